This is an optimization exercise on Yosys and OpenROAD, whose aim is small area, not a production implementation.
In this exercise RTL edits were held to simulation tests only and were not proved equivalent to the original.
Runs are listed by start time; runs that overlapped did not see each other's results, and the first one shown may already differ from the original design.
The series may have gaps, and a smaller design here may also do less where the tests do not look.
The clock cells of runs 9 to 11 come from the design's own scripts or RTL, not from TritonCTS.
The clock port is modelled as an ideal driver, which makes a skipped or thinned clock tree look cheaper than it is; a real chip needs a root buffer or a tree.

==> flow/design.v <==
module spi_master #(
  parameter SLAVES  = 4,    
  parameter D_WIDTH = 16    
) (
  input  wire               clock,     
  input  wire               reset_n,   
  input  wire               enable,    
  input  wire               cpol,      
  input  wire               cpha,      
  input  wire               cont,      
  input  wire [7:0]         clk_div,   
  input  wire [7:0]         addr,      
  input  wire [D_WIDTH-1:0] tx_data,   
  input  wire               miso,      
  output reg                sclk,      
  output reg  [SLAVES-1:0]  ss_n,      
  output reg                mosi,      
  output reg                mosi_oe,   
  output reg                busy,      
  output reg  [D_WIDTH-1:0] rx_data    
);
  localparam READY   = 1'b0;
  localparam EXECUTE = 1'b1;
  reg                state;         
  reg  signed [31:0] slave;         
  reg  signed [31:0] clk_ratio;     
  reg  signed [31:0] count;         
  reg         [5:0]  clk_toggles;   
  reg                assert_data;   
  reg                continue_f;    
  reg  [D_WIDTH-1:0] rx_buffer;     
  reg  [D_WIDTH-1:0] tx_buffer;     
  reg         [5:0]  last_bit_rx;   
  always @(posedge clock or negedge reset_n) begin
    if (!reset_n) begin
      busy    <= 1'b1;
      ss_n    <= {SLAVES{1'b1}};
      mosi_oe <= 1'b0;
      rx_data <= {D_WIDTH{1'b0}};
      state   <= READY;
    end else begin
      case (state)
        READY: begin
          busy       <= 1'b0;
          ss_n       <= {SLAVES{1'b1}};
          mosi_oe    <= 1'b0;
          continue_f <= 1'b0;
          if (enable) begin
            busy <= 1'b1;
            if ({24'd0, addr} < SLAVES)
              slave <= {24'd0, addr};
            else
              slave <= 0;
            if (clk_div == 8'd0) begin
              clk_ratio <= 1;
              count     <= 1;
            end else begin
              clk_ratio <= {24'd0, clk_div};
              count     <= {24'd0, clk_div};
            end
            sclk        <= cpol;
            assert_data <= ~cpha;
            tx_buffer   <= tx_data;
            clk_toggles <= 6'd0;
            last_bit_rx <= D_WIDTH*2 + cpha - 1;
            state       <= EXECUTE;
          end else begin
            state <= READY;
          end
        end
        EXECUTE: begin
          busy        <= 1'b1;
          ss_n[slave] <= 1'b0;
          if (count == clk_ratio) begin
            count       <= 1;
            assert_data <= ~assert_data;
            if (clk_toggles == D_WIDTH*2 + 1)
              clk_toggles <= 6'd0;
            else
              clk_toggles <= clk_toggles + 6'd1;
            if (clk_toggles <= D_WIDTH*2 && ss_n[slave] == 1'b0)
              sclk <= ~sclk;
            if (assert_data == 1'b0 && clk_toggles < last_bit_rx + 6'd1 && ss_n[slave] == 1'b0)
              rx_buffer <= {rx_buffer[D_WIDTH-2:0], miso};
            if (assert_data == 1'b1 && clk_toggles < last_bit_rx) begin
              mosi      <= tx_buffer[D_WIDTH-1];
              mosi_oe   <= 1'b1;
              tx_buffer <= {tx_buffer[D_WIDTH-2:0], 1'b0};
            end
            if (clk_toggles == last_bit_rx && cont == 1'b1) begin
              tx_buffer   <= tx_data;
              clk_toggles <= last_bit_rx - D_WIDTH*2 + 1;
              continue_f  <= 1'b1;
            end
            if (continue_f == 1'b1) begin
              continue_f <= 1'b0;
              busy       <= 1'b0;
              rx_data    <= rx_buffer;
            end
            if (clk_toggles == D_WIDTH*2 + 1 && cont == 1'b0) begin
              busy    <= 1'b0;
              ss_n    <= {SLAVES{1'b1}};
              mosi_oe <= 1'b0;
              rx_data <= rx_buffer;
              state   <= READY;
            end else begin
              state <= EXECUTE;
            end
          end else begin
            count <= count + 1;
            state <= EXECUTE;
          end
        end
      endcase
    end
  end
endmodule
==> flow/run.sh <==
#!/bin/bash
# synth_recipe.tcl (not shown) runs the flow's synth.tcl, then flattens the netlist and writes it again
# the make line also repeats each setting of config.mk as NAME=value (left out here)
make -C /OpenROAD-flow-scripts/flow DESIGN_CONFIG=/design/flow/config.mk WORK_HOME=/design/flow/orfs CLKGATE_MAP_FILE= SYNTH_SCRIPT=/design/flow/synth_recipe.tcl finish
==> flow/config.mk <==
export PLATFORM = sky130hd
export DESIGN_NAME = spi_master
export DESIGN_NICKNAME = spi_master
export VERILOG_FILES = /design/flow/design.v
export SDC_FILE = /design/flow/constraint.sdc
export NUM_CORES = 4
export LEC_CHECK = 0
export CAP_MARGIN = 20
export CORE_MARGIN = 2
export CORE_UTILIZATION = 40
export SLEW_MARGIN = 20
==> flow/constraint.sdc <==
create_clock -name core_clock -period 10.0 [get_ports {clock}]
set_input_delay 2.0000 -clock core_clock [delete_from_list [all_inputs] [get_ports {clock}]]
set_output_delay 2.0000 -clock core_clock [all_outputs]
set_load 0.01 [all_outputs]
==> results of run 1 <==
==> cell usage after synthesis (2+ instances only) <==
| cell type | number |
|---|---|
| a21o_1 | 2 |
| a21oi_1 | 6 |
| and2_1 | 4 |
| and3_1 | 7 |
| and4_1 | 6 |
| buf_2 | 6 |
| clkbuf_1 | 15 |
| dfrtp_1 | 18 |
| dfstp_2 | 5 |
| edfxtp_1 | 92 |
| ha_1 | 14 |
| inv_1 | 18 |
| mux2_1 | 9 |
| mux2_2 | 22 |
| nand2_1 | 32 |
| nand2b_1 | 4 |
| nand3_1 | 16 |
| nand4_1 | 12 |
| nor2_1 | 45 |
| nor2b_1 | 2 |
| nor3_1 | 12 |
| nor3b_1 | 3 |
| nor4_1 | 14 |
| nor4b_1 | 2 |
| o211a_1 | 2 |
| o21ai_0 | 5 |
| o22ai_1 | 2 |
| o2bb2ai_1 | 4 |
| o31ai_1 | 3 |
| o41ai_1 | 2 |
| xnor2_1 | 36 |
| xor2_1 | 8 |
==> per-stage QoR <==
stage	hold WS, ns	worst slack [ns]
2_1_floorplan	0.400	6.30
3_3_place_gp	0.404	5.55
3_5_place_dp	0.414	5.48
4_1_cts	0.431	5.93
5_1_grt	0.457	5.74
6_report	0.436	6.00
==> worst min-delay path by stage <==
stage | endpoint
final | mosi
after global routing | mosi
after CTS | mosi
after detailed placement | mosi
after global placement | mosi
after floorplan | mosi
==> registers in the layout (all words and copies together), names as in the netlist <==
name	count
last_bit_rx	2
mosi	1
count	32
state	1
ss_n	4
slave	8
clk_toggles	6
tx_buffer	16
rx_data	16
busy	1
assert_data	1
clk_ratio	8
rx_buffer	16
mosi_oe	1
continue_f	1
sclk	1
==> routing by layer <==
layer | global-route usage (%) | up-vias | routed length [um]
met2 | 23.5 | 81 | 4850
li1 | - | 1727 | -
met5 | 0 | - | 0
met4 | 8.26 | 0 | 269
met3 | 4.28 | 20 | 493
met1 | 20.9 | 1751 | 5100
==> logic make-up after synthesis <==
kind of cell,share of synthesized area (%)
AOI/OAI and AO/OA,3.93
xor gates and xnor gates,7.00
adders and majority gates,3.18
buffers and inverters,3.21
DFF,60.8
muxes,6.94
other,0.0681
and+or+nand+nor,14.9
==> cell type report <==
type	instances	share of cell area, %
well taps	176	3.19
repair buffers	66	9.42
clock buffers	23	7.70
inverters	18	0.978
flip-flops and latches	115	48.4
clock inverters	9	1.30
multi-input cells	289	29.0
==> summary.txt, run 1 <==
# TYPE chip_impl_metric gauge
chip_impl_metric{name="clock_buffer_depth",unit=""} 2
chip_impl_metric{name="crit_arrival",unit="ns"} 4.05
chip_impl_metric{name="placementRows",unit=""} 42
chip_impl_metric{name="postCtsHoldBufs",unit=""} 0
chip_impl_metric{name="tns",unit="ns"} 0
chip_impl_metric{name="num_vias",unit=""} 3579
chip_impl_metric{name="grt_max_degree",unit=""} 34
chip_impl_metric{name="finalWeightedCongestion",unit=""} 0.802
chip_impl_metric{name="insertedDiodeCount",unit=""} 0
chip_impl_metric{name="vias_in_the_first_global_route",unit=""} 3646
chip_impl_info{name="critical_path.cell_chain",value="clkdlybuf4s50_1 -> nand2_1 -> nor3_1 -> nand2b_1 -> o211a_1"} 1
chip_impl_metric{name="core_area",unit="sq um"} 13300
chip_impl_info{name="slowest_stage",value="o211a_1"} 1
chip_impl_metric{name="multiInputGateArea",unit="sq um"} 2000
chip_impl_metric{name="timing.clock.skew",unit="ns"} 0.00564
chip_impl_metric{name="cts_inserted_buffers",unit=""} 17
chip_impl_metric{name="initial_utilization",unit="%"} 41.2
chip_impl_metric{name="worst-path-stages",unit=""} 5
chip_impl_info{name="r2r-start",value="count[27]"} 1
chip_impl_info{name="timing.hold.worst.class",value="reg2reg"} 1
chip_impl_info{name="clockRootBuffer",value="clkbuf_16"} 1
chip_impl_metric{name="worst_skew_pair.late_latency",unit="ns"} 0.41
chip_impl_info{name="crit_end",value="tx_buffer[10]"} 1
chip_impl_metric{name="layout.cells.non_filler",unit=""} 696
chip_impl_metric{name="synth_warnings",unit=""} 1
chip_impl_metric{name="antenna_found_initial",unit=""} 0
chip_impl_metric{name="grt_first_pass_wirelength",unit="mm"} 17.7
chip_impl_metric{name="overflow",unit=""} 0
chip_impl_metric{name="io_buffer_count",unit=""} 62
chip_impl_metric{name="post_drt_wl_per_cell",unit="um"} 15.4
chip_impl_info{name="synth_ff_type",value="edfxtp_1"} 1
chip_impl_metric{name="seq_area_frac_synth",unit="%"} 60.8
chip_impl_metric{name="report.final.slew_viol_count",unit=""} 0
chip_impl_metric{name="regToRegSetupSlack",unit="ns"} 6.85
chip_impl_info{name="critical-path-top-delay-family",value="simple AND/OR/NAND/NOR gates"} 1
chip_impl_metric{name="post-route-cell-area",unit="sq um"} 6910
chip_impl_metric{name="maxCapViolations",unit=""} 0
chip_impl_metric{name="worst-slew-pin-transition",unit="ns"} 0.901
chip_impl_metric{name="post-synth-top-area-fraction",unit="%"} 50.2
chip_impl_metric{name="cts_num_sinks",unit=""} 115
chip_impl_metric{name="viasPerCell",unit=""} 5.14
chip_impl_metric{name="critPathMaxStageDelay",unit="ns"} 0.67
chip_impl_info{name="tritoncts",value="yes"} 1
chip_impl_info{name="timing.rr.end",value="rx_data[5]"} 1
chip_impl_metric{name="die-width",unit="um"} 121
chip_impl_info{name="worst_setup_path_startpoint",value="cont"} 1
chip_impl_info{name="synthDominantAreaCellType",value="edfxtp_1"} 1
chip_impl_metric{name="max_fanout_on_critical_path",unit=""} 19
chip_impl_metric{name="number_of_cells_on_the_worst_hold_path",unit=""} 0
chip_impl_metric{name="area.growth.synth_to_final",unit="%"} 25.5
chip_impl_info{name="start_kind",value="input pin"} 1
chip_impl_metric{name="worst_setup_hold_path_clk_slew",unit="ns"} 0.05
chip_impl_metric{name="die_h",unit="um"} 121
chip_impl_metric{name="nFillCells",unit=""} 1218
chip_impl_metric{name="critical_path_buf_inv_count",unit=""} 1
chip_impl_metric{name="placedCellCount",unit=""} 664
chip_impl_metric{name="hold_violations",unit=""} 0
chip_impl_metric{name="synth_area",unit="sq um"} 5500
chip_impl_metric{name="routed_wl",unit="mm"} 10.7
chip_impl_metric{name="post-route-drc-count",unit=""} 0
chip_impl_metric{name="design.final.nets",unit=""} 560
chip_impl_metric{name="setup_viol",unit=""} 0
chip_impl_metric{name="post-cts-setup-buffer-count",unit=""} 0
chip_impl_info{name="timing_worst_setup_path_type",value="in2reg"} 1
chip_impl_metric{name="seqCellArea",unit="sq um"} 3340
chip_impl_metric{name="antenna_violating_nets_post_route",unit=""} 0
chip_impl_info{name="unrepaired_setup_endpoints_after_global_routing",value="false"} 1
chip_impl_info{name="top_cells_by_area_in_the_synthesized_netlist",value="edfxtp_1 (50%), dfrtp_1 (8.2%), xnor2_1 (5.7%)"} 1
chip_impl_metric{name="dpl_hpwl",unit="mm"} 7.15
chip_impl_metric{name="critPathRequiredTime",unit="ns"} 10.05
chip_impl_info{name="mostFrequentLayoutCells",value="edfxtp_1 (92), clkdlybuf4s50_1 (62), nor2_1 (45)"} 1
chip_impl_info{name="leading_cell_type_in_the_layout_fill_and_taps_excluded",value="edfxtp_1"} 1
chip_impl_metric{name="number_of_flops_mapped_to_enable_cells_by_yosys",unit=""} 92
chip_impl_metric{name="share_of_async_settable_or_async_resettable_flops_after_synthesis",unit="%"} 20.0
chip_impl_metric{name="utilization",unit="%"} 51.7
chip_impl_metric{name="cts_max_level",unit=""} 4
chip_impl_info{name="timing.hold.worst.start",value="tx_buffer[15]"} 1
chip_impl_metric{name="post-route-period-util",unit="%"} 40.0
chip_impl_metric{name="drive_gt1_share",unit="%"} 12.3
chip_impl_metric{name="detailedRoute.firstIterationViolations",unit=""} 184
chip_impl_metric{name="relSlewSlack",unit="%"} 39.9
chip_impl_info{name="end_kind",value="flip-flop"} 1
chip_impl_metric{name="synth_seq_cells",unit=""} 115
chip_impl_metric{name="fin_crit",unit="ns"} 4.00
chip_impl_metric{name="post_synth_num_cell_types",unit=""} 44
chip_impl_metric{name="achievable-frequency",unit="GHz"} 0.250
chip_impl_metric{name="syn_area_per_cell",unit="sq um"} 12.5
chip_impl_metric{name="drtPass1Iterations",unit=""} 6
chip_impl_metric{name="area_of_the_die",unit="sq um"} 14700
chip_impl_metric{name="post_cts_gate_resize_count",unit=""} 0
chip_impl_metric{name="synthesis.instances",unit=""} 440
chip_impl_metric{name="worst-r2r-cell-count",unit=""} 5
chip_impl_metric{name="io_pins",unit=""} 63
chip_impl_info{name="status",value="finished clean"} 1
chip_impl_metric{name="placedInstanceArea",unit="sq um"} 6280
chip_impl_metric{name="grt_use_total",unit="%"} 15.7
Power of run 1 is not shown: the default activity estimate is doubtful for this run.
==> run 2, diff against run 1 <==
==> flow/design.v (replaced) <==
module spi_master #(
  parameter SLAVES  = 4,    
  parameter D_WIDTH = 16    
) (
  input  wire               clock,     
  input  wire               reset_n,   
  input  wire               enable,    
  input  wire               cpol,      
  input  wire               cpha,      
  input  wire               cont,      
  input  wire [7:0]         clk_div,   
  input  wire [7:0]         addr,      
  input  wire [D_WIDTH-1:0] tx_data,   
  input  wire               miso,      
  output reg                sclk,      
  output wire [SLAVES-1:0]  ss_n,      
  output reg                mosi,      
  output reg                mosi_oe,   
  output reg                busy,      
  output reg  [D_WIDTH-1:0] rx_data    
);
  reg                state;         
  reg                sel;           
  reg         [1:0]  slave;         
  reg         [7:0]  ratio;         
  reg         [7:0]  count;         
  reg         [5:0]  k;             
  reg                ph;            
  reg                continue_f;    
  reg  [D_WIDTH-1:0] rx_buffer;     
  reg  [D_WIDTH-1:0] tx_buffer;     
  assign ss_n = sel ? ~(4'b0001 << slave) : 4'b1111;
  wire toggle = ~sel | ~|count[7:1];
  wire ad     = ~(ph ^ k[0]);                  
  wire is33   = k[5] & k[0];
  wire tx     = ad & ~k[5];
  wire rx     = ~ad & sel & ~is33;
  wire reload = cont & ~ad & (ph ? k[5] : &k[4:1]);
  wire fin    = is33 & ~cont;
  always @(posedge clock or negedge reset_n) begin
    if (!reset_n) begin
      busy    <= 1'b1;
      mosi_oe <= 1'b0;
      rx_data <= {D_WIDTH{1'b0}};
      state   <= 1'b0;
      sel     <= 1'b0;
    end else if (!state) begin
      busy    <= enable;
      mosi_oe <= 1'b0;
      state   <= enable;
      sel     <= 1'b0;
    end else begin
      sel <= 1'b1;
      busy <= 1'b1;
      if (toggle) begin
        if (tx)
          mosi_oe <= 1'b1;
        if (continue_f)
          busy <= 1'b0;
        if (continue_f | fin)
          rx_data <= rx_buffer;
        if (fin) begin
          busy    <= 1'b0;
          mosi_oe <= 1'b0;
          state   <= 1'b0;
          sel     <= 1'b0;
        end
      end
    end
  end
  always @(posedge clock) begin
    count <= toggle ? ratio : count - 8'd1;
    if (!state) begin
      slave      <= (addr[7:2] == 6'd0) ? addr[1:0] : 2'd0;
      ratio      <= clk_div;
      ph         <= cpha;
      tx_buffer  <= tx_data;
      k          <= 6'd0;
      continue_f <= 1'b0;
      if (enable & reset_n)
        sclk <= cpol;
    end else if (toggle) begin
      continue_f <= reload;
      if (reload)
        k <= {5'd0, ph};
      else if (is33)
        k <= 6'd0;
      else
        k <= k + 6'd1;
      if (sel & ~is33)
        sclk <= ~sclk;
      if (rx)
        rx_buffer <= {rx_buffer[D_WIDTH-2:0], miso};
      if (tx) begin
        mosi      <= tx_buffer[D_WIDTH-1];
        tx_buffer <= {tx_buffer[D_WIDTH-2:0], 1'b0};
      end
      if (reload)
        tx_buffer <= tx_data;
    end
  end
endmodule
==> run 2 against run 1 <==
Final area is 41% lower. Die area is 41% lower. Critical path depth is 1 higher. Non-clock buffer count is 2 lower. First-iteration DRC count is 55% lower.
==> summary.txt, run 2 <==
# TYPE chip_impl_metric gauge
chip_impl_metric{name="synth_area",unit="sq um"} 3180
chip_impl_info{name="timing.hold.worst.start",value="tx_buffer[15]"} 1
chip_impl_metric{name="synthesis.instances",unit=""} 227
chip_impl_info{name="start_kind",value="input pin"} 1
chip_impl_metric{name="hold_violations",unit=""} 0
chip_impl_metric{name="crit_arrival",unit="ns"} 4.00
chip_impl_metric{name="io_buffer_count",unit=""} 62
chip_impl_metric{name="post-cts-setup-buffer-count",unit=""} 0
chip_impl_metric{name="number_of_flops_mapped_to_enable_cells_by_yosys",unit=""} 45
chip_impl_metric{name="drive_gt1_share",unit="%"} 15.4
chip_impl_metric{name="vias_in_the_first_global_route",unit=""} 1946
chip_impl_metric{name="core_area",unit="sq um"} 7730
chip_impl_metric{name="insertedDiodeCount",unit=""} 0
chip_impl_info{name="timing_worst_setup_path_type",value="in2reg"} 1
chip_impl_info{name="synth_ff_type",value="edfxtp_1"} 1
chip_impl_metric{name="placedCellCount",unit=""} 384
chip_impl_metric{name="dpl_hpwl",unit="mm"} 3.84
chip_impl_metric{name="cts_inserted_buffers",unit=""} 9
chip_impl_info{name="mostFrequentLayoutCells",value="clkdlybuf4s50_1 (62), edfxtp_1 (45), mux2_2 (22)"} 1
chip_impl_metric{name="syn_area_per_cell",unit="sq um"} 14.0
chip_impl_metric{name="postCtsHoldBufs",unit=""} 0
chip_impl_metric{name="post_drt_wl_per_cell",unit="um"} 14.0
chip_impl_metric{name="design.final.nets",unit=""} 334
chip_impl_metric{name="grt_max_degree",unit=""} 23
chip_impl_info{name="tritoncts",value="yes"} 1
chip_impl_metric{name="viasPerCell",unit=""} 4.95
chip_impl_metric{name="area.growth.synth_to_final",unit="%"} 28.2
chip_impl_metric{name="hold-worst-slack",unit="ns"} 0.424
chip_impl_metric{name="maxCapViolations",unit=""} 0
chip_impl_metric{name="max_fanout_on_critical_path",unit=""} 18
chip_impl_info{name="r2r-start",value="count[4]"} 1
chip_impl_info{name="end_kind",value="flip-flop"} 1
chip_impl_metric{name="routed_wl",unit="mm"} 5.61
chip_impl_metric{name="initial_utilization",unit="%"} 41.2
chip_impl_metric{name="fin_crit",unit="ns"} 3.96
chip_impl_metric{name="io_pins",unit=""} 63
chip_impl_metric{name="post-route-drc-count",unit=""} 0
chip_impl_metric{name="detailedRoute.firstIterationViolations",unit=""} 82
chip_impl_metric{name="post-route-period-util",unit="%"} 39.6
chip_impl_info{name="top_regs",value="rx_buffer: 16 flops, rx_data: 16 flops, tx_buffer: 16 flops"} 1
chip_impl_metric{name="synth_warnings",unit=""} 1
chip_impl_info{name="worst_setup_path_startpoint",value="cont"} 1
chip_impl_metric{name="share_of_async_settable_or_async_resettable_flops_after_synthesis",unit="%"} 25.0
chip_impl_metric{name="worst_setup_hold_path_clk_slew",unit="ns"} 0.08
chip_impl_metric{name="antenna_found_initial",unit=""} 0
chip_impl_metric{name="antenna_violating_nets_post_route",unit=""} 0
chip_impl_metric{name="clock_buffer_depth",unit=""} 2
chip_impl_info{name="unrepaired_setup_endpoints_after_global_routing",value="false"} 1
chip_impl_metric{name="overflow",unit=""} 0
chip_impl_metric{name="post-synth-top-area-fraction",unit="%"} 42.5
chip_impl_info{name="clockRootBuffer",value="clkbuf_8"} 1
chip_impl_metric{name="synth_seq_cells",unit=""} 80
chip_impl_metric{name="grt_use_total",unit="%"} 14.1
chip_impl_metric{name="die_h",unit="um"} 93.2
chip_impl_metric{name="critPathRequiredTime",unit="ns"} 10.04
chip_impl_metric{name="achievable-frequency",unit="GHz"} 0.253
chip_impl_metric{name="report.final.slew_viol_count",unit=""} 0
chip_impl_info{name="top_cells_by_area_in_the_synthesized_netlist",value="edfxtp_1 (42%), dfrtp_1 (15%), dfxtp_1 (9.4%)"} 1
chip_impl_metric{name="grt_first_pass_wirelength",unit="mm"} 9.37
chip_impl_metric{name="setup_viol",unit=""} 0
chip_impl_info{name="synth.most_common_cell",value="edfxtp_1"} 1
chip_impl_metric{name="post_synth_num_cell_types",unit=""} 44
chip_impl_metric{name="worst_skew_pair.late_latency",unit="ns"} 0.35
chip_impl_info{name="leading_cell_type_in_the_layout_fill_and_taps_excluded",value="clkdlybuf4s50_1"} 1
chip_impl_metric{name="area_of_the_die",unit="sq um"} 8680
chip_impl_metric{name="timing.clock.skew",unit="ns"} 0.00834
chip_impl_metric{name="post_cts_gate_resize_count",unit=""} 0
chip_impl_info{name="timing.hold.worst.class",value="reg2reg"} 1
chip_impl_metric{name="tns",unit="ns"} 0
chip_impl_metric{name="relSlewSlack",unit="%"} 41.1
chip_impl_metric{name="die-width",unit="um"} 93.2
chip_impl_metric{name="drtPass1Iterations",unit=""} 4
chip_impl_metric{name="worst-slew-pin-transition",unit="ns"} 0.881
chip_impl_metric{name="placementRows",unit=""} 32
chip_impl_metric{name="cts_max_level",unit=""} 3
chip_impl_metric{name="num_vias",unit=""} 1978
chip_impl_info{name="status",value="finished clean"} 1
chip_impl_metric{name="finalWeightedCongestion",unit=""} 0.800
chip_impl_info{name="synthDominantAreaCellType",value="edfxtp_1"} 1
chip_impl_metric{name="layout.cells.non_filler",unit=""} 400
chip_impl_metric{name="seq_area_frac_synth",unit="%"} 67.7
chip_impl_info{name="post_synth_most_frequent_cells",value="edfxtp_1 (45), mux2_2 (22), dfrtp_1 (19), nand2_1 (19), dfxtp_1 (15)"} 1
chip_impl_metric{name="cts_num_sinks",unit=""} 80
-- run 2: changes by cell type in the layout (fill, tap and decap cells not counted), sizes merged, moves of 14 or more --
cell    change
clkbuf     -14
xnor2      -32
dfxtp      +15
edfxtp     -47
nor2       -34
-- run 2: kinds of logic (layout without fill, tap and decap cells) --
logic type,after synthesis,after routing,share of synthesized area [%]
AOI/OAI and AO/OA,30,30,6.69
xor gates and xnor gates,5,5,1.38
adders and majority gates,2,2,0.786
buffers and inverters,13,84,1.93
DFF,80,80,67.7
muxes,31,31,11.0
and+or+nand+nor,66,66,10.6
-- run 2: critical path: stages --
cell	delay, ns
clkdlybuf4s50_1	0.57
nand4b_1	0.18
o211ai_2	0.74
nor2_1	0.11
a21oi_1	0.14
buf_4	0.25
-- run 2: path summary, 6_finish.rpt --
path                                 endpoint  slack, ns  cells past startpoint
worst max-delay path            tx_buffer[11]       6.04                      6
worst min-delay path                     mosi       0.42                      0
worst max register to register     rx_data[3]       7.06                      4
worst min register to register           mosi       0.42                      0
max in group asynchronous                busy       7.74                      2
min in group asynchronous          rx_data[7]       1.98                      2
-- run 2: per-stage QoR --
| stage | worst slack, ns | util, % | instance area (sq um) |
|---|---|---|---|
| 3_5_place_dp | 5.67 | 50.5 | 3900 |
| 2_1_floorplan | 5.85 | - | 3180 |
| 3_3_place_gp | 5.70 | 50.5 | 3900 |
| 6_report | 6.04 | 52.8 | 4080 |
| 4_1_cts | 6.02 | 52.8 | 4080 |
| 5_1_grt | 5.83 | 52.8 | 4080 |
-- run 2: metal layers --
layer	wire, um	vias up	share of wire (%)	GRT usage (%)
met5	0	-	0	0
met4	100	0	1.8	6.99
met3	253	9	4.5	3.30
met2	2550	45	45	20.7
met1	2710	947	48	19.7
li1	-	977	-	-
-- run 2: area by class of cell --
| type | count | area, sq um |
|---|---|---|
| Clock buffer | 9 | 124 |
| Clock inverter | 7 | 55.1 |
| Fill cell | 684 | 3650 |
| Inverter | 4 | 15.0 |
| Multi-Input combinational cell | 134 | 967 |
| Sequential cell | 80 | 2150 |
| Tap cell | 102 | 128 |
| Timing Repair Buffer | 64 | 636 |
Power of run 2 is not shown: the default activity estimate is doubtful for this run.
==> run 3, diff against run 2 <==
==> flow/flow/run.sh (new file) <==
#!/bin/bash
# Standard ORFS layout with two changes: port buffers are buf_1 cells, and
# the clock tree is built from clkbuf_4 cells without dummy loads.
set -euo pipefail
export BUFFER_PORTS_ARGS="-buffer_cell sky130_fd_sc_hd__buf_1"
export CTS_ARGS="-sink_clustering_enable -repair_clock_nets -dont_use_dummy_load -buf_list sky130_fd_sc_hd__clkbuf_4"
bash standard.sh > standard.log 2>&1
==> flow/standard.sh (new file) <==
#!/bin/bash
# synth_recipe.tcl (not shown) runs the flow's synth.tcl, then flattens the netlist and writes it again
# the make line also repeats each setting of config.mk as NAME=value (left out here)
make -C /OpenROAD-flow-scripts/flow DESIGN_CONFIG=/design/flow/config.mk WORK_HOME=/design/flow/orfs CLKGATE_MAP_FILE= SYNTH_SCRIPT=/design/flow/synth_recipe.tcl "${@:-finish}"
--- a/flow/config.mk
+++ b/flow/config.mk
@@ -7,5 +7,5 @@
 export LEC_CHECK = 0
 export CAP_MARGIN = 20
 export CORE_MARGIN = 2
-export CORE_UTILIZATION = 40
+export CORE_UTILIZATION = 60
 export SLEW_MARGIN = 20
removed: flow/run.sh
==> run 3 against run 2 <==
Count of clock-buffer cells in the layout unchanged. Routed wire length down 7.6%. Via count down 0.61%. First-iteration DRC count down 18%. Utilization up 17 points. Non-clock buffer count unchanged. Critical endpoint is now ss_n[0]. Synthesized cell count unchanged. Die area down 32%. Register-to-register slack about the same. Critical path depth down 4. Hold slack better by 0.0084 ns.
==> summary.txt, run 3 <==
# TYPE chip_impl_metric gauge
chip_impl_metric{name="utilization",unit="%"} 69.3
chip_impl_info{name="worst_setup_path_startpoint",value="sel"} 1
chip_impl_metric{name="dpl_hpwl",unit="mm"} 3.48
chip_impl_metric{name="routed_wl",unit="mm"} 5.18
chip_impl_metric{name="multiInputGateArea",unit="sq um"} 967
chip_impl_metric{name="placedCellCount",unit=""} 352
chip_impl_metric{name="viasPerCell",unit=""} 5.45
chip_impl_metric{name="placedInstanceArea",unit="sq um"} 3470
chip_impl_info{name="post_synth_most_frequent_cells",value="edfxtp_1 (45), mux2_2 (22), dfrtp_1 (19), nand2_1 (19), dfxtp_1 (15)"} 1
chip_impl_metric{name="design.final.nets",unit=""} 334
chip_impl_info{name="top_regs",value="rx_buffer: 16 flops, rx_data: 16 flops, tx_buffer: 16 flops"} 1
chip_impl_metric{name="critPathMaxStageDelay",unit="ns"} 0.56
chip_impl_metric{name="post_cts_gate_resize_count",unit=""} 0
chip_impl_metric{name="seq_area_frac_synth",unit="%"} 67.7
chip_impl_metric{name="max_fanout_on_critical_path",unit=""} 9
chip_impl_metric{name="postCtsHoldBufs",unit=""} 0
chip_impl_info{name="slowest_stage",value="dfrtp_1"} 1
chip_impl_metric{name="post_synth_xor_area_fraction",unit="%"} 1.38
chip_impl_info{name="synth_ff_type",value="edfxtp_1"} 1
chip_impl_metric{name="initial_utilization",unit="%"} 62.3
chip_impl_metric{name="synth_adder_area_share",unit="%"} 0.786
chip_impl_info{name="status",value="finished clean"} 1
chip_impl_metric{name="layout.cells.non_filler",unit=""} 361
chip_impl_metric{name="post_synth_and_or_nand_nor_area_fraction",unit="%"} 10.6
chip_impl_info{name="critical_path.cell_chain",value="or3b_2 -> buf_1"} 1
chip_impl_metric{name="tns",unit="ns"} 0
chip_impl_metric{name="detailedRoute.firstIterationViolations",unit=""} 67
chip_impl_metric{name="die_h",unit="um"} 76.8
chip_impl_metric{name="synth-compound-area-share",unit="%"} 6.69
chip_impl_metric{name="synthesis.instances",unit=""} 227
chip_impl_metric{name="area_of_the_die",unit="sq um"} 5900
chip_impl_metric{name="timing.clock.skew",unit="ns"} 0.0217
chip_impl_info{name="timing.hold.worst.start",value="rx_buffer[14]"} 1
chip_impl_info{name="synth.most_common_cell",value="edfxtp_1"} 1
chip_impl_metric{name="worst_skew_pair.late_latency",unit="ns"} 0.41
chip_impl_metric{name="relSlewSlack",unit="%"} 42.7
chip_impl_metric{name="worst-slew-pin-transition",unit="ns"} 0.857
chip_impl_metric{name="grt_use_total",unit="%"} 19.1
chip_impl_info{name="dominant_combinational_cell_family_by_area_after_synthesis",value="multiplexers"} 1
chip_impl_metric{name="post-synth-top-area-fraction",unit="%"} 42.5
chip_impl_metric{name="share_of_async_settable_or_async_resettable_flops_after_synthesis",unit="%"} 25.0
chip_impl_metric{name="clock_buffer_depth",unit=""} 2
chip_impl_info{name="clockRootBuffer",value="clkbuf_4"} 1
chip_impl_metric{name="num_vias",unit=""} 1966
chip_impl_metric{name="hold_violations",unit=""} 0
chip_impl_metric{name="critPathRequiredTime",unit="ns"} 8.00
chip_impl_info{name="critical-path-top-delay-family",value="flip-flops"} 1
chip_impl_metric{name="worst_setup_hold_path_clk_slew",unit="ns"} 0.11
chip_impl_metric{name="nFillCells",unit=""} 404
chip_impl_info{name="mostFrequentLayoutCells",value="buf_1 (62), edfxtp_1 (45), mux2_2 (22)"} 1
chip_impl_metric{name="critical_path_buf_inv_count",unit=""} 1
chip_impl_metric{name="io_pins",unit=""} 63
chip_impl_metric{name="post_drt_wl_per_cell",unit="um"} 14.4
chip_impl_metric{name="cts_max_level",unit=""} 3
chip_impl_metric{name="overflow",unit=""} 0
chip_impl_metric{name="finalWeightedCongestion",unit=""} 0.752
chip_impl_metric{name="post-route-cell-area",unit="sq um"} 3540
chip_impl_metric{name="synth_seq_cells",unit=""} 80
chip_impl_metric{name="achievable-frequency",unit="GHz"} 0.280
chip_impl_metric{name="number_of_flops_mapped_to_enable_cells_by_yosys",unit=""} 45
chip_impl_metric{name="post_synth_num_cell_types",unit=""} 44
chip_impl_metric{name="die-width",unit="um"} 76.8
chip_impl_metric{name="post-route-period-util",unit="%"} 35.7
chip_impl_metric{name="grt_first_pass_wirelength",unit="mm"} 8.69
chip_impl_info{name="top_cells_by_area_in_the_synthesized_netlist",value="edfxtp_1 (42%), dfrtp_1 (15%), dfxtp_1 (9.4%)"} 1
chip_impl_metric{name="placementRows",unit=""} 26
chip_impl_metric{name="core_area",unit="sq um"} 5110
chip_impl_metric{name="insertedDiodeCount",unit=""} 0
chip_impl_metric{name="report.final.slew_viol_count",unit=""} 0
chip_impl_metric{name="antenna_found_initial",unit=""} 0
chip_impl_metric{name="cts_num_sinks",unit=""} 80
chip_impl_info{name="end_kind",value="output port"} 1
chip_impl_metric{name="io_buffer_count",unit=""} 62
chip_impl_metric{name="area.growth.synth_to_final",unit="%"} 11.2
chip_impl_metric{name="drive_gt1_share",unit="%"} 13.4
chip_impl_metric{name="cts_inserted_buffers",unit=""} 9
chip_impl_info{name="start_kind",value="flip-flop"} 1
chip_impl_info{name="synthDominantAreaCellType",value="edfxtp_1"} 1
chip_impl_metric{name="grt_max_degree",unit=""} 23
chip_impl_info{name="timing.hold.worst.class",value="reg2reg"} 1
chip_impl_info{name="timing_worst_setup_path_type",value="reg2out"} 1
chip_impl_metric{name="synth_area",unit="sq um"} 3180
chip_impl_info{name="tritoncts",value="yes"} 1
chip_impl_metric{name="post-route-drc-count",unit=""} 0
chip_impl_metric{name="maxCapViolations",unit=""} 0
chip_impl_metric{name="syn_area_per_cell",unit="sq um"} 14.0
chip_impl_metric{name="setup_viol",unit=""} 0
chip_impl_metric{name="post-cts-setup-buffer-count",unit=""} 0
chip_impl_info{name="leading_cell_type_in_the_layout_fill_and_taps_excluded",value="buf_1"} 1
chip_impl_metric{name="crit_arrival",unit="ns"} 1.57
chip_impl_metric{name="synth_warnings",unit=""} 1
chip_impl_info{name="r2r-start",value="count[4]"} 1
chip_impl_metric{name="fin_crit",unit="ns"} 3.57
chip_impl_metric{name="drtPass1Iterations",unit=""} 4
chip_impl_metric{name="synth.area.mux_share",unit="%"} 11.0
chip_impl_info{name="unrepaired_setup_endpoints_after_global_routing",value="false"} 1
chip_impl_metric{name="antenna_violating_nets_post_route",unit=""} 0
chip_impl_metric{name="vias_in_the_first_global_route",unit=""} 1880
chip_impl_metric{name="seqCellArea",unit="sq um"} 2150
==> run 3: cell counts after synthesis <==
No cell type changed its count.
==> run 3: final cells by class <==
type / count / share of cell area, %
multi-input combinational: 134 / 27.3
sequential: 80 / 60.9
tap: 70 / 2.48
inverter: 4 / 0.424
clock buffer: 9 / 1.91
timing repair buffer: 64 / 7.00
==> run 3: stage by stage <==
stage | setup slack [ns] | hold slack (ns)
2_1_floorplan | 5.85 | 0.400
3_3_place_gp | 6.11 | 0.404
3_5_place_dp | 6.06 | 0.426
4_1_cts | 6.42 | 0.436
5_1_grt | 6.32 | 0.434
6_report | 6.43 | 0.432
==> run 3: layer usage <==
| metal | track usage [%] | vias up | wire, um |
|---|---|---|---|
| li1 | - | 969 | - |
| met1 | 26.2 | 938 | 2420 |
| met2 | 28.9 | 54 | 2400 |
| met3 | 7.18 | 5 | 317 |
| met4 | 5.45 | 0 | 46 |
| met5 | 0 | - | 0 |
==> run 3: path summary, 6_finish.rpt <==
kind	endpoint	slack, ns	cells after the start
worst max register to register	rx_data[5]	7.07	4
min in group asynchronous	rx_data[10]	1.53	2
max in group asynchronous	busy	8.17	2
worst min-delay path	rx_buffer[15]	0.43	0
worst max-delay path	ss_n[0]	6.43	2
worst min register to register	rx_buffer[15]	0.43	0
==> run 3: kinds of logic after synthesis <==
group | Yosys count
buf+inv | 13
compound gates | 30
flops | 80
fa+ha+maj | 2
mux | 31
xor+xnor | 5
simple gates | 66
Power of run 3 is not shown: the default activity estimate is doubtful for this run.
==> run 4, diff against run 3 <==
--- a/flow/design.v
+++ b/flow/design.v
@@ -29,6 +29,7 @@
   reg                continue_f;    
   reg  [D_WIDTH-1:0] rx_buffer;     
   reg  [D_WIDTH-1:0] tx_buffer;     
+  reg                tx_done;       
   assign ss_n = sel ? ~(4'b0001 << slave) : 4'b1111;
   wire toggle = ~sel | ~|count[7:1];
   wire ad     = ~(ph ^ k[0]);                  
@@ -75,6 +76,7 @@
       ratio      <= clk_div;
       ph         <= cpha;
       tx_buffer  <= tx_data;
+      tx_done    <= 1'b0;
       k          <= 6'd0;
       continue_f <= 1'b0;
       if (enable & reset_n)
@@ -91,12 +93,14 @@
         sclk <= ~sclk;
       if (rx)
         rx_buffer <= {rx_buffer[D_WIDTH-2:0], miso};
-      if (tx) begin
-        mosi      <= tx_buffer[D_WIDTH-1];
-        tx_buffer <= {tx_buffer[D_WIDTH-2:0], 1'b0};
+      if (tx)
+        mosi <= tx_buffer[~k[4:1]] & ~tx_done;
+      if (is33)
+        tx_done <= 1'b1;
+      if (reload) begin
+        tx_buffer <= tx_data;
+        tx_done   <= 1'b0;
       end
-      if (reload)
-        tx_buffer <= tx_data;
     end
   end
 endmodule
==> run 4 against run 3 <==
Setup slack better by 0.031 ns. Critical path depth is the same. Die area is 1.3% lower. Synthesized cell count down 1.8%. Area after synthesis is 1.3% lower. Cell count shrank 1.9%. Routed wire length decreased by 4.5%. Utilization down 0.49 points. Hold slack improved by 0.013 ns. Critical path type unchanged. Critical endpoint unchanged. Highest routed layer unchanged.
==> summary.txt, run 4 <==
# TYPE chip_impl_metric gauge
chip_impl_metric{name="report.final.slew_viol_count",unit=""} 0
chip_impl_info{name="synth_ff_type",value="edfxtp_1"} 1
chip_impl_info{name="mostFrequentLayoutCells",value="buf_1 (62), edfxtp_1 (45), dfrtp_1 (19)"} 1
chip_impl_metric{name="finalWeightedCongestion",unit=""} 0.744
chip_impl_metric{name="post_cts_gate_resize_count",unit=""} 0
chip_impl_metric{name="initial_utilization",unit="%"} 61.9
chip_impl_info{name="worst_hold_path.endpoint",value="count[7]"} 1
chip_impl_metric{name="io_pins",unit=""} 63
chip_impl_info{name="top_cells_by_area_in_the_synthesized_netlist",value="edfxtp_1 (43%), dfrtp_1 (15%), dfxtp_1 (10%)"} 1
chip_impl_metric{name="maxCapViolations",unit=""} 0
chip_impl_metric{name="synth_warnings",unit=""} 1
chip_impl_metric{name="num_vias",unit=""} 1936
chip_impl_metric{name="hold-worst-slack",unit="ns"} 0.445
chip_impl_metric{name="viasPerCell",unit=""} 5.47
chip_impl_metric{name="core_area",unit="sq um"} 5070
chip_impl_metric{name="worst-r2r-cell-count",unit=""} 4
chip_impl_info{name="tritoncts",value="yes"} 1
chip_impl_metric{name="crit_arrival",unit="ns"} 1.54
chip_impl_metric{name="synth_area",unit="sq um"} 3140
chip_impl_metric{name="worst_skew_pair.late_latency",unit="ns"} 0.40
chip_impl_metric{name="post-cts-setup-buffer-count",unit=""} 0
chip_impl_metric{name="post_drt_wl_per_cell",unit="um"} 14.0
chip_impl_metric{name="antenna_found_initial",unit=""} 0
chip_impl_metric{name="hold_violations",unit=""} 0
chip_impl_metric{name="regToRegSetupSlack",unit="ns"} 6.98
chip_impl_info{name="end_kind",value="output port"} 1
chip_impl_metric{name="achievable-frequency",unit="GHz"} 0.283
chip_impl_info{name="start_kind",value="flip-flop"} 1
chip_impl_metric{name="post-route-drc-count",unit=""} 0
chip_impl_info{name="status",value="finished clean"} 1
chip_impl_metric{name="synthesis.instances",unit=""} 223
chip_impl_metric{name="clock_buffer_depth",unit=""} 2
chip_impl_metric{name="design.final.nets",unit=""} 327
chip_impl_metric{name="placementRows",unit=""} 26
chip_impl_metric{name="seq_area_frac_synth",unit="%"} 69.2
chip_impl_metric{name="fin_crit",unit="ns"} 3.54
chip_impl_metric{name="cts_inserted_buffers",unit=""} 9
chip_impl_metric{name="post-synth-top-area-fraction",unit="%"} 43.0
chip_impl_metric{name="setup_viol",unit=""} 0
chip_impl_metric{name="vias_in_the_first_global_route",unit=""} 1826
chip_impl_info{name="clockRootBuffer",value="clkbuf_4"} 1
chip_impl_metric{name="drive_gt1_share",unit="%"} 10.9
chip_impl_metric{name="grt_max_degree",unit=""} 28
chip_impl_metric{name="synth_seq_cells",unit=""} 81
chip_impl_metric{name="dpl_hpwl",unit="mm"} 3.45
chip_impl_info{name="synthDominantAreaCellType",value="edfxtp_1"} 1
chip_impl_metric{name="critPathRequiredTime",unit="ns"} 8.00
chip_impl_metric{name="layout.cells.non_filler",unit=""} 354
chip_impl_metric{name="tns",unit="ns"} 0
chip_impl_metric{name="max_fanout_on_critical_path",unit=""} 9
chip_impl_info{name="post_synth_most_frequent_cells",value="edfxtp_1 (45), dfrtp_1 (19), nand2_1 (18)"} 1
chip_impl_info{name="leading_cell_type_in_the_layout_fill_and_taps_excluded",value="buf_1"} 1
chip_impl_metric{name="routed_wl",unit="mm"} 4.95
chip_impl_metric{name="area_of_the_die",unit="sq um"} 5830
chip_impl_metric{name="number_of_flops_mapped_to_enable_cells_by_yosys",unit=""} 45
chip_impl_info{name="synth.most_common_cell",value="edfxtp_1"} 1
chip_impl_metric{name="nFillCells",unit=""} 402
chip_impl_metric{name="overflow",unit=""} 0
chip_impl_metric{name="grt_use_total",unit="%"} 18.3
chip_impl_metric{name="die_h",unit="um"} 76.3
chip_impl_metric{name="antenna_violating_nets_post_route",unit=""} 0
chip_impl_metric{name="share_of_async_settable_or_async_resettable_flops_after_synthesis",unit="%"} 24.7
chip_impl_metric{name="die-width",unit="um"} 76.3
chip_impl_info{name="timing.hold.worst.class",value="reg2reg"} 1
chip_impl_info{name="timing.hold.worst.start",value="ratio[7]"} 1
chip_impl_info{name="timing_worst_setup_path_type",value="reg2out"} 1
chip_impl_metric{name="syn_area_per_cell",unit="sq um"} 14.1
chip_impl_metric{name="timing.clock.skew",unit="ns"} 0.0290
chip_impl_info{name="top_regs",value="rx_buffer: 16 flops, rx_data: 16 flops, tx_buffer: 16 flops"} 1
chip_impl_metric{name="relSlewSlack",unit="%"} 36.0
chip_impl_metric{name="grt_first_pass_wirelength",unit="mm"} 8.22
chip_impl_metric{name="postCtsHoldBufs",unit=""} 0
chip_impl_metric{name="drtPass1Iterations",unit=""} 4
chip_impl_info{name="timing.rr.end",value="rx_data[6]"} 1
chip_impl_metric{name="post_synth_num_cell_types",unit=""} 44
chip_impl_metric{name="area.growth.synth_to_final",unit="%"} 11.2
chip_impl_info{name="unrepaired_setup_endpoints_after_global_routing",value="false"} 1
chip_impl_metric{name="cts_num_sinks",unit=""} 81
chip_impl_metric{name="worst-slew-pin-transition",unit="ns"} 0.960
chip_impl_info{name="r2r-start",value="count[3]"} 1
chip_impl_metric{name="worst_setup_hold_path_clk_slew",unit="ns"} 0.11
chip_impl_metric{name="io_buffer_count",unit=""} 62
chip_impl_metric{name="detailedRoute.firstIterationViolations",unit=""} 85
chip_impl_metric{name="number_of_cells_on_the_worst_hold_path",unit=""} 2
chip_impl_metric{name="insertedDiodeCount",unit=""} 0
chip_impl_metric{name="cts_max_level",unit=""} 3
chip_impl_metric{name="post-route-period-util",unit="%"} 35.4
chip_impl_metric{name="placedCellCount",unit=""} 345
-- run 4: changes by cell type after synthesis, sizes merged, moves of 2 or more --
cell    change
clkbuf      +3
nand4b      -2
a31oi       +4
nor3        -5
mux2       -11
nor2b       +2
nor2        +3
a21oi       -2
mux4        +2
-- run 4: worst max-delay path by stage --
stage	from	end	depth (start not counted)
6_report	sel	ss_n[0]	2
4_1_cts	sel	ss_n[0]	2
5_1_grt	sel	ss_n[0]	2
2_1_floorplan	sel	ss_n[0]	2
3_5_place_dp	cont	rx_data[6]	4
3_3_place_gp	cont	rx_data[4]	4
-- run 4: layer usage --
metal | share of wire [%] | routed length, um | global-route usage, %
met1 | 45 | 2230 | 23.6
met2 | 50 | 2480 | 29.6
met3 | 3.6 | 179 | 4.27
met4 | 1.3 | 63 | 8.73
met5 | 0 | 0 | 0
-- run 4: area by class of cell --
type / count / area (sq um) / share of cell area [%]
inverter: 3 / 11.3 / 0.323
clock buffer: 9 / 67.6 / 1.94
sequential: 81 / 2170 / 62.3
tap: 70 / 87.6 / 2.51
multi-input combinational: 127 / 903 / 25.9
timing repair buffer: 64 / 248 / 7.10
-- run 4: cell families (layout without fill, tap and decap cells) --
family	after synthesis	after routing	share of synthesized area (%)
compound gates	32	32	7.13
simple gates	66	66	10.6
xor+xnor	5	5	1.39
buf+inv	15	76	2.19
fa+ha+maj	2	2	0.797
mux	22	22	8.61
flops	81	81	69.2
-- run 4: per-stage QoR --
stage	setup WS (ns)	instance area, sq um	utilization [%]
final	6.46	3490	68.8
after CTS	6.44	3490	68.8
after floorplan	6.92	3140	-
after global routing	6.37	3490	68.8
after global placement	6.55	3420	67.5
after detailed placement	6.49	3420	67.5
-- run 4: worst max-delay path: stages, from the launching register on --
cell and delay [ns]:
dfrtp_1 0.55, or3b_2 0.47, buf_1 0.14
Power of run 4 is not shown: the default activity estimate is doubtful for this run.
==> run 5, diff against run 4 <==
==> flow/flow/run.sh (replaced) <==
#!/bin/bash
# Standard ORFS layout with three changes: ABC maps the logic with an
# area-oriented script (flow/synth_area.tcl), port buffers are buf_1 cells,
# and the clock tree is built from clkbuf_4 cells without dummy loads.
set -euo pipefail
here=$(pwd)
export AREA_ABC_SCRIPT=$here/flow/area.abc
export FLOW_SYNTH_TCL=$here/synth_recipe.tcl
export BUFFER_PORTS_ARGS="-buffer_cell sky130_fd_sc_hd__buf_1"
export CTS_ARGS="-sink_clustering_enable -repair_clock_nets -dont_use_dummy_load -buf_list sky130_fd_sc_hd__clkbuf_4"
sed "s#SYNTH_SCRIPT=[^ ]*#SYNTH_SCRIPT=$here/flow/synth_area.tcl#" standard.sh > standard_area.sh
grep -q "SYNTH_SCRIPT=$here/flow/synth_area.tcl" standard_area.sh
bash standard_area.sh > standard.log 2>&1
==> flow/flow/area.abc (new file) <==
strash
&get -n
&st
&dch
&nf -R 1000
&put
strash
&get -n
&st
&dch
&nf -R 1000
&put
==> flow/flow/synth_area.tcl (new file) <==
# The standard synthesis (synth_recipe.tcl), with ABC run on an area-oriented
# script instead of ORFS's speed script. Only the combinational mapping changes.
proc abc {args} {
  set i [lsearch -exact $args -script]
  if { $i >= 0 } {
    set args [lreplace $args [expr { $i + 1 }] [expr { $i + 1 }] $::env(AREA_ABC_SCRIPT)]
  }
  puts "abc (area script): $args"
  yosys abc {*}$args
}
source $::env(FLOW_SYNTH_TCL)
==> run 5 against run 4 <==
Still clean. Area after synthesis is 4.2% lower. Routed wire length is 5.1% lower. Via count is 6.4% lower. Setup slack better by 0.41 ns. Non-clock buffer count is 3 higher. Maximum frequency is 13% higher. Final area is 1.8% lower. Utilization is 2.8 points higher. Critical path type unchanged. Critical endpoint is now ss_n[1]. Highest routed layer unchanged.
==> summary.txt, run 5 <==
# TYPE chip_impl_metric gauge
chip_impl_metric{name="placedCellCount",unit=""} 334
chip_impl_metric{name="post_synth_xor_area_fraction",unit="%"} 2.62
chip_impl_metric{name="critPathRequiredTime",unit="ns"} 8.00
chip_impl_metric{name="post_synth_and_or_nand_nor_area_fraction",unit="%"} 7.99
chip_impl_metric{name="achievable-frequency",unit="GHz"} 0.320
chip_impl_metric{name="synth.area.mux_share",unit="%"} 9.36
chip_impl_metric{name="drive_gt1_share",unit="%"} 6.88
chip_impl_metric{name="report.final.slew_viol_count",unit=""} 0
chip_impl_metric{name="worst-r2r-cell-count",unit=""} 7
chip_impl_metric{name="crit_arrival",unit="ns"} 1.13
chip_impl_metric{name="insertedDiodeCount",unit=""} 0
chip_impl_metric{name="relSlewSlack",unit="%"} 57.6
chip_impl_metric{name="synth_warnings",unit=""} 1
chip_impl_metric{name="postCtsHoldBufs",unit=""} 0
chip_impl_metric{name="overflow",unit=""} 0
chip_impl_metric{name="drtPass1Iterations",unit=""} 4
chip_impl_metric{name="synthesis.instances",unit=""} 200
chip_impl_metric{name="placementRows",unit=""} 25
chip_impl_metric{name="post_drt_wl_per_cell",unit="um"} 13.7
chip_impl_metric{name="synth_area",unit="sq um"} 3010
chip_impl_metric{name="post_synth_num_cell_types",unit=""} 29
chip_impl_metric{name="seq_area_frac_synth",unit="%"} 72.3
chip_impl_info{name="synth.most_common_cell",value="edfxtp_1"} 1
chip_impl_metric{name="viasPerCell",unit=""} 5.29
chip_impl_metric{name="worst_setup_hold_path_clk_slew",unit="ns"} 0.09
chip_impl_info{name="status",value="finished clean"} 1
chip_impl_metric{name="die_h",unit="um"} 74.8
chip_impl_info{name="critical_path.cell_chain",value="nand3b_1 -> buf_1"} 1
chip_impl_metric{name="antenna_found_initial",unit=""} 0
chip_impl_metric{name="synth-compound-area-share",unit="%"} 6.16
chip_impl_info{name="post_synth_most_frequent_cells",value="edfxtp_1 (45), dfrtp_1 (19), mux2_1 (17), nand2_1 (17)"} 1
chip_impl_metric{name="post-route-drc-count",unit=""} 0
chip_impl_info{name="timing_worst_setup_path_type",value="reg2out"} 1
chip_impl_info{name="end_kind",value="output port"} 1
chip_impl_info{name="tritoncts",value="yes"} 1
chip_impl_info{name="start_kind",value="flip-flop"} 1
chip_impl_metric{name="detailedRoute.firstIterationViolations",unit=""} 74
chip_impl_metric{name="number_of_cells_on_the_worst_hold_path",unit=""} 2
chip_impl_metric{name="vias_in_the_first_global_route",unit=""} 1765
chip_impl_metric{name="area.growth.synth_to_final",unit="%"} 14.0
chip_impl_info{name="leading_cell_type_in_the_layout_fill_and_taps_excluded",value="buf_1"} 1
chip_impl_metric{name="maxCapViolations",unit=""} 0
chip_impl_metric{name="routed_wl",unit="mm"} 4.70
chip_impl_metric{name="setup_viol",unit=""} 0
chip_impl_info{name="critical-path-top-delay-family",value="flip-flops"} 1
chip_impl_metric{name="design.final.nets",unit=""} 319
chip_impl_metric{name="dpl_hpwl",unit="mm"} 3.29
chip_impl_info{name="synth_ff_type",value="edfxtp_1"} 1
chip_impl_info{name="clockRootBuffer",value="clkbuf_4"} 1
chip_impl_info{name="worst_setup_path_startpoint",value="sel"} 1
chip_impl_info{name="timing.hold.worst.class",value="reg2reg"} 1
chip_impl_metric{name="hold_violations",unit=""} 0
chip_impl_metric{name="layout.cells.non_filler",unit=""} 343
chip_impl_metric{name="synth_adder_area_share",unit="%"} 0.832
chip_impl_metric{name="post-synth-top-area-fraction",unit="%"} 44.9
chip_impl_metric{name="worst-path-stages",unit=""} 2
chip_impl_info{name="slowest_stage",value="dfrtp_1"} 1
chip_impl_metric{name="grt_first_pass_wirelength",unit="mm"} 7.77
chip_impl_metric{name="finalWeightedCongestion",unit=""} 0.756
chip_impl_metric{name="antenna_violating_nets_post_route",unit=""} 0
chip_impl_info{name="top_regs",value="rx_buffer: 16 flops, rx_data: 16 flops, tx_buffer: 16 flops"} 1
chip_impl_metric{name="num_vias",unit=""} 1813
chip_impl_metric{name="die-width",unit="um"} 74.8
chip_impl_metric{name="timing.clock.skew",unit="ns"} 0.0325
chip_impl_metric{name="io_buffer_count",unit=""} 62
chip_impl_metric{name="worst_skew_pair.late_latency",unit="ns"} 0.40
chip_impl_metric{name="grt_max_degree",unit=""} 22
chip_impl_metric{name="area_of_the_die",unit="sq um"} 5590
chip_impl_metric{name="tns",unit="ns"} 0
chip_impl_info{name="top_cells_by_area_in_the_synthesized_netlist",value="edfxtp_1 (45%), dfrtp_1 (16%), dfxtp_1 (11%)"} 1
chip_impl_metric{name="max_fanout_on_critical_path",unit=""} 8
chip_impl_info{name="unrepaired_setup_endpoints_after_global_routing",value="false"} 1
chip_impl_metric{name="post-route-period-util",unit="%"} 31.3
chip_impl_metric{name="post_cts_gate_resize_count",unit=""} 0
chip_impl_info{name="dominant_combinational_cell_family_by_area_after_synthesis",value="multiplexers"} 1
chip_impl_metric{name="syn_area_per_cell",unit="sq um"} 15.0
chip_impl_metric{name="core_area",unit="sq um"} 4790
chip_impl_metric{name="share_of_async_settable_or_async_resettable_flops_after_synthesis",unit="%"} 24.7
chip_impl_info{name="r2r-start",value="count[4]"} 1
chip_impl_metric{name="cts_inserted_buffers",unit=""} 9
chip_impl_metric{name="dpl_worst_slack",unit="ns"} 6.89
chip_impl_metric{name="layout_setup_ws",unit="ns"} 6.87
chip_impl_metric{name="clock_buffer_depth",unit=""} 2
chip_impl_metric{name="io_pins",unit=""} 63
chip_impl_metric{name="fin_crit",unit="ns"} 3.13
chip_impl_info{name="timing.hold.worst.start",value="ratio[1]"} 1
chip_impl_metric{name="critPathMaxStageDelay",unit="ns"} 0.47
chip_impl_metric{name="post-cts-setup-buffer-count",unit=""} 0
chip_impl_metric{name="critical_path_buf_inv_count",unit=""} 1
chip_impl_metric{name="number_of_flops_mapped_to_enable_cells_by_yosys",unit=""} 45
chip_impl_metric{name="synth_seq_cells",unit=""} 81
chip_impl_info{name="synthDominantAreaCellType",value="edfxtp_1"} 1
chip_impl_metric{name="initial_utilization",unit="%"} 62.8
chip_impl_metric{name="worst-slew-pin-transition",unit="ns"} 0.633
chip_impl_info{name="mostFrequentLayoutCells",value="buf_1 (62), edfxtp_1 (45), dfrtp_1 (19)"} 1
chip_impl_metric{name="cts_num_sinks",unit=""} 81
chip_impl_metric{name="cts_max_level",unit=""} 3
chip_impl_metric{name="grt_use_total",unit="%"} 19.3
==> run 5: cell types whose count changed in the layout (fill, tap and decap cells not counted), sizes merged, moves of 4 or more <==
cell	previous run	this run
a32o	0	5
nor3	2	6
nor2b	5	0
nand3	10	5
a31oi	7	2
clkinv	0	6
==> run 5: metrics by stage <==
stage	instance area (sq um)	utilization (%)	hold WS (ns)
after floorplan	3010	-	0.418
after CTS	3430	71.6	0.448
after global placement	3360	70.2	0.425
after global routing	3430	71.6	0.456
final	3430	71.6	0.452
after detailed placement	3360	70.2	0.435
==> run 5: area by class of cell <==
cell class | instances | area (sq um)
inverters | 6 | 22.5
clock buffers | 9 | 67.6
multi-input cells | 113 | 811
fillers | 361 | 1360
well taps | 67 | 83.8
flip-flops and latches | 81 | 2170
repair buffers | 67 | 270
==> run 5: cells by family after synthesis <==
kind of cell               Yosys count
DFF                                 81
and+or+nand+nor                     53
AOI/OAI and AO/OA                   28
muxes                               21
xor gates and xnor gates             9
buffers and inverters                6
adders and majority gates            2
==> run 5: final timing paths <==
path                               endpoint  slack [ns]
worst max-delay path                ss_n[1]        6.87
worst min-delay path               count[1]        0.45
worst max register to register  rx_data[14]        7.82
worst min register to register     count[1]        0.45
max in group asynchronous              busy        8.17
min in group asynchronous        rx_data[2]        1.54
==> run 5: metal layers <==
metal  wire (um)  global-route usage (%)
met4          38                    8.33
met1        2110                    23.3
met5           0                       0
met2        2340                    31.6
met3         213                    6.83
==> run 5: worst reg2reg max path: stages (launching register included) <==
cell and delay, ns:
dfxtp_1 0.36, nor4_1 0.35, nand2_1 0.10, o21ai_1 0.30, nand2_1 0.21, nor2_1 0.14, buf_4 0.25, mux2_1 0.35
Power of run 5 is not shown: the default activity estimate is doubtful for this run.
==> run 6, diff against run 5 <==
--- a/flow/design.v
+++ b/flow/design.v
@@ -15,7 +15,7 @@
   output reg                sclk,      
   output wire [SLAVES-1:0]  ss_n,      
   output reg                mosi,      
-  output reg                mosi_oe,   
+  output wire               mosi_oe,   
   output reg                busy,      
   output reg  [D_WIDTH-1:0] rx_data    
 );
@@ -31,6 +31,7 @@
   reg  [D_WIDTH-1:0] tx_buffer;     
   reg                tx_done;       
   assign ss_n = sel ? ~(4'b0001 << slave) : 4'b1111;
+  assign mosi_oe = sel & ~(ph & (k == 6'd1) & ~continue_f & ~tx_done);
   wire toggle = ~sel | ~|count[7:1];
   wire ad     = ~(ph ^ k[0]);                  
   wire is33   = k[5] & k[0];
@@ -41,29 +42,24 @@
   always @(posedge clock or negedge reset_n) begin
     if (!reset_n) begin
       busy    <= 1'b1;
-      mosi_oe <= 1'b0;
       rx_data <= {D_WIDTH{1'b0}};
       state   <= 1'b0;
       sel     <= 1'b0;
     end else if (!state) begin
       busy    <= enable;
-      mosi_oe <= 1'b0;
       state   <= enable;
       sel     <= 1'b0;
     end else begin
       sel <= 1'b1;
       busy <= 1'b1;
       if (toggle) begin
-        if (tx)
-          mosi_oe <= 1'b1;
         if (continue_f)
           busy <= 1'b0;
         if (continue_f | fin)
           rx_data <= rx_buffer;
         if (fin) begin
           busy    <= 1'b0;
-          mosi_oe <= 1'b0;
-          state   <= 1'b0;
+              state   <= 1'b0;
           sel     <= 1'b0;
         end
       end
==> run 6 against run 5 <==
Maximum frequency is 15% lower. Critical path depth is 3 higher. Die area down 0.64%. Non-clock buffer count down 1. Utilization shrank 0.11 points. Synthesized cell count is 1.0% higher. Routed wire length decreased by 1.7%. Hold slack improved by 0.0015 ns. Count of clock-buffer cells in the layout unchanged. Critical path type unchanged.
==> summary.txt, run 6 <==
# TYPE chip_impl_metric gauge
chip_impl_metric{name="drtPass1Iterations",unit=""} 4
chip_impl_metric{name="post-cts-setup-buffer-count",unit=""} 0
chip_impl_metric{name="core_area",unit="sq um"} 4750
chip_impl_metric{name="worst_skew_pair.late_latency",unit="ns"} 0.40
chip_impl_metric{name="die-width",unit="um"} 74.6
chip_impl_metric{name="io_buffer_count",unit=""} 62
chip_impl_metric{name="placedInstanceArea",unit="sq um"} 3330
chip_impl_metric{name="post_drt_wl_per_cell",unit="um"} 13.4
chip_impl_info{name="end_kind",value="output port"} 1
chip_impl_metric{name="hold_violations",unit=""} 0
chip_impl_metric{name="synth_area",unit="sq um"} 2990
chip_impl_metric{name="placedCellCount",unit=""} 335
chip_impl_metric{name="detailedRoute.firstIterationViolations",unit=""} 75
chip_impl_metric{name="post-route-drc-count",unit=""} 0
chip_impl_metric{name="setup_viol",unit=""} 0
chip_impl_info{name="synth.most_common_cell",value="edfxtp_1"} 1
chip_impl_metric{name="viasPerCell",unit=""} 5.35
chip_impl_metric{name="initial_utilization",unit="%"} 62.8
chip_impl_metric{name="seq_area_frac_synth",unit="%"} 71.9
chip_impl_metric{name="worst-r2r-cell-count",unit=""} 7
chip_impl_metric{name="post-route-period-util",unit="%"} 36.7
chip_impl_metric{name="post_synth_num_cell_types",unit=""} 30
chip_impl_metric{name="share_of_async_settable_or_async_resettable_flops_after_synthesis",unit="%"} 23.8
chip_impl_metric{name="post-synth-top-area-fraction",unit="%"} 45.2
chip_impl_metric{name="clock_buffer_depth",unit=""} 2
chip_impl_info{name="post_synth_most_frequent_cells",value="edfxtp_1 (45), dfrtp_1 (18), nor2_1 (18)"} 1
chip_impl_metric{name="insertedDiodeCount",unit=""} 0
chip_impl_info{name="leading_cell_type_in_the_layout_fill_and_taps_excluded",value="buf_1"} 1
chip_impl_info{name="top_cells_by_area_in_the_synthesized_netlist",value="edfxtp_1 (45%), dfrtp_1 (15%), dfxtp_1 (11%)"} 1
chip_impl_metric{name="fin_crit",unit="ns"} 3.67
chip_impl_metric{name="syn_area_per_cell",unit="sq um"} 14.8
chip_impl_info{name="tritoncts",value="yes"} 1
chip_impl_metric{name="synth_warnings",unit=""} 1
chip_impl_metric{name="routed_wl",unit="mm"} 4.62
chip_impl_metric{name="achievable-frequency",unit="GHz"} 0.273
chip_impl_metric{name="area_of_the_die",unit="sq um"} 5560
chip_impl_metric{name="placementRows",unit=""} 25
chip_impl_metric{name="layout_setup_ws",unit="ns"} 6.33
chip_impl_metric{name="cts_max_level",unit=""} 3
chip_impl_metric{name="report.final.slew_viol_count",unit=""} 0
chip_impl_metric{name="relSlewSlack",unit="%"} 61.7
chip_impl_info{name="timing.hold.worst.class",value="reg2reg"} 1
chip_impl_metric{name="post_cts_gate_resize_count",unit=""} 0
chip_impl_metric{name="postCtsHoldBufs",unit=""} 0
chip_impl_info{name="unrepaired_setup_endpoints_after_global_routing",value="false"} 1
chip_impl_info{name="mostFrequentLayoutCells",value="buf_1 (62), edfxtp_1 (45), nor2_1 (18), dfrtp_1 (18)"} 1
chip_impl_metric{name="design.final.nets",unit=""} 321
chip_impl_metric{name="crit_arrival",unit="ns"} 1.67
chip_impl_metric{name="post-route-cell-area",unit="sq um"} 3400
chip_impl_info{name="clockRootBuffer",value="clkbuf_4"} 1
chip_impl_metric{name="vias_in_the_first_global_route",unit=""} 1710
chip_impl_metric{name="num_vias",unit=""} 1840
chip_impl_metric{name="grt_max_degree",unit=""} 21
chip_impl_metric{name="max_fanout_on_critical_path",unit=""} 8
chip_impl_metric{name="dpl_worst_slack",unit="ns"} 6.73
chip_impl_info{name="start_kind",value="flip-flop"} 1
chip_impl_metric{name="layout.cells.non_filler",unit=""} 344
chip_impl_metric{name="antenna_found_initial",unit=""} 0
chip_impl_metric{name="drive_gt1_share",unit="%"} 6.50
chip_impl_metric{name="worst_setup_hold_path_clk_slew",unit="ns"} 0.11
chip_impl_metric{name="overflow",unit=""} 0
chip_impl_info{name="top_regs",value="rx_buffer: 16 flops, rx_data: 16 flops, tx_buffer: 16 flops"} 1
chip_impl_metric{name="area.growth.synth_to_final",unit="%"} 13.9
chip_impl_metric{name="synthesis.instances",unit=""} 202
chip_impl_metric{name="finalWeightedCongestion",unit=""} 0.823
chip_impl_metric{name="antenna_violating_nets_post_route",unit=""} 0
chip_impl_metric{name="critPathRequiredTime",unit="ns"} 8.00
chip_impl_metric{name="grt_first_pass_wirelength",unit="mm"} 7.69
chip_impl_metric{name="cts_inserted_buffers",unit=""} 9
chip_impl_metric{name="timing.clock.skew",unit="ns"} 0.0340
chip_impl_info{name="status",value="finished clean"} 1
chip_impl_info{name="timing_worst_setup_path_type",value="reg2out"} 1
chip_impl_metric{name="maxCapViolations",unit=""} 0
chip_impl_metric{name="synth_seq_cells",unit=""} 80
chip_impl_metric{name="dpl_hpwl",unit="mm"} 3.25
chip_impl_metric{name="tns",unit="ns"} 0
chip_impl_info{name="synth_ff_type",value="edfxtp_1"} 1
chip_impl_info{name="synthDominantAreaCellType",value="edfxtp_1"} 1
chip_impl_metric{name="io_pins",unit=""} 63
chip_impl_metric{name="cts_num_sinks",unit=""} 80
chip_impl_metric{name="worst-slew-pin-transition",unit="ns"} 0.573
chip_impl_metric{name="number_of_cells_on_the_worst_hold_path",unit=""} 0
chip_impl_metric{name="grt_use_total",unit="%"} 19.0
chip_impl_metric{name="die_h",unit="um"} 74.6
chip_impl_metric{name="number_of_flops_mapped_to_enable_cells_by_yosys",unit=""} 45
[run 6: critical path, stage by stage (launching register included)]
cell and delay (ns):
dfxtp_1 0.56, clkinv_1 0.17, ha_1 0.20, nand3b_1 0.08, o41a_1 0.13, buf_1 0.16
[run 6: final timing paths]
| path | from | endpoint | slack, ns |
|---|---|---|---|
| max in group asynchronous | reset_n | busy | 8.18 |
| max reg2reg | count[3] | rx_data[0] | 7.78 |
| min | rx_buffer[2] | rx_buffer[3] | 0.45 |
| max | k[1] | mosi_oe | 6.33 |
| min in group asynchronous | reset_n | rx_data[5] | 1.54 |
| min reg2reg | rx_buffer[2] | rx_buffer[3] | 0.45 |
[run 6: cells by family (layout without fill, tap and decap cells)]
family	count (synthesis)	after routing	synth area share (%)
simple gates	58	58	9.09
fa+ha+maj	3	3	1.26
buf+inv	4	79	0.503
mux	20	20	9.05
flops	80	80	71.9
compound gates	28	28	5.53
xor+xnor	9	9	2.64
[run 6: cell type report]
class                      count  area, sq um
clock buffer                   9         67.6
inverter                       4         15.0
timing repair buffer          66          263
tap                           67         83.8
sequential                    80         2150
fill                         371         1350
multi-input combinational    118          823
[run 6: metrics by stage]
| stage | utilization (%) | hold WS (ns) |
|---|---|---|
| floorplan | - | 0.418 |
| global placement | 70.1 | 0.427 |
| finish | 71.5 | 0.454 |
| CTS | 71.5 | 0.458 |
| global route | 71.5 | 0.476 |
| detailed placement | 70.1 | 0.430 |
[run 6: per-layer routing]
| metal | vias up | routed length (um) | GRT usage (%) | part of all wire [%] |
|---|---|---|---|---|
| li1 | 904 | - | - | - |
| met1 | 860 | 2220 | 26.4 | 48 |
| met2 | 68 | 2050 | 28.3 | 44 |
| met3 | 8 | 263 | 4.34 | 5.7 |
| met4 | 0 | 83 | 10.1 | 1.8 |
| met5 | - | 0 | 0 | 0 |
Power of run 6 is not shown: the default activity estimate is doubtful for this run.
==> run 7, diff against run 6 <==
==> flow/flow/run.sh (replaced) <==
#!/bin/bash
# Standard ORFS layout with three changes: ABC maps the logic with several
# area-oriented scripts and keeps the smallest result (flow/synth_area.tcl),
# port buffers are buf_1 cells, and the clock tree is built from clkbuf_4
# cells without dummy loads. The resizer may only add small buffers
# (flow/dont_use.tcl, run before each step that can buffer), and after CTS
# a leaf clock buffer whose flip-flops would see a clock slew over 110 ps is
# upsized (flow/clock_fix.tcl). Each ORFS step logs to orfs/logs/.
set -euo pipefail
here=$(pwd)
export AREA_ABC_SCRIPTS="$(ls $here/flow/abc*.abc | tr '\n' ' ')"
export FLOW_SYNTH_TCL=$here/synth_recipe.tcl
export BUFFER_PORTS_ARGS="-buffer_cell sky130_fd_sc_hd__buf_1"
for step in GLOBAL_PLACE RESIZE CTS REPAIR_TIMING_POST_PLACE GLOBAL_ROUTE DETAIL_PLACE; do
  export PRE_${step}_TCL=$here/flow/dont_use.tcl
done
export POST_CTS_TCL=$here/flow/clock_fix.tcl
export CLOCK_SLEW_TARGET_PS=110
export CTS_ARGS="-sink_clustering_enable -repair_clock_nets -dont_use_dummy_load -buf_list sky130_fd_sc_hd__clkbuf_4"
sed "s#SYNTH_SCRIPT=[^ ]*#SYNTH_SCRIPT=$here/flow/synth_area.tcl#" standard.sh > standard_area.sh
grep -q "SYNTH_SCRIPT=$here/flow/synth_area.tcl" standard_area.sh
bash standard_area.sh > standard.log 2>&1
==> flow/flow/abc1.abc (new file) <==
strash
&get -n
&st
&dch
&nf -R 1000
&put
strash
&get -n
&st
&dch
&nf -R 1000
&put
==> flow/flow/abc2.abc (new file) <==
strash
&get -n
&st
&b
&dch
&nf -R 1000
&put
==> flow/flow/abc3.abc (new file) <==
strash
&get -n
&st
&syn3
&dch
&nf -R 1000
&put
strash
&get -n
&st
&syn3
&dch
&nf -R 1000
&put
==> flow/flow/abc4.abc (new file) <==
strash
&get -n
&st
&dch -f
&nf -R 1000
&put
==> flow/flow/abc5.abc (new file) <==
strash
&get -n
&st
&syn3
&dch
&nf -R 1000
&put
==> flow/flow/abc6.abc (new file) <==
strash
&get -n
&st
&dc2
&syn3
&dch
&nf -R 1000
&put
==> flow/flow/clock_fix.tcl (new file) <==
# Post-CTS hook: a clock buffer whose flip-flop clock pins would see a slew
# over the target gets the next larger clock buffer, then placement is
# legalized again.
proc my_clock_sink_slew { buf } {
  set worst 0
  set out [get_pins -of_objects $buf -filter "direction==output"]
  foreach pin [get_pins -of_objects [get_nets -of_objects $out] -filter "direction==input"] {
    if { [get_property $pin name] ne "CLK" } { continue }
    foreach a {min max} {
      foreach e {rise fall} {
        set s [get_property $pin slew_${a}_$e]
        if { $s > $worst } { set worst $s }
      }
    }
  }
  return $worst
}
set my_next_clkbuf {
  sky130_fd_sc_hd__clkbuf_2 sky130_fd_sc_hd__clkbuf_4
  sky130_fd_sc_hd__clkbuf_4 sky130_fd_sc_hd__clkbuf_8
  sky130_fd_sc_hd__clkbuf_8 sky130_fd_sc_hd__clkbuf_16
}
set my_slew_target [expr { $::env(CLOCK_SLEW_TARGET_PS) * 1e-12 }]
for { set pass 0 } { $pass < 3 } { incr pass } {
  estimate_parasitics -placement
  set changed 0
  foreach buf [get_cells clkbuf_*] {
    set slew [sta::time_ui_sta [my_clock_sink_slew $buf]]
    set cell [get_property $buf ref_name]
    if { $slew > $my_slew_target && [dict exists $my_next_clkbuf $cell] } {
      set bigger [dict get $my_next_clkbuf $cell]
      puts "clock_fix: [get_full_name $buf] $cell -> $bigger (sink slew [format %.1f [expr { $slew * 1e12 }]] ps)"
      replace_cell $buf $bigger
      incr changed
    }
  }
  if { $changed == 0 } { break }
  detailed_placement
}
estimate_parasitics -placement
set worst 0
foreach buf [get_cells clkbuf_*] {
  set worst [expr { max($worst, [sta::time_ui_sta [my_clock_sink_slew $buf]]) }]
}
puts "clock_fix: worst clock sink slew [format %.1f [expr { $worst * 1e12 }]] ps"
==> flow/flow/dont_use.tcl (new file) <==
# Keep the resizer's buffering to small buffers (step hook).
set_dont_use {sky130_fd_sc_hd__buf_4 sky130_fd_sc_hd__buf_6 sky130_fd_sc_hd__buf_8 sky130_fd_sc_hd__buf_12 sky130_fd_sc_hd__buf_16 sky130_fd_sc_hd__bufbuf_* sky130_fd_sc_hd__dlygate4sd* sky130_fd_sc_hd__dlymetal6s* sky130_fd_sc_hd__clkdlybuf4s* sky130_fd_sc_hd__clkbuf_8 sky130_fd_sc_hd__clkbuf_16}
==> flow/flow/synth_area.tcl (replaced) <==
# The standard synthesis (synth_recipe.tcl), except that ABC maps the logic
# with each of the area-oriented scripts in AREA_ABC_SCRIPTS instead of
# ORFS's speed script, and the smallest result is kept. Only the
# combinational mapping changes; the registers are mapped before ABC runs.
proc abc {args} {
  set i [lsearch -exact $args -script]
  set lib_args {}
  foreach lib $::env(LIB_FILES) { lappend lib_args -liberty $lib }
  yosys design -save my_pre_abc
  set best_area 1e30
  set best_script ""
  foreach script $::env(AREA_ABC_SCRIPTS) {
    yosys design -load my_pre_abc
    yosys abc {*}[lreplace $args [expr { $i + 1 }] [expr { $i + 1 }] $script]
    set out [yosys tee -q -s result.string stat {*}$lib_args]
    if { ![regexp {Chip area for module[^:]*:\s*([0-9.]+)} $out -> area] } {
      error "no area for ABC script $script"
    }
    puts "ABC script $script: area $area"
    if { $area < $best_area } {
      set best_area $area
      set best_script $script
    }
  }
  puts "ABC script kept: $best_script (area $best_area)"
  yosys design -load my_pre_abc
  yosys abc {*}[lreplace $args [expr { $i + 1 }] [expr { $i + 1 }] $best_script]
}
source $::env(FLOW_SYNTH_TCL)
removed: flow/flow/area.abc
==> run 7 against run 6 <==
Still clean. Area after synthesis about the same. Cell count fell by 0.87%. Non-clock buffer count unchanged. First-iteration DRC count is 51% higher. Critical path type unchanged. Critical endpoint unchanged.
==> summary.txt, run 7 <==
# TYPE chip_impl_metric gauge
chip_impl_info{name="timing.hold.worst.class",value="reg2reg"} 1
chip_impl_metric{name="antenna_found_initial",unit=""} 0
chip_impl_info{name="synth.most_common_cell",value="edfxtp_1"} 1
chip_impl_metric{name="io_pins",unit=""} 63
chip_impl_metric{name="placementRows",unit=""} 25
chip_impl_info{name="top_regs",value="rx_buffer: 16 flops, rx_data: 16 flops, tx_buffer: 16 flops"} 1
chip_impl_metric{name="post-synth-top-area-fraction",unit="%"} 45.3
chip_impl_metric{name="tns",unit="ns"} 0
chip_impl_metric{name="drive_gt1_share",unit="%"} 4.74
chip_impl_metric{name="worst-slew-pin-transition",unit="ns"} 0.975
chip_impl_metric{name="io_buffer_count",unit=""} 62
chip_impl_info{name="timing_worst_setup_path_type",value="reg2out"} 1
chip_impl_metric{name="syn_area_per_cell",unit="sq um"} 15.0
chip_impl_metric{name="nFillCells",unit=""} 360
chip_impl_info{name="status",value="finished clean"} 1
chip_impl_metric{name="timing.clock.skew",unit="ns"} 0.0280
chip_impl_metric{name="worst-r2r-cell-count",unit=""} 5
chip_impl_metric{name="num_vias",unit=""} 1821
chip_impl_info{name="post_synth_most_frequent_cells",value="edfxtp_1 (45), dfrtp_1 (18), nor2_1 (18)"} 1
chip_impl_metric{name="vias_in_the_first_global_route",unit=""} 1681
chip_impl_info{name="mostFrequentLayoutCells",value="buf_1 (66), edfxtp_1 (45), nor2_1 (18), dfrtp_1 (18)"} 1
chip_impl_info{name="end_kind",value="output port"} 1
chip_impl_metric{name="achievable-frequency",unit="GHz"} 0.257
chip_impl_metric{name="insertedDiodeCount",unit=""} 0
chip_impl_metric{name="critPathRequiredTime",unit="ns"} 8.00
chip_impl_metric{name="dpl_hpwl",unit="mm"} 3.39
chip_impl_info{name="start_kind",value="flip-flop"} 1
chip_impl_metric{name="grt_use_total",unit="%"} 18.8
chip_impl_info{name="tritoncts",value="yes"} 1
chip_impl_metric{name="overflow",unit=""} 0
chip_impl_metric{name="area.growth.synth_to_final",unit="%"} 13.8
chip_impl_info{name="worst_setup_path_startpoint",value="k[1]"} 1
chip_impl_metric{name="synthesis.instances",unit=""} 199
chip_impl_metric{name="viasPerCell",unit=""} 5.34
chip_impl_metric{name="placedCellCount",unit=""} 332
chip_impl_metric{name="route.layer.met1.wl",unit="mm"} 2.21
chip_impl_metric{name="worst_setup_hold_path_clk_slew",unit="ns"} 0.10
chip_impl_metric{name="post-route-period-util",unit="%"} 38.9
chip_impl_metric{name="synth_seq_cells",unit=""} 80
chip_impl_metric{name="die-width",unit="um"} 74.5
chip_impl_metric{name="hold_violations",unit=""} 0
chip_impl_info{name="top_layer",value="met4"} 1
chip_impl_metric{name="initial_utilization",unit="%"} 62.8
chip_impl_metric{name="max_fanout_on_critical_path",unit=""} 10
chip_impl_metric{name="crit_arrival",unit="ns"} 1.89
chip_impl_info{name="synthDominantAreaCellType",value="edfxtp_1"} 1
chip_impl_metric{name="worst_skew_pair.late_latency",unit="ns"} 0.41
chip_impl_metric{name="post_synth_num_cell_types",unit=""} 34
chip_impl_metric{name="hold-worst-slack",unit="ns"} 0.432
chip_impl_metric{name="dpl_worst_slack",unit="ns"} 6.38
chip_impl_metric{name="share_of_async_settable_or_async_resettable_flops_after_synthesis",unit="%"} 23.8
chip_impl_metric{name="design.final.nets",unit=""} 318
chip_impl_metric{name="maxCapViolations",unit=""} 0
chip_impl_info{name="timing.rr.end",value="tx_buffer[15]"} 1
chip_impl_metric{name="finalWeightedCongestion",unit=""} 0.789
chip_impl_metric{name="routed_wl",unit="mm"} 4.78
chip_impl_info{name="leading_cell_type_in_the_layout_fill_and_taps_excluded",value="buf_1"} 1
chip_impl_metric{name="drtPass1Iterations",unit=""} 4
chip_impl_metric{name="grt_max_degree",unit=""} 18
chip_impl_metric{name="grt_first_pass_wirelength",unit="mm"} 7.53
chip_impl_metric{name="seq_area_frac_synth",unit="%"} 72.0
chip_impl_info{name="r2r-start",value="count[4]"} 1
chip_impl_metric{name="synth_area",unit="sq um"} 2990
chip_impl_metric{name="antenna_violating_nets_post_route",unit=""} 0
chip_impl_metric{name="regToRegSetupSlack",unit="ns"} 6.87
chip_impl_metric{name="post-route-drc-count",unit=""} 0
chip_impl_info{name="synth_ff_type",value="edfxtp_1"} 1
chip_impl_metric{name="route.met3.wl",unit="um"} 275
chip_impl_metric{name="area_of_the_die",unit="sq um"} 5560
chip_impl_info{name="top_cells_by_area_in_the_synthesized_netlist",value="edfxtp_1 (45%), dfrtp_1 (15%), dfxtp_1 (11%)"} 1
chip_impl_info{name="unrepaired_setup_endpoints_after_global_routing",value="false"} 1
chip_impl_metric{name="relSlewSlack",unit="%"} 35.0
chip_impl_metric{name="core_area",unit="sq um"} 4750
chip_impl_metric{name="number_of_flops_mapped_to_enable_cells_by_yosys",unit=""} 45
chip_impl_metric{name="die_h",unit="um"} 74.5
chip_impl_metric{name="detailedRoute.firstIterationViolations",unit=""} 113
chip_impl_metric{name="setup_viol",unit=""} 0
chip_impl_metric{name="layout.cells.non_filler",unit=""} 341
chip_impl_metric{name="dr_wl_met2",unit="mm"} 2.26
chip_impl_metric{name="layout_setup_ws",unit="ns"} 6.11
chip_impl_metric{name="fin_crit",unit="ns"} 3.89
chip_impl_metric{name="report.final.slew_viol_count",unit=""} 0
chip_impl_metric{name="post_drt_wl_per_cell",unit="um"} 14.0
chip_impl_metric{name="synth_warnings",unit=""} 1
chip_impl_info{name="crit_end",value="mosi_oe"} 1
chip_impl_metric{name="cts_num_sinks",unit=""} 80
run 7: changes by cell type in the layout (fill, tap and decap cells not counted), moves of 3 or more:
cell	before	now
o21ai_0	8	2
buf_1	62	66
buf_4	4	0
nand3_1	7	3
nand2_1	16	13
run 7: how the worst min path moves through the flow:
| stage | to | depth (start not counted) | slack [ns] | from |
|---|---|---|---|---|
| global placement | rx_buffer[4] | 0 | 0.42 | rx_buffer[3] |
| global route | rx_buffer[15] | 0 | 0.44 | rx_buffer[14] |
| floorplan | count[0] | 2 | 0.42 | ratio[0] |
| finish | rx_buffer[15] | 0 | 0.43 | rx_buffer[14] |
| detailed placement | count[0] | 2 | 0.43 | ratio[0] |
run 7: stage by stage:
stage	util, %	area, sq um
2_1_floorplan	-	2990
3_3_place_gp	69.8	3320
3_5_place_dp	69.8	3320
5_1_grt	71.4	3400
6_report	71.4	3400
run 7: kinds of logic after synthesis:
kind of cell / after synthesis / share of synthesized area (%)
flip-flops: 80 / 72.0
AND/OR/NAND/NOR: 56 / 9.35
AO/OA/AOI/OAI: 26 / 5.32
multiplexers: 21 / 8.97
XOR/XNOR: 9 / 2.64
buffers and inverters: 4 / 0.503
adder cells (fa/ha/maj): 3 / 1.26
run 7: area by class of cell:
type                            instances  area, sq um  share of cell area (%)
Inverter                                4         15.0                   0.442
Tap cell                               67         83.8                    2.47
Multi-Input combinational cell        115          822                    24.2
Clock buffer                            9         80.1                    2.36
Sequential cell                        80         2150                    63.2
Timing Repair Buffer                   66          248                    7.29
run 7: layer usage:
metal / up-vias / GRT usage (%)
met1: 858 / 24.2
met4: 0 / 5.36
li1: 896 / -
met2: 63 / 29.4
met5: - / 0
met3: 4 / 8.13
run 7: worst max-delay path, stage by stage (launching register included):
cell      delay, ns
dfxtp_1        0.60
clkinv_1       0.17
ha_1           0.21
nor4b_1        0.13
a21boi_0       0.19
buf_1          0.17
Power of run 7 is not shown: the default activity estimate is doubtful for this run.
==> run 8, diff against run 7 <==
--- a/flow/design.v
+++ b/flow/design.v
@@ -36,7 +36,7 @@
   wire ad     = ~(ph ^ k[0]);                  
   wire is33   = k[5] & k[0];
   wire tx     = ad & ~k[5];
-  wire rx     = ~ad & sel & ~is33;
+  wire rx     = ~ad;
   wire reload = cont & ~ad & (ph ? k[5] : &k[4:1]);
   wire fin    = is33 & ~cont;
   always @(posedge clock or negedge reset_n) begin
@@ -91,7 +91,7 @@
         rx_buffer <= {rx_buffer[D_WIDTH-2:0], miso};
       if (tx)
         mosi <= tx_buffer[~k[4:1]] & ~tx_done;
-      if (is33)
+      if (k[5])
         tx_done <= 1'b1;
       if (reload) begin
         tx_buffer <= tx_data;
==> run 8 against run 7 <==
Still clean on timing, DRC and antenna. First-iteration DRC count down 35%. Utilization down 0.079 points. Cell count up 0.88%. Hold slack about the same. Area after synthesis down 0.34%. Global-route usage down 0.42 points. Largest cell class unchanged.
==> summary.txt, run 8 <==
# TYPE chip_impl_metric gauge
chip_impl_metric{name="post_synth_xor_area_fraction",unit="%"} 2.65
chip_impl_metric{name="viasPerCell",unit=""} 5.26
chip_impl_metric{name="post-route-period-util",unit="%"} 36.8
chip_impl_metric{name="synthesis.instances",unit=""} 202
chip_impl_metric{name="timing.clock.skew",unit="ns"} 0.0287
chip_impl_metric{name="relSlewSlack",unit="%"} 31.0
chip_impl_metric{name="io_pins",unit=""} 63
chip_impl_metric{name="drtPass1Iterations",unit=""} 4
chip_impl_metric{name="critPathRequiredTime",unit="ns"} 8.00
chip_impl_metric{name="worst_skew_pair.late_latency",unit="ns"} 0.41
chip_impl_metric{name="post-route-drc-count",unit=""} 0
chip_impl_metric{name="worst-slew-pin-transition",unit="ns"} 1.03
chip_impl_metric{name="overflow",unit=""} 0
chip_impl_metric{name="core_area",unit="sq um"} 4750
chip_impl_metric{name="antenna_found_initial",unit=""} 0
chip_impl_metric{name="worst_setup_hold_path_clk_slew",unit="ns"} 0.10
chip_impl_metric{name="synth_warnings",unit=""} 1
chip_impl_info{name="mostFrequentLayoutCells",value="buf_1 (66), edfxtp_1 (45), nand2_1 (20)"} 1
chip_impl_metric{name="number_of_flops_mapped_to_enable_cells_by_yosys",unit=""} 45
chip_impl_metric{name="report.final.slew_viol_count",unit=""} 0
chip_impl_metric{name="post_synth_num_cell_types",unit=""} 31
chip_impl_metric{name="area_of_the_die",unit="sq um"} 5540
chip_impl_info{name="end_kind",value="output port"} 1
chip_impl_metric{name="cts_num_sinks",unit=""} 80
chip_impl_metric{name="maxCapViolations",unit=""} 0
chip_impl_info{name="dominant_combinational_cell_family_by_area_after_synthesis",value="multiplexers"} 1
chip_impl_metric{name="share_of_async_settable_or_async_resettable_flops_after_synthesis",unit="%"} 23.8
chip_impl_metric{name="insertedDiodeCount",unit=""} 0
chip_impl_metric{name="dpl_hpwl",unit="mm"} 3.27
chip_impl_metric{name="achievable-frequency",unit="GHz"} 0.272
chip_impl_metric{name="crit_arrival",unit="ns"} 1.68
chip_impl_metric{name="grt_first_pass_wirelength",unit="mm"} 7.35
chip_impl_info{name="synthDominantAreaCellType",value="edfxtp_1"} 1
chip_impl_metric{name="num_vias",unit=""} 1809
chip_impl_metric{name="seqCellArea",unit="sq um"} 2150
chip_impl_metric{name="synth_seq_cells",unit=""} 80
chip_impl_metric{name="nFillCells",unit=""} 345
chip_impl_info{name="synth_ff_type",value="edfxtp_1"} 1
chip_impl_metric{name="hold_violations",unit=""} 0
chip_impl_metric{name="routed_wl",unit="mm"} 4.62
chip_impl_metric{name="finalWeightedCongestion",unit=""} 0.777
chip_impl_metric{name="placementRows",unit=""} 25
chip_impl_metric{name="grt_use_total",unit="%"} 18.4
chip_impl_metric{name="multiInputGateArea",unit="sq um"} 808
chip_impl_metric{name="vias_in_the_first_global_route",unit=""} 1693
chip_impl_metric{name="hold-worst-slack",unit="ns"} 0.432
chip_impl_metric{name="synth_adder_area_share",unit="%"} 1.26
chip_impl_info{name="tritoncts",value="yes"} 1
chip_impl_metric{name="syn_area_per_cell",unit="sq um"} 14.7
chip_impl_info{name="leading_cell_type_in_the_layout_fill_and_taps_excluded",value="buf_1"} 1
chip_impl_metric{name="fin_crit",unit="ns"} 3.68
chip_impl_info{name="post_synth_most_frequent_cells",value="edfxtp_1 (45), nand2_1 (20), dfrtp_1 (18)"} 1
chip_impl_info{name="top_regs",value="rx_buffer: 16 flops, rx_data: 16 flops, tx_buffer: 16 flops"} 1
chip_impl_metric{name="die-width",unit="um"} 74.4
chip_impl_metric{name="utilization",unit="%"} 71.4
chip_impl_info{name="timing_worst_setup_path_type",value="reg2out"} 1
chip_impl_metric{name="post_synth_and_or_nand_nor_area_fraction",unit="%"} 8.45
chip_impl_metric{name="detailedRoute.firstIterationViolations",unit=""} 74
chip_impl_metric{name="seq_area_frac_synth",unit="%"} 72.2
chip_impl_metric{name="tns",unit="ns"} 0
chip_impl_info{name="synth.most_common_cell",value="edfxtp_1"} 1
chip_impl_metric{name="initial_utilization",unit="%"} 62.6
chip_impl_info{name="status",value="finished clean"} 1
chip_impl_metric{name="design.final.nets",unit=""} 321
chip_impl_metric{name="setup_viol",unit=""} 0
chip_impl_metric{name="synth_area",unit="sq um"} 2980
chip_impl_metric{name="grt_max_degree",unit=""} 18
chip_impl_info{name="timing.hold.worst.class",value="reg2reg"} 1
chip_impl_info{name="top_cells_by_area_in_the_synthesized_netlist",value="edfxtp_1 (45%), dfrtp_1 (15%), dfxtp_1 (11%)"} 1
chip_impl_metric{name="antenna_violating_nets_post_route",unit=""} 0
chip_impl_metric{name="io_buffer_count",unit=""} 62
chip_impl_metric{name="drive_gt1_share",unit="%"} 5.05
chip_impl_metric{name="post-synth-top-area-fraction",unit="%"} 45.4
chip_impl_info{name="unrepaired_setup_endpoints_after_global_routing",value="false"} 1
chip_impl_metric{name="max_fanout_on_critical_path",unit=""} 8
chip_impl_metric{name="die_h",unit="um"} 74.4
chip_impl_metric{name="area.growth.synth_to_final",unit="%"} 14.0
chip_impl_info{name="start_kind",value="flip-flop"} 1
chip_impl_metric{name="post_drt_wl_per_cell",unit="um"} 13.4
chip_impl_metric{name="synth.area.mux_share",unit="%"} 9.08
chip_impl_metric{name="synth-compound-area-share",unit="%"} 5.72
run 8: changes by cell type after synthesis, moves of 3 or more:
cell	delta
a21oi_1	-3
nand2_1	+7
nand3_1	+3
nor2_1	-5
o21ai_0	+11
run 8: path summary, 6_finish.rpt:
check / start / slack (ns) / end / cells past startpoint
min: ratio[3] / 0.43 / count[3] / 2
min reg2reg: ratio[3] / 0.43 / count[3] / 2
min in group asynchronous: reset_n / 1.50 / rx_data[12] / 1
max in group asynchronous: reset_n / 7.53 / rx_data[6] / 2
max: k[1] / 6.32 / mosi_oe / 5
max reg2reg: count[4] / 7.20 / rx_data[7] / 7
run 8: routing by layer:
layer | vias up | part of all wire (%) | GRT usage, %
met4 | 0 | 1.9 | 7.54
met2 | 49 | 48 | 29.0
met1 | 851 | 45 | 22.6
met5 | - | 0 | 0
li1 | 895 | - | -
met3 | 14 | 5.3 | 7.59
run 8: kinds of logic (layout without fill, tap and decap cells):
kind of cell,Yosys count,count (layout)
AND/OR/NAND/NOR,55,55
XOR/XNOR,9,9
multiplexers,20,20
flip-flops,80,80
adder cells (fa/ha/maj),3,3
AO/OA/AOI/OAI,30,30
buffers and inverters,5,80
run 8: area by class of cell:
class,instances,share of cell area [%]
sequential,80,63.3
clock buffer,9,2.54
inverter,5,0.553
tap,67,2.47
timing repair buffer,66,7.30
multi-input combinational,117,23.8
run 8: per-stage QoR:
step	setup WS, ns	area, sq um	cells
floorplan	6.20	2980	202
global route	6.12	3390	344
global placement	6.42	3310	335
finish	6.32	3390	344
detailed placement	6.36	3310	335
run 8: critical path, stage by stage (launching register included):
cell and delay (ns):
dfxtp_1 0.57, clkinv_1 0.16, ha_1 0.21, nand3_1 0.07, o21a_1 0.11, buf_1 0.18
Power of run 8 is not shown: the default activity estimate is doubtful for this run.
==> run 9, diff against run 8 <==
==> flow/flow/run.sh (replaced) <==
#!/bin/bash
# Standard ORFS layout (standard.sh) with these changes:
#  - ABC maps the logic with several area-oriented scripts and keeps the
#    smallest result (flow/synth_area.tcl); the registers are unchanged.
#  - port buffers are buf_1 cells.
#  - the resizer may only add small buffers (flow/dont_use.tcl, run before
#    each step that can buffer).
#  - the clock tree is built by hand (flow/clock_tree.tcl, in place of
#    TritonCTS): the clock port drives 4 clkbuf_8 cells, each feeding a
#    quarter of the flip-flops; after CTS a clock buffer whose flip-flops
#    would see a clock slew over 120 ps is upsized (flow/clock_fix.tcl).
# Each ORFS step logs to orfs/logs/; make's output goes to standard.log.
set -euo pipefail
here=$(pwd)
export AREA_ABC_SCRIPTS="$(ls $here/flow/abc*.abc | tr '\n' ' ')"
export FLOW_SYNTH_TCL=$here/synth_recipe.tcl
export BUFFER_PORTS_ARGS="-buffer_cell sky130_fd_sc_hd__buf_1"
for step in GLOBAL_PLACE RESIZE REPAIR_TIMING_POST_PLACE GLOBAL_ROUTE DETAIL_PLACE; do
  export PRE_${step}_TCL=$here/flow/dont_use.tcl
done
export PRE_CTS_TCL=$here/flow/clock_tree.tcl
export CLOCK_PORT_NET=clock
export CLOCK_TREE_LEAVES=4
export CLOCK_LEAF_CELL=sky130_fd_sc_hd__clkbuf_8
export CLOCK_ROOT_CELL=sky130_fd_sc_hd__clkbuf_4
export POST_CTS_TCL=$here/flow/clock_fix.tcl
export CLOCK_SLEW_TARGET_PS=120
sed "s#SYNTH_SCRIPT=[^ ]*#SYNTH_SCRIPT=$here/flow/synth_area.tcl#" standard.sh > standard_area.sh
grep -q "SYNTH_SCRIPT=$here/flow/synth_area.tcl" standard_area.sh
bash standard_area.sh > standard.log 2>&1
==> flow/flow/clock_tree.tcl (new file) <==
source [file join [file dirname [info script]] dont_use.tcl]

proc my_bisect { sinks n axis } {
  if { $n <= 1 || [llength $sinks] <= 1 } { return [list $sinks] }
  set idx [expr { $axis == 0 ? 1 : 2 }]
  set sorted [lsort -real -index $idx $sinks]
  set half [expr { [llength $sorted] / 2 }]
  set na [expr { $n / 2 }]
  set a [lrange $sorted 0 [expr { $half - 1 }]]
  set b [lrange $sorted $half end]
  return [concat [my_bisect $a $na [expr { 1 - $axis }]] \
            [my_bisect $b [expr { $n - $na }] [expr { 1 - $axis }]]]
}

proc my_manual_clock_tree { } {
  set block [ord::get_db_block]
  set db [ord::get_db]
  set clk [$block findNet $::env(CLOCK_PORT_NET)]
  set leaf_master [$db findMaster $::env(CLOCK_LEAF_CELL)]
  set root_master [$db findMaster $::env(CLOCK_ROOT_CELL)]
  set nleaves $::env(CLOCK_TREE_LEAVES)
  set sinks {}
  foreach it [$clk getITerms] {
    set inst [$it getInst]
    set box [$inst getBBox]
    set x [expr { ([$box xMin] + [$box xMax]) / 2 }]
    set y [expr { ([$box yMin] + [$box yMax]) / 2 }]
    lappend sinks [list $it $x $y]
  }
  set die [$block getDieArea]
  set axis [expr { ([$die dx] >= [$die dy]) ? 0 : 1 }]
  set groups [my_bisect $sinks $nleaves $axis]
  if { $nleaves > 4 } {
    set root [odb::dbInst_create $block $root_master clkbuf_root]
    set root_net [odb::dbNet_create $block clknet_root]
    $root_net setSigType CLOCK
    [$root findITerm A] connect $clk
    [$root findITerm X] connect $root_net
    set drive_net $root_net
  } else {
    set drive_net $clk
  }
  set lx 0; set ly 0; set c 0
  foreach g $groups {
    set sx 0; set sy 0
    foreach s $g { set sx [expr { $sx + [lindex $s 1] }]; set sy [expr { $sy + [lindex $s 2] }] }
    set cx [expr { $sx / [llength $g] }]
    set cy [expr { $sy / [llength $g] }]
    set leaf [odb::dbInst_create $block $leaf_master clkbuf_leaf_$c]
    set net [odb::dbNet_create $block clknet_leaf_$c]
    $net setSigType CLOCK
    foreach s $g {
      set it [lindex $s 0]
      $it disconnect
      $it connect $net
    }
    [$leaf findITerm A] connect $drive_net
    [$leaf findITerm X] connect $net
    $leaf setLocation [expr { int($cx) }] [expr { int($cy) }]
    $leaf setPlacementStatus PLACED
    set lx [expr { $lx + $cx }]; set ly [expr { $ly + $cy }]
    puts "clock_tree: leaf $c drives [llength $g] sinks"
    incr c
  }
  if { $nleaves > 4 } {
    $root setLocation [expr { int($lx / $c) }] [expr { int($ly / $c) }]
    $root setPlacementStatus PLACED
  }
}

# ORFS's cts.tcl calls clock_tree_synthesis next; build the tree here instead.
proc clock_tree_synthesis { args } {
  puts "clock_tree_synthesis replaced by the manual clock tree (flow/clock_tree.tcl)"
  my_manual_clock_tree
  # as clock_tree_synthesis does, time the clock through the new buffers
  set_propagated_clock [all_clocks]
}
==> run 9 against run 8 <==
Die area unchanged. First-iteration DRC count increased by 16%. Utilization decreased by 0.66 points. Clock skew decreased by 0.021 ns. Synthesized cell count unchanged. Sequential share of layout area increased by 0.59 points. Area after synthesis unchanged.
==> summary.txt, run 9 <==
# TYPE chip_impl_metric gauge
chip_impl_info{name="status",value="finished clean"} 1
chip_impl_metric{name="antenna_found_initial",unit=""} 0
chip_impl_metric{name="drive_gt1_share",unit="%"} 3.31
chip_impl_metric{name="synth_seq_cells",unit=""} 80
chip_impl_info{name="leading_cell_type_in_the_layout_fill_and_taps_excluded",value="buf_1"} 1
chip_impl_metric{name="setup_viol",unit=""} 0
chip_impl_metric{name="synth_area",unit="sq um"} 2980
chip_impl_info{name="timing.hold.worst.start",value="rx_buffer[8]"} 1
chip_impl_metric{name="die-width",unit="um"} 74.4
chip_impl_metric{name="number_of_flops_mapped_to_enable_cells_by_yosys",unit=""} 45
chip_impl_metric{name="worst_setup_hold_path_clk_slew",unit="ns"} 0.11
chip_impl_metric{name="report.final.slew_viol_count",unit=""} 0
chip_impl_metric{name="antenna_violating_nets_post_route",unit=""} 0
chip_impl_metric{name="post-route-period-util",unit="%"} 34.6
chip_impl_metric{name="post_synth_num_cell_types",unit=""} 31
chip_impl_metric{name="relSlewSlack",unit="%"} 31.3
chip_impl_metric{name="critPathRequiredTime",unit="ns"} 10.05
chip_impl_metric{name="grt_first_pass_wirelength",unit="mm"} 7.17
chip_impl_metric{name="routed_wl",unit="mm"} 4.55
chip_impl_metric{name="timing.clock.skew",unit="ns"} 0.00803
chip_impl_metric{name="crit_arrival",unit="ns"} 3.52
chip_impl_info{name="timing.hold.worst.class",value="reg2reg"} 1
chip_impl_metric{name="dpl_hpwl",unit="mm"} 3.27
chip_impl_metric{name="area_of_the_die",unit="sq um"} 5540
chip_impl_metric{name="post-synth-top-area-fraction",unit="%"} 45.4
chip_impl_metric{name="io_pins",unit=""} 63
chip_impl_metric{name="post_drt_wl_per_cell",unit="um"} 13.4
chip_impl_metric{name="drtPass1Iterations",unit=""} 4
chip_impl_metric{name="maxCapViolations",unit=""} 0
chip_impl_metric{name="viasPerCell",unit=""} 5.20
chip_impl_metric{name="max_fanout_on_critical_path",unit=""} 17
chip_impl_info{name="top_cells_by_area_in_the_synthesized_netlist",value="edfxtp_1 (45%), dfrtp_1 (15%), dfxtp_1 (11%)"} 1
chip_impl_metric{name="finalWeightedCongestion",unit=""} 0.777
chip_impl_metric{name="hold_violations",unit=""} 0
chip_impl_info{name="start_kind",value="input pin"} 1
chip_impl_metric{name="synth_warnings",unit=""} 1
chip_impl_metric{name="seq_area_frac_synth",unit="%"} 72.2
chip_impl_metric{name="syn_area_per_cell",unit="sq um"} 14.7
chip_impl_metric{name="fin_crit",unit="ns"} 3.46
chip_impl_info{name="mostFrequentLayoutCells",value="buf_1 (66), edfxtp_1 (45), nand2_1 (20)"} 1
chip_impl_info{name="timing_worst_setup_path_type",value="in2reg"} 1
chip_impl_metric{name="vias_in_the_first_global_route",unit=""} 1633
chip_impl_metric{name="share_of_async_settable_or_async_resettable_flops_after_synthesis",unit="%"} 23.8
chip_impl_metric{name="grt_use_total",unit="%"} 16.3
chip_impl_info{name="top_regs",value="rx_buffer: 16 flops, rx_data: 16 flops, tx_buffer: 16 flops"} 1
chip_impl_metric{name="post-route-drc-count",unit=""} 0
chip_impl_metric{name="area.growth.synth_to_final",unit="%"} 13.0
chip_impl_info{name="synthDominantAreaCellType",value="edfxtp_1"} 1
chip_impl_metric{name="detailedRoute.firstIterationViolations",unit=""} 86
chip_impl_metric{name="grt_max_degree",unit=""} 21
chip_impl_info{name="r2r-start",value="count[4]"} 1
chip_impl_info{name="end_kind",value="flip-flop"} 1
chip_impl_info{name="unrepaired_setup_endpoints_after_global_routing",value="false"} 1
chip_impl_metric{name="core_area",unit="sq um"} 4750
chip_impl_metric{name="io_buffer_count",unit=""} 62
chip_impl_metric{name="utilization",unit="%"} 70.7
chip_impl_metric{name="die_h",unit="um"} 74.4
chip_impl_metric{name="num_vias",unit=""} 1764
chip_impl_metric{name="worst_skew_pair.late_latency",unit="ns"} 0.17
chip_impl_metric{name="worst-slew-pin-transition",unit="ns"} 1.03
chip_impl_metric{name="tns",unit="ns"} 0
chip_impl_metric{name="achievable-frequency",unit="GHz"} 0.289
chip_impl_info{name="synth.most_common_cell",value="edfxtp_1"} 1
chip_impl_metric{name="initial_utilization",unit="%"} 62.6
chip_impl_info{name="post_synth_most_frequent_cells",value="edfxtp_1 (45), nand2_1 (20), dfrtp_1 (18)"} 1
chip_impl_metric{name="overflow",unit=""} 0
chip_impl_metric{name="insertedDiodeCount",unit=""} 0
chip_impl_info{name="worst_setup_path_startpoint",value="cont"} 1
chip_impl_metric{name="placementRows",unit=""} 25
chip_impl_metric{name="synthesis.instances",unit=""} 202
chip_impl_info{name="synth_ff_type",value="edfxtp_1"} 1
chip_impl_metric{name="design.final.nets",unit=""} 316
==> run 9: layout make-up <==
class	count	area (sq um)
Buffer	4	55.1
Tap cell	67	83.8
Sequential cell	80	2150
Multi-Input combinational cell	117	808
Inverter	5	18.8
Timing Repair Buffer	66	248
Fill cell	350	1390
==> run 9: stage by stage <==
| stage | hold slack, ns | setup WS, ns | instance area (sq um) | std cells |
|---|---|---|---|---|
| floorplan | 0.418 | 6.20 | 2980 | 202 |
| global placement | 0.427 | 6.42 | 3310 | 335 |
| detailed placement | 0.433 | 6.36 | 3310 | 335 |
| finish | 0.455 | 6.54 | 3360 | 339 |
| global route | 0.471 | 6.35 | 3360 | 339 |
==> run 9: routing by layer <==
metal	track usage, %	wire length, um
met2	27.7	2190
met4	3.37	106
met3	1.36	154
met1	23.3	2100
met5	0	0
==> run 9: kinds of logic (layout without fill, tap and decap cells) <==
kind of cell,count (synthesis),after routing,share of synthesized area (%)
and+or+nand+nor,55,55,8.45
xor gates and xnor gates,9,9,2.65
muxes,20,20,9.08
adders and majority gates,3,3,1.26
DFF,80,80,72.2
buffers and inverters,5,75,0.631
AOI/OAI and AO/OA,30,30,5.72
==> run 9: worst max-delay path: stages <==
cell and delay [ns]:
buf_1 0.09, nor2_1 0.14, nor2_1 0.05, nor2_1 0.07, buf_1 0.77, mux2_1 0.39
==> run 9: worst paths after layout <==
kind,to,slack (ns),cells after the start
worst min-delay path,rx_buffer[9],0.45,0
min in group asynchronous,sel,1.73,1
worst max register to register,rx_data[7],7.23,7
worst max-delay path,rx_data[7],6.54,6
max in group asynchronous,rx_data[5],7.30,2
worst min register to register,rx_buffer[9],0.45,0
Power of run 9 is not shown: the default activity estimate is doubtful for this run.
==> run 10, diff against run 9 <==
--- a/flow/config.mk
+++ b/flow/config.mk
@@ -5,7 +5,8 @@
 export SDC_FILE = /design/flow/constraint.sdc
 export NUM_CORES = 4
 export LEC_CHECK = 0
-export CAP_MARGIN = 20
+export CAP_MARGIN = 0
 export CORE_MARGIN = 2
 export CORE_UTILIZATION = 60
-export SLEW_MARGIN = 20
+export GPL_TIMING_DRIVEN = 0
+export SLEW_MARGIN = 0
==> run 10 against run 9 <==
Still clean on timing, DRC and antenna. Clock skew is 0.00052 ns higher. Routed wire length is 3.6% lower. Maximum frequency is 1.6% higher. Setup slack better by 0.056 ns. Final area hardly changed.
==> summary.txt, run 10 <==
# TYPE chip_impl_metric gauge
chip_impl_info{name="status",value="finished clean"} 1
chip_impl_metric{name="drive_gt1_share",unit="%"} 4.44
chip_impl_info{name="top_cells_by_area_in_the_synthesized_netlist",value="edfxtp_1 (45%), dfrtp_1 (15%), dfxtp_1 (11%)"} 1
chip_impl_info{name="mostFrequentLayoutCells",value="buf_1 (62), edfxtp_1 (45), nand2_1 (20)"} 1
chip_impl_metric{name="core_area",unit="sq um"} 4750
chip_impl_metric{name="synth_warnings",unit=""} 1
chip_impl_metric{name="overflow",unit=""} 0
chip_impl_metric{name="placementRows",unit=""} 25
chip_impl_metric{name="insertedDiodeCount",unit=""} 0
chip_impl_metric{name="syn_area_per_cell",unit="sq um"} 14.7
chip_impl_metric{name="antenna_violating_nets_post_route",unit=""} 0
chip_impl_metric{name="post_drt_wl_per_cell",unit="um"} 13.0
chip_impl_metric{name="worst_setup_hold_path_clk_slew",unit="ns"} 0.11
chip_impl_metric{name="nFillCells",unit=""} 362
chip_impl_metric{name="worst-path-stages",unit=""} 5
chip_impl_metric{name="num_vias",unit=""} 1780
chip_impl_metric{name="area.growth.synth_to_final",unit="%"} 12.9
chip_impl_metric{name="routed_wl",unit="mm"} 4.38
chip_impl_metric{name="max_fanout_on_critical_path",unit=""} 8
chip_impl_metric{name="hold-worst-slack",unit="ns"} 0.455
chip_impl_info{name="synth_ff_type",value="edfxtp_1"} 1
chip_impl_metric{name="achievable-frequency",unit="GHz"} 0.294
chip_impl_metric{name="viasPerCell",unit=""} 5.28
chip_impl_metric{name="placedCellCount",unit=""} 333
chip_impl_metric{name="drtPass1Iterations",unit=""} 4
chip_impl_metric{name="critPathMaxStageDelay",unit="ns"} 0.56
chip_impl_metric{name="critPathRequiredTime",unit="ns"} 8.00
chip_impl_metric{name="timing.clock.skew",unit="ns"} 0.00855
chip_impl_metric{name="number_of_cells_on_the_worst_hold_path",unit=""} 2
chip_impl_metric{name="seq_area_frac_synth",unit="%"} 72.2
chip_impl_metric{name="io_pins",unit=""} 63
chip_impl_metric{name="layout.cells.non_filler",unit=""} 337
chip_impl_metric{name="die_h",unit="um"} 74.4
chip_impl_metric{name="hold_violations",unit=""} 0
chip_impl_metric{name="grt_max_degree",unit=""} 21
chip_impl_info{name="top_regs",value="rx_buffer: 16 flops, rx_data: 16 flops, tx_buffer: 16 flops"} 1
chip_impl_metric{name="regToRegSetupSlack",unit="ns"} 7.26
chip_impl_metric{name="number_of_flops_mapped_to_enable_cells_by_yosys",unit=""} 45
chip_impl_metric{name="crit_arrival",unit="ns"} 1.41
chip_impl_info{name="synthDominantAreaCellType",value="edfxtp_1"} 1
chip_impl_metric{name="maxCapViolations",unit=""} 0
chip_impl_info{name="timing.hold.worst.class",value="reg2reg"} 1
chip_impl_metric{name="antenna_found_initial",unit=""} 0
chip_impl_metric{name="grt_first_pass_wirelength",unit="mm"} 7.09
chip_impl_info{name="leading_cell_type_in_the_layout_fill_and_taps_excluded",value="buf_1"} 1
chip_impl_metric{name="detailedRoute.firstIterationViolations",unit=""} 51
chip_impl_metric{name="io_buffer_count",unit=""} 62
chip_impl_info{name="slowest_stage",value="dfxtp_1"} 1
chip_impl_info{name="start_kind",value="flip-flop"} 1
chip_impl_metric{name="synth_seq_cells",unit=""} 80
chip_impl_metric{name="critical_path_buf_inv_count",unit=""} 2
chip_impl_info{name="timing_worst_setup_path_type",value="reg2out"} 1
chip_impl_metric{name="post-route-drc-count",unit=""} 0
chip_impl_metric{name="worst_skew_pair.late_latency",unit="ns"} 0.17
chip_impl_metric{name="die-width",unit="um"} 74.4
chip_impl_metric{name="fin_crit",unit="ns"} 3.41
chip_impl_info{name="critical_path.cell_chain",value="clkinv_1 -> ha_1 -> nand3_1 -> o21a_1 -> buf_1"} 1
chip_impl_metric{name="worst-slew-pin-transition",unit="ns"} 1.08
chip_impl_metric{name="tns",unit="ns"} 0
chip_impl_metric{name="grt_use_total",unit="%"} 16.0
chip_impl_metric{name="post-synth-top-area-fraction",unit="%"} 45.4
chip_impl_metric{name="post-route-period-util",unit="%"} 34.1
chip_impl_metric{name="initial_utilization",unit="%"} 62.6
chip_impl_metric{name="synthesis.instances",unit=""} 202
chip_impl_metric{name="dpl_hpwl",unit="mm"} 3.21
chip_impl_info{name="end_kind",value="output port"} 1
chip_impl_metric{name="area_of_the_die",unit="sq um"} 5540
chip_impl_metric{name="share_of_async_settable_or_async_resettable_flops_after_synthesis",unit="%"} 23.8
chip_impl_metric{name="post_synth_num_cell_types",unit=""} 31
chip_impl_metric{name="finalWeightedCongestion",unit=""} 0.778
chip_impl_metric{name="setup_viol",unit=""} 0
chip_impl_info{name="unrepaired_setup_endpoints_after_global_routing",value="false"} 1
chip_impl_info{name="critical-path-top-delay-family",value="flip-flops"} 1
chip_impl_metric{name="utilization",unit="%"} 70.7
chip_impl_info{name="post_synth_most_frequent_cells",value="edfxtp_1 (45), nand2_1 (20), dfrtp_1 (18)"} 1
chip_impl_metric{name="relSlewSlack",unit="%"} 28.1
chip_impl_metric{name="synth_area",unit="sq um"} 2980
chip_impl_info{name="synth.most_common_cell",value="edfxtp_1"} 1
chip_impl_metric{name="worst-r2r-cell-count",unit=""} 6
chip_impl_metric{name="design.final.nets",unit=""} 314
chip_impl_metric{name="vias_in_the_first_global_route",unit=""} 1634
chip_impl_metric{name="report.final.slew_viol_count",unit=""} 0
## run 10: logic make-up after synthesis
logic type	after synthesis	synth area share (%)
flops	80	72.2
simple gates	55	8.45
compound gates	30	5.72
mux	20	9.08
xor+xnor	9	2.65
buf+inv	5	0.631
fa+ha+maj	3	1.26
## run 10: cell type report
type                    instances  area, sq um  area share (%)
plain buffers                   4         55.1            1.64
repair buffers                 64          243            7.23
flip-flops and latches         80         2150            63.9
multi-input cells             117          811            24.1
inverters                       5         18.8           0.559
well taps                      67         83.8            2.50
## run 10: worst min-delay path, stage by stage, from the launching register on
cell and delay [ns]:
edfxtp_1 0.34, nand2_1 0.04, o21ai_0 0.05
## run 10: worst paths after layout
path,startpoint,endpoint
max in group asynchronous,reset_n,rx_data[2]
worst min register to register,ratio[1],count[1]
worst min-delay path,ratio[1],count[1]
worst max register to register,count[4],tx_buffer[11]
worst max-delay path,k[1],mosi_oe
min in group asynchronous,reset_n,rx_data[14]
## run 10: metal layers
layer / vias to the layer above / track usage [%] / part of all wire (%)
met1: 852 / 21.7 / 45
met4: 0 / 3.17 / 1.7
met3: 8 / 1.36 / 3.9
met5: - / 0 / 0
met2: 37 / 28.5 / 49
li1: 883 / - / -
## run 10: per-stage QoR
| stage | setup WS [ns] | instance area (sq um) |
|---|---|---|
| 6_report | 6.59 | 3360 |
| 5_1_grt | 6.44 | 3360 |
| 3_5_place_dp | 6.41 | 3300 |
| 3_3_place_gp | 5.18 | 3290 |
| 2_1_floorplan | 6.20 | 2980 |
Power of run 10 is not shown: the default activity estimate is doubtful for this run.
==> run 11, diff against run 10 <==
--- a/flow/design.v
+++ b/flow/design.v
@@ -17,7 +17,7 @@
   output reg                mosi,      
   output wire               mosi_oe,   
   output reg                busy,      
-  output reg  [D_WIDTH-1:0] rx_data    
+  output wire [D_WIDTH-1:0] rx_data    
 );
   reg                state;         
   reg                sel;           
@@ -27,9 +27,12 @@
   reg         [5:0]  k;             
   reg                ph;            
   reg                continue_f;    
-  reg  [D_WIDTH-1:0] rx_buffer;     
+  reg  [D_WIDTH-1:0] rx_buffer_n;   
+  reg  [D_WIDTH-1:0] rx_word_n;     
+  reg                rx_none;       
   reg  [D_WIDTH-1:0] tx_buffer;     
   reg                tx_done;       
+  assign rx_data = ~rx_word_n & {D_WIDTH{~rx_none}};
   assign ss_n = sel ? ~(4'b0001 << slave) : 4'b1111;
   assign mosi_oe = sel & ~(ph & (k == 6'd1) & ~continue_f & ~tx_done);
   wire toggle = ~sel | ~|count[7:1];
@@ -42,7 +45,7 @@
   always @(posedge clock or negedge reset_n) begin
     if (!reset_n) begin
       busy    <= 1'b1;
-      rx_data <= {D_WIDTH{1'b0}};
+      rx_none <= 1'b1;
       state   <= 1'b0;
       sel     <= 1'b0;
     end else if (!state) begin
@@ -56,7 +59,7 @@
         if (continue_f)
           busy <= 1'b0;
         if (continue_f | fin)
-          rx_data <= rx_buffer;
+          rx_none <= 1'b0;
         if (fin) begin
           busy    <= 1'b0;
               state   <= 1'b0;
@@ -79,6 +82,8 @@
         sclk <= cpol;
     end else if (toggle) begin
       continue_f <= reload;
+      if (continue_f | fin)
+        rx_word_n <= rx_buffer_n;
       if (reload)
         k <= {5'd0, ph};
       else if (is33)
@@ -88,7 +93,7 @@
       if (sel & ~is33)
         sclk <= ~sclk;
       if (rx)
-        rx_buffer <= {rx_buffer[D_WIDTH-2:0], miso};
+        rx_buffer_n <= {rx_buffer_n[D_WIDTH-2:0], ~miso};
       if (tx)
         mosi <= tx_buffer[~k[4:1]] & ~tx_done;
       if (k[5])
==> run 11 against run 10 <==
Global-route usage is 0.69 points higher. Clock skew hardly changed. Largest cell class unchanged. Register-to-register slack better by 0.06 ns. Via count is 2.2% lower. Die area is 0.20% lower. Critical endpoint unchanged.
==> summary.txt, run 11 <==
# TYPE chip_impl_metric gauge
chip_impl_metric{name="num_vias",unit=""} 1741
chip_impl_metric{name="post-route-period-util",unit="%"} 34.3
chip_impl_metric{name="core_area",unit="sq um"} 4750
chip_impl_metric{name="crit_arrival",unit="ns"} 1.43
chip_impl_metric{name="critPathMaxStageDelay",unit="ns"} 0.57
chip_impl_metric{name="grt_max_degree",unit=""} 22
chip_impl_metric{name="hold-worst-slack",unit="ns"} 0.435
chip_impl_info{name="start_kind",value="flip-flop"} 1
chip_impl_metric{name="report.final.slew_viol_count",unit=""} 0
chip_impl_metric{name="drtPass1Iterations",unit=""} 4
chip_impl_metric{name="overflow",unit=""} 0
chip_impl_info{name="synth_ff_type",value="edfxtp_1"} 1
chip_impl_metric{name="post-route-cell-area",unit="sq um"} 3350
chip_impl_metric{name="worst-slew-pin-transition",unit="ns"} 0.891
chip_impl_metric{name="maxCapViolations",unit=""} 0
chip_impl_metric{name="routed_wl",unit="mm"} 4.45
chip_impl_metric{name="post-synth-top-area-fraction",unit="%"} 61.7
chip_impl_metric{name="grt_use_total",unit="%"} 16.7
chip_impl_metric{name="post_synth_num_cell_types",unit=""} 28
chip_impl_metric{name="synth_warnings",unit=""} 1
chip_impl_info{name="top_cells_by_area_in_the_synthesized_netlist",value="edfxtp_1 (62%), dfxtp_1 (11%), nor2_1 (3.5%)"} 1
chip_impl_metric{name="post-route-drc-count",unit=""} 0
chip_impl_metric{name="insertedDiodeCount",unit=""} 0
chip_impl_metric{name="tns",unit="ns"} 0
chip_impl_metric{name="post_drt_wl_per_cell",unit="um"} 13.2
chip_impl_info{name="critical-path-top-delay-family",value="flip-flops"} 1
chip_impl_metric{name="synth_seq_cells",unit=""} 81
chip_impl_metric{name="area_of_the_die",unit="sq um"} 5530
chip_impl_metric{name="drive_gt1_share",unit="%"} 4.43
chip_impl_metric{name="io_pins",unit=""} 63
chip_impl_info{name="leading_cell_type_in_the_layout_fill_and_taps_excluded",value="buf_1"} 1
chip_impl_metric{name="syn_area_per_cell",unit="sq um"} 14.5
chip_impl_metric{name="achievable-frequency",unit="GHz"} 0.291
chip_impl_metric{name="synthesis.instances",unit=""} 205
chip_impl_metric{name="grt_first_pass_wirelength",unit="mm"} 7.26
chip_impl_info{name="critical_path.cell_chain",value="clkinv_1 -> ha_1 -> nand2_1 -> o41a_1 -> buf_1"} 1
chip_impl_metric{name="critPathRequiredTime",unit="ns"} 8.00
chip_impl_metric{name="die-width",unit="um"} 74.3
chip_impl_metric{name="max_fanout_on_critical_path",unit=""} 8
chip_impl_metric{name="finalWeightedCongestion",unit=""} 0.800
chip_impl_metric{name="worst_setup_hold_path_clk_slew",unit="ns"} 0.11
chip_impl_metric{name="fin_crit",unit="ns"} 3.43
chip_impl_metric{name="timing.clock.skew",unit="ns"} 0.00866
chip_impl_metric{name="placedInstanceArea",unit="sq um"} 3290
chip_impl_metric{name="layout_setup_ws",unit="ns"} 6.57
chip_impl_metric{name="share_of_async_settable_or_async_resettable_flops_after_synthesis",unit="%"} 4.94
chip_impl_info{name="top_regs",value="rx_buffer_n: 16 flops, rx_word_n: 16 flops, tx_buffer: 16 flops"} 1
chip_impl_info{name="status",value="finished clean"} 1
chip_impl_metric{name="initial_utilization",unit="%"} 62.4
chip_impl_metric{name="setup_viol",unit=""} 0
chip_impl_metric{name="die_h",unit="um"} 74.3
chip_impl_info{name="unrepaired_setup_endpoints_after_global_routing",value="false"} 1
chip_impl_metric{name="dpl_worst_slack",unit="ns"} 6.06
chip_impl_metric{name="vias_in_the_first_global_route",unit=""} 1614
chip_impl_metric{name="placementRows",unit=""} 25
chip_impl_metric{name="viasPerCell",unit=""} 5.15
chip_impl_metric{name="worst_skew_pair.late_latency",unit="ns"} 0.17
chip_impl_metric{name="synth_area",unit="sq um"} 2970
chip_impl_info{name="synthDominantAreaCellType",value="edfxtp_1"} 1
chip_impl_metric{name="relSlewSlack",unit="%"} 40.6
chip_impl_metric{name="antenna_found_initial",unit=""} 0
chip_impl_info{name="timing.hold.worst.class",value="reg2reg"} 1
chip_impl_metric{name="dpl_hpwl",unit="mm"} 3.17
chip_impl_info{name="end_kind",value="output port"} 1
chip_impl_metric{name="hold_violations",unit=""} 0
chip_impl_metric{name="antenna_violating_nets_post_route",unit=""} 0
chip_impl_info{name="synth.most_common_cell",value="edfxtp_1"} 1
chip_impl_metric{name="number_of_flops_mapped_to_enable_cells_by_yosys",unit=""} 61
chip_impl_metric{name="design.final.nets",unit=""} 315
chip_impl_info{name="mostFrequentLayoutCells",value="buf_1 (62), edfxtp_1 (61), nor2_1 (27)"} 1
chip_impl_metric{name="critical_path_buf_inv_count",unit=""} 2
chip_impl_info{name="post_synth_most_frequent_cells",value="edfxtp_1 (61), nor2_1 (28), nand2_1 (24)"} 1
chip_impl_metric{name="area.growth.synth_to_final",unit="%"} 12.7
chip_impl_metric{name="io_buffer_count",unit=""} 62
chip_impl_metric{name="seq_area_frac_synth",unit="%"} 75.9
chip_impl_info{name="slowest_stage",value="dfxtp_1"} 1
chip_impl_metric{name="detailedRoute.firstIterationViolations",unit=""} 83
chip_impl_info{name="timing_worst_setup_path_type",value="reg2out"} 1
run 11: final cells by class:
cell class | instances | area, sq um
flip-flops and latches | 81 | 2250
well taps | 67 | 83.8
repair buffers | 62 | 233
multi-input cells | 118 | 698
fillers | 354 | 1410
plain buffers | 4 | 55.1
inverters | 6 | 22.5
run 11: final timing paths:
path | startpoint | to | slack (ns) | cells past startpoint
worst max-delay path | k[1] | mosi_oe | 6.57 | 5
worst min-delay path | rx_buffer_n[15] | rx_word_n[15] | 0.43 | 0
worst max register to register | count[4] | tx_buffer[0] | 7.32 | 5
worst min register to register | rx_buffer_n[15] | rx_word_n[15] | 0.43 | 0
max in group asynchronous | reset_n | busy | 8.10 | 1
min in group asynchronous | reset_n | sel | 1.65 | 1
run 11: through the flow:
stage / cells / util [%]
final: 338 / 70.4
after global routing: 338 / 70.4
after detailed placement: 334 / 69.1
after global placement: 334 / 69.1
after floorplan: 205 / -
run 11: cell families (layout without fill, tap and decap cells):
logic type | Yosys count | after routing | synth area share (%)
fa+ha+maj | 3 | 3 | 1.26
mux | 5 | 5 | 3.41
buf+inv | 6 | 72 | 0.758
compound gates | 28 | 28 | 5.31
flops | 81 | 81 | 75.9
simple gates | 73 | 73 | 10.7
xor+xnor | 9 | 9 | 2.65
run 11: metal layers:
metal / routed length, um / track usage [%]
met1: 1990 / 23.5
met2: 2200 / 29.6
met3: 213 / 2.17
met4: 42 / 1.39
met5: 0 / 0
Power of run 11 is not shown: the default activity estimate is doubtful for this run.

-- port drivers added, routing unchanged --
Ports are ideal in the flow. The routed layouts listed here were re-timed in OpenROAD.
Step 1 (the two cells are an assumption about what drives the block):
set clk [get_ports {clock}]
set_driving_cell -lib_cell sky130_fd_sc_hd__clkbuf_16 $clk
set_driving_cell -lib_cell sky130_fd_sc_hd__buf_2 [delete_from_list [all_inputs] $clk]
Step 2 moves the port delays by t, midway between the first and last clock arrival at a register: inputs arrive t later, outputs are due t later. That takes back most of the time a late clock gives input paths.
Three values: ideal ports, drivers, drivers and shift; two values: the first two.
| run | t (ns) | slack for setup (ns) | clock arrival spread, ns | slew at the worst register clock pin (ns) | worst slew at a driven data input, ns |
|---|---|---|---|---|---|
| run 1 | 0.452 | 5.998 / 6.015 / 5.564 | 0.006 / 0.005 | 0.06 / 0.06 | 0.05 |
| run 2 | 0.375 | 6.045 / 6.037 / 5.662 | 0.010 / 0.010 | 0.09 / 0.09 | 0.04 |
| run 3 | 0.423 | 6.433 / 6.408 / 6.036 | 0.022 / 0.021 | 0.11 / 0.11 | 0.04 |
| run 4 | 0.406 | 6.464 / 6.440 / 6.509 | 0.031 / 0.030 | 0.11 / 0.11 | 0.04 |
| run 5 | 0.414 | 6.872 / 6.844 / 6.886 | 0.033 / 0.032 | 0.12 / 0.12 | 0.04 |
| run 6 | 0.404 | 6.332 / 6.306 / 6.711 | 0.035 / 0.035 | 0.12 / 0.12 | 0.04 |
| run 7 | 0.421 | 6.111 / 6.088 / 6.366 | 0.029 / 0.030 | 0.10 / 0.10 | 0.04 |
| run 8 | 0.421 | 6.323 / 6.298 / 6.323 | 0.029 / 0.029 | 0.10 / 0.10 | 0.04 |
| run 9 | 0.221 | 6.538 / 6.482 / 6.343 | 0.009 / 0.009 | 0.11 / 0.11 | 0.04 |
| run 10 | 0.216 | 6.594 / 6.541 / 6.404 | 0.009 / 0.009 | 0.11 / 0.11 | 0.05 |
| run 11 | 0.218 | 6.569 / 6.512 / 6.574 | 0.009 / 0.009 | 0.11 / 0.11 | 0.04 |
After both steps every run listed still meets setup and hold. The setup slack of run 1, which loses most, moves by +0.017 ns with the drivers and by -0.434 ns with both steps.
